From an optimization exercise on the open Yosys and OpenROAD flow, aimed at a short achievable clock period and few clock cycles; shortcuts taken in it are not production practice. The RTL was checked by simulation tests, not by an equivalence proof against the original design. Order is by start time. A run may have started before the one above it ended, and the first run may already hold edits. The series may have gaps, and a smaller design here may also do less where the tests do not look. No activity file was given, so power comes from the tool's default toggle rates.

==> flow/design.v <==
module cla4_nov(din1, din2, carry_in, dout, carry_out);
  input	[3:0]	din1,din2;
  input		carry_in;
  output[3:0]	dout;
  output	carry_out;
  wire	[3:0]	din_and, din_or;
  wire	[4:0]	c;
  assign din_and[0] = din1[0] & din2[0];
  assign din_and[1] = din1[1] & din2[1];
  assign din_and[2] = din1[2] & din2[2];
  assign din_and[3] = din1[3] & din2[3];
  assign din_or[0] = din1[0] | din2[0];
  assign din_or[1] = din1[1] | din2[1];
  assign din_or[2] = din1[2] | din2[2];
  assign din_or[3] = din1[3] | din2[3];
  assign c[0] = carry_in;
  assign c[1] = din_and[0] | (din_or[0] & c[0]);
  assign c[2] = din_and[1] | (din_or[1] & din_and[0]) | (din_or[1] & din_or[0] & c[0]);  
  assign c[3] = din_and[2] | (din_or[2] & din_and[1]) | (din_or[2] & din_or[1] & din_and[0]) | (din_or[2] & din_or[1] & din_or[0] & c[0]);  
  assign c[4] = din_and[3] | (din_or[3] & din_and[2]) | (din_or[3] & din_or[2] & din_and[1]) | (din_or[3] & din_or[2] & din_or[1] & din_and[0]) | (din_or[3] & din_or[2] & din_or[1] & din_or[0] & c[0]); 
  assign dout[0] = din1[0] ^ din2[0] ^ c[0];
  assign dout[1] = din1[1] ^ din2[1] ^ c[1];
  assign dout[2] = din1[2] ^ din2[2] ^ c[2];
  assign dout[3] = din1[3] ^ din2[3] ^ c[3];
  assign carry_out = c[4];
endmodule
module cla4_nov_nco(din1, din2, carry_in, dout);
  input	[3:0]	din1,din2;
  input		carry_in;
  output[3:0]	dout;
  wire	[2:0]	din_and, din_or;
  wire	[3:0]	c;
  assign din_and[0] = din1[0] & din2[0];
  assign din_and[1] = din1[1] & din2[1];
  assign din_and[2] = din1[2] & din2[2];
  assign din_or[0] = din1[0] | din2[0];
  assign din_or[1] = din1[1] | din2[1];
  assign din_or[2] = din1[2] | din2[2];
  assign c[0] = carry_in;
  assign c[1] = din_and[0] | (din_or[0] & c[0]);
  assign c[2] = din_and[1] | (din_or[1] & din_and[0]) | (din_or[1] & din_or[0] & c[0]);  
  assign c[3] = din_and[2] | (din_or[2] & din_and[1]) | (din_or[2] & din_or[1] & din_and[0]) | (din_or[2] & din_or[1] & din_or[0] & c[0]);  
  assign dout[0] = din1[0] ^ din2[0] ^ c[0];
  assign dout[1] = din1[1] ^ din2[1] ^ c[1];
  assign dout[2] = din1[2] ^ din2[2] ^ c[2];
  assign dout[3] = din1[3] ^ din2[3] ^ c[3];
endmodule
module csa8_nov(din1, din2, carry_in, dout, carry_out);
  input	[7:0]	din1,din2;
  input		carry_in;
  output[7:0]	dout;
  output	carry_out;
  wire	[3:0]	sum1, sum2;
  wire		sel, cout1, cout2;
  cla4_nov a0(.din1(din1[3:0]), .din2(din2[3:0]), .carry_in(carry_in), .dout(dout[3:0]), .carry_out(sel));
  cla4_nov a1(.din1(din1[7:4]), .din2(din2[7:4]), .carry_in(1'b0), .dout(sum1), .carry_out(cout1));
  cla4_nov a2(.din1(din1[7:4]), .din2(din2[7:4]), .carry_in(1'b1), .dout(sum2), .carry_out(cout2));
  assign carry_out = (sel == 1'b1) ? cout2 : cout1;
  assign dout[7:4] = (sel == 1'b1) ? sum2 : sum1;
endmodule
module csa8_nov_nco(din1, din2, carry_in, dout);
  input	[7:0]	din1,din2;
  input		carry_in;
  output[7:0]	dout;
  wire	[3:0]	sum1, sum2;
  wire		sel;
  cla4_nov a0(.din1(din1[3:0]), .din2(din2[3:0]), .carry_in(carry_in), .dout(dout[3:0]), .carry_out(sel));
  cla4_nov_nco a1(.din1(din1[7:4]), .din2(din2[7:4]), .carry_in(1'b0), .dout(sum1));
  cla4_nov_nco a2(.din1(din1[7:4]), .din2(din2[7:4]), .carry_in(1'b1), .dout(sum2));
  assign dout[7:4] = (sel == 1'b1) ? sum2 : sum1;
endmodule
module csa16_nov(din1, din2, carry_in, dout, carry_out);
  input	[15:0]	din1,din2;
  input		carry_in;
  output[15:0]	dout;
  output	carry_out;
  wire	[7:0]	sum1, sum2;
  wire		sel, cout1, cout2;
  csa8_nov a0(.din1(din1[7:0]), .din2(din2[7:0]), .carry_in(carry_in), .dout(dout[7:0]), .carry_out(sel));
  csa8_nov a1(.din1(din1[15:8]), .din2(din2[15:8]), .carry_in(1'b0), .dout(sum1), .carry_out(cout1));
  csa8_nov a2(.din1(din1[15:8]), .din2(din2[15:8]), .carry_in(1'b1), .dout(sum2), .carry_out(cout2));
  assign carry_out = (sel == 1'b1) ? cout2 : cout1;
  assign dout[15:8] = (sel == 1'b1) ? sum2 : sum1;
endmodule
module csa16_nov_nco(din1, din2, carry_in, dout);
  input	[15:0]	din1,din2;
  input		carry_in;
  output[15:0]	dout;
  wire	[7:0]	sum1, sum2;
  wire		sel;
  csa8_nov a0(.din1(din1[7:0]), .din2(din2[7:0]), .carry_in(carry_in), .dout(dout[7:0]), .carry_out(sel));
  csa8_nov_nco a1(.din1(din1[15:8]), .din2(din2[15:8]), .carry_in(1'b0), .dout(sum1));
  csa8_nov_nco a2(.din1(din1[15:8]), .din2(din2[15:8]), .carry_in(1'b1), .dout(sum2));
  assign dout[15:8] = (sel == 1'b1) ? sum2 : sum1;
endmodule
module csa32_nov_nco(din1, din2, carry_in, dout);
  input	[31:0]	din1,din2;
  input		carry_in;
  output[31:0]	dout;
  wire	[15:0]	sum1, sum2;
  wire		sel;
  csa16_nov a0(.din1(din1[15:0]), .din2(din2[15:0]), .carry_in(carry_in), .dout(dout[15:0]), .carry_out(sel));
  csa16_nov_nco a1(.din1(din1[31:16]), .din2(din2[31:16]), .carry_in(1'b0), .dout(sum1));
  csa16_nov_nco a2(.din1(din1[31:16]), .din2(din2[31:16]), .carry_in(1'b1), .dout(sum2));
  assign dout[31:16] = (sel == 1'b1) ? sum2 : sum1;
endmodule
module ALU (Input1, Input2, EXE_CMD, aluOut);
  input [32-1:0] Input1, Input2;
  input [4-1:0] EXE_CMD;
  output reg [32-1:0] aluOut;
  wire            adder_sub;
  wire    [32-1:0]  bus_b;
  wire    [32-1:0]  bus_add;
  wire    [32-1:0]  bus_and, bus_or, bus_xor, bus_nor;
  wire    [32-1:0]  bus_logic;
  wire    [32-1:0]  bus_slt;
  always@(bus_logic or bus_add or bus_slt or
          EXE_CMD)
  begin
      case(EXE_CMD)
          4'b0000: aluOut = bus_add;       
          4'b0001: aluOut = bus_add;       
          4'b0010: aluOut = bus_add;       
          4'b0011: aluOut = bus_add;       
          4'b0100: aluOut = bus_logic;     
          4'b0101: aluOut = bus_logic;     
          4'b0110: aluOut = bus_logic;     
          4'b0111: aluOut = bus_logic;     
          4'b1000: aluOut = bus_add;       
          4'b1001: aluOut = bus_add;       
          4'b1010: aluOut = bus_slt;       
          4'b1011: aluOut = bus_slt;       
          4'b1100: aluOut = bus_logic;     
          4'b1101: aluOut = bus_logic;     
          4'b1110: aluOut = bus_logic;     
          default: aluOut = 32'hxxxx_xxxx;
      endcase
  end        
  assign  adder_sub = (EXE_CMD[2:1]==2'b01) ? 1'b1 : 1'b0 ;
  assign  bus_b=(adder_sub)?~Input2:Input2;
  csa32_nov_nco   u_adder32(
                    .din1          (Input1),
                    .din2          (bus_b),
                    .carry_in      (adder_sub),
                    .dout          (bus_add)
                  );
  assign  bus_and=Input1&Input2;
  assign  bus_or=Input1|Input2;
  assign  bus_xor=Input1^Input2;
  assign  bus_nor = ~(Input1|Input2);
  assign  bus_logic = (EXE_CMD[1:0]==2'b00)?bus_and:
                      (EXE_CMD[1:0]==2'b01)?bus_or:
                      (EXE_CMD[1:0]==2'b10)?bus_xor:
                      (EXE_CMD[1:0]==2'b11)?bus_nor:
                      32'b0;
  assign  bus_slt[32-1:1]=31'b0;
  assign  bus_slt[0] = (EXE_CMD[0]&({Input1[32-1],Input2[32-1]}==2'b01))?1'b1:
                        (EXE_CMD[0]&({Input1[32-1],Input2[32-1]}==2'b10))?1'b0:
                        (~EXE_CMD[0]&(Input1[32-1]^Input2[32-1]))?Input1[32-1]:
                        bus_add[32-1];
endmodule
module shifter(dout, din, sd,   sn);
        output  [31:0]  dout;
        input   [31:0]  din;
        input           sd;      
        input   [4:0]   sn;      
	wire	[31:0]	sl1, sl2, sl3, sl4, sl5;
	wire	[31:0]	sr1, sr2, sr3, sr4, sr5;
	wire	[31:0]	sl_result;	 
	wire	[31:0]	sr_result;	 
	wire		sr_value;
	reg	[31:0]	dout;	
	assign	sl1 = (sn[4]==1'b1) 
	               ? {din[15:0], 16'b0}
	               : din ;
	assign	sl2 = (sn[3]==1'b1) 
	               ? {sl1[23:0], 8'b0}
	               : sl1 ;
	assign	sl3 = (sn[2]==1'b1) 
	               ? {sl2[27:0], 4'b0}
	               : sl2 ;
	assign	sl4 = (sn[1]==1'b1) 
	               ? {sl3[29:0], 2'b0}
	               : sl3 ;	               
	assign	sl5 = (sn[0]==1'b1) 
	               ? {sl4[30:0], 1'b0}
	               : sl4 ;
	assign	sl_result = sl5;
	assign	sr_value = 1'b0 ;
	assign	sr1 = (sn[4]==1'b0) 
			? din
			: (sr_value) 
			? {16'b1111_1111_1111_1111, din[31:16]}
			: {16'b0000_0000_0000_0000, din[31:16]} ;
	assign	sr2 = (sn[3]==1'b0) 
			? sr1
			: (sr_value) 
			? {8'b1111_1111, sr1[31:8]}
			: {8'b0000_0000, sr1[31:8]} ;
	assign	sr3 = (sn[2]==1'b0) 
			? sr2
			: (sr_value) 
			? {4'b1111, sr2[31:4]}
			: {4'b0000, sr2[31:4]} ;
	assign	sr4 = (sn[1]==1'b0) 
			? sr3
			: (sr_value) 
			? {2'b11, sr3[31:2]}
			: {2'b00, sr3[31:2]} ;	               
	assign	sr5 = (sn[0]==1'b0) 
			? sr4
			: (sr_value) 
			? {1'b1, sr4[31:1]}
			: {1'b0, sr4[31:1]} ;	 
	assign	sr_result = sr5;
	always@(sd or sl_result or sr_result)
	begin
	    if(sd==1'b0) 		 
	    	dout = sl_result ;
	    else 			 
	    	dout = sr_result ;
	end	               
endmodule
module Mux32 (in1, in2, sel, out);
  input sel;
  input [31:0] in1, in2;
  output [31:0] out;
  assign out = (sel == 1'b0) ? in1 : in2;
endmodule  
module Mux5 (in1, in2, sel, out);
  input sel;
  input [4:0] in1, in2;
  output [4:0] out;
  assign out = (sel == 1'b0) ? in1 : in2;
endmodule  
module Mux_3input32 (in1, in2, in3, sel, out);
  input [31:0] in1, in2, in3;
  input [1:0] sel;
  output [31:0] out;
  assign out = (sel == 2'd0) ? in1 :
               (sel == 2'd1) ? in2 : in3;
endmodule  
module signExtend (in, out);
  input [15:0] in;
  output [32-1:0] out;
  assign out = (in[15] == 1'b1) ? {16'b1111111111111111, in} : {16'b0000000000000000, in};
endmodule  
module Register (clk, rst, writeEn, regIn, regOut);
  input clk, rst, writeEn;
  input [32-1:0] regIn;
  output [32-1:0] regOut;
  reg [32-1:0] regOut;
  always @ (posedge clk or posedge rst) begin
    if (rst) regOut <= 32'd0;
    else if (writeEn) regOut <= regIn;
  end
endmodule  
module controller ( hazard_detected, instruction, Branch_En, is_imm, ST_or_BNE, WB_EN, Mem_Read_EN, Mem_Write_EN, Shift_Direction, Result_sel, Branch_CMD, EXE_CMD );
  input hazard_detected;
  input [32-1:0] instruction;
  output Branch_En;
  output is_imm, WB_EN, Mem_Read_EN, Mem_Write_EN;
  output Shift_Direction, Result_sel; 
  output [1:0] Branch_CMD;
  output [4-1:0] EXE_CMD;  
  output ST_or_BNE;
    wire            nop_ins;
    wire            arith_reg_ins;
    wire            shift_ins;
    wire            SLL_ins;
    wire            SRL_ins;
    wire            arith_imm_ins;    
    wire            LW_ins;
    wire            SW_ins;
    wire            branch_ins;
    wire            BEQ_ins;
    wire            BNE_ins;
    wire            J_ins;
        assign  nop_ins = (instruction[31:0]==32'b0) ? 1'b1 : 1'b0 ;
        assign  arith_reg_ins = (instruction[31:26]==6'b0)&(instruction[10:4]==7'b0000010);
        assign  shift_ins = SLL_ins  |
                            SRL_ins  ;
        assign  SLL_ins   = (instruction[31:26]==6'b000000)&
                            (instruction[25:21]==5'b00000)&
                            (instruction[5:3]==3'b000)&
                            (instruction[2:0]==3'b000);
        assign  SRL_ins   = (instruction[31:26]==6'b000000)&
                            (instruction[25:21]==5'b00000)&
                            (instruction[5:3]==3'b000)&
                            (instruction[2:0]==3'b010);
        assign  arith_imm_ins = (instruction[31:29]==3'b001);
        assign  LW_ins  = (instruction[31:26]==6'b100011);
        assign  SW_ins    = (instruction[31:26]==6'b101011);
        assign  branch_ins = BEQ_ins |
                              BNE_ins ;
        assign  BEQ_ins    = (instruction[31:26]==6'b000100);
        assign  BNE_ins    = (instruction[31:26]==6'b000101);
        assign  J_ins      = (instruction[31:26]==6'b000010);
    assign  Branch_En = J_ins | branch_ins;
	  assign  Branch_CMD = J_ins ? 2'b10 :
                         BEQ_ins ? 2'b11 :
                         BNE_ins ? 2'b01 :
                         2'b00 ;
    assign  is_imm = arith_imm_ins|LW_ins|SW_ins|branch_ins|J_ins; 
    assign  ST_or_BNE = SW_ins|branch_ins; 
    assign  EXE_CMD[3] = (arith_reg_ins&instruction[3])|
                           (arith_imm_ins&instruction[29]);
    assign  EXE_CMD[2] = (arith_reg_ins&instruction[2])|
                           (arith_imm_ins&instruction[28]);
    assign  EXE_CMD[1] = (arith_reg_ins&instruction[1])|
                           (arith_imm_ins&instruction[27]);
    assign  EXE_CMD[0] = (arith_reg_ins&instruction[0])|
                           (arith_imm_ins&instruction[26]);
    assign  Shift_Direction = instruction[1];
    assign  Result_sel = shift_ins;
    assign  Mem_Write_EN = SW_ins & ~hazard_detected;
    assign  Mem_Read_EN = LW_ins & ~hazard_detected;
    assign      WB_EN = ((LW_ins)|
                        (shift_ins&(~nop_ins))|
                        (arith_reg_ins)|
                        (arith_imm_ins)) & ~hazard_detected;
endmodule   
module conditionChecker (Rs_Value, Rt_Value, branch_CMD, branch_Cond);
  input [32-1: 0] Rs_Value, Rt_Value;
  input [1:0] branch_CMD;
  output reg branch_Cond;
  always @ (*) begin
    case (branch_CMD)
      2'b10: branch_Cond = 1'b1;
      2'b11: branch_Cond = (Rs_Value == Rt_Value) ? 1'b1 : 1'b0;
      2'b01: branch_Cond = (Rs_Value != Rt_Value) ? 1'b1 : 1'b0;
      default: branch_Cond = 1'b0;
    endcase
  end
endmodule  
module forwarding_EXE (EXE_Rs, EXE_Rt, EXE_Store_Value, MEM_Dest, WB_Dest, MEM_WB_EN, WB_WB_EN, EXE_is_imm, ALU_src1_sel, ALU_src2_sel, Store_Value_sel);
  input [5-1:0] EXE_Rs, EXE_Rt, EXE_Store_Value, MEM_Dest, WB_Dest;
  input MEM_WB_EN, WB_WB_EN, EXE_is_imm;
  output reg [2-1:0] ALU_src1_sel, ALU_src2_sel, Store_Value_sel;
  always @ (EXE_Rs or EXE_Rt or EXE_Store_Value or MEM_Dest or WB_Dest or MEM_WB_EN or WB_WB_EN or EXE_is_imm) begin
    if (MEM_WB_EN & EXE_Store_Value == MEM_Dest & MEM_Dest != 5'b0)
      Store_Value_sel = 2'd1;
    else if (WB_WB_EN & EXE_Store_Value == WB_Dest & WB_Dest != 5'b0)
      Store_Value_sel = 2'd2;
    else
      Store_Value_sel = 2'd0;
    if (MEM_WB_EN & EXE_Rs == MEM_Dest & MEM_Dest != 5'b0) 
      ALU_src1_sel = 2'd1;
    else if (WB_WB_EN & EXE_Rs == WB_Dest & WB_Dest != 5'b0) 
      ALU_src1_sel = 2'd2;
    else
      ALU_src1_sel = 2'd0;
    if (MEM_WB_EN & EXE_Rt == MEM_Dest & MEM_Dest != 5'b0 & ~EXE_is_imm) 
      ALU_src2_sel = 2'd1;
    else if (WB_WB_EN & EXE_Rt == WB_Dest & WB_Dest != 5'b0 & ~EXE_is_imm) 
      ALU_src2_sel = 2'd2;
    else
      ALU_src2_sel = 2'd0;
  end
endmodule
module hazard_detection( ID_Rs, ID_Rt, EXE_Dest, MEM_Dest, Branch_CMD, ID_is_imm, ST_or_BNE, EXE_WB_EN, MEM_WB_EN, EXE_Mem_Read_EN, hazard_detected );
  input [5-1:0] ID_Rs, ID_Rt, EXE_Dest, MEM_Dest;
  input [1:0] Branch_CMD;
  input ID_is_imm, EXE_WB_EN, MEM_WB_EN, EXE_Mem_Read_EN;
  input ST_or_BNE;
  output hazard_detected;
  wire   instr_is_branch, load_use_hazard, branch_hazard;
  assign instr_is_branch = (Branch_CMD == 2'b11 | Branch_CMD == 2'b01);
  assign load_use_hazard = EXE_Mem_Read_EN & (ID_Rs == EXE_Dest | ( ( (~ID_is_imm) || ST_or_BNE ) & ID_Rt == EXE_Dest));
  assign branch_hazard = instr_is_branch & (EXE_WB_EN & (ID_Rs == EXE_Dest | ID_Rt == EXE_Dest) |  
                                            (MEM_WB_EN & (ID_Rs == MEM_Dest | ID_Rt == MEM_Dest) ) ); 
  assign hazard_detected = load_use_hazard | branch_hazard; 
endmodule
module regFile (clk, rst, readreg1, readreg2, writereg, writeData, writeEn, readdata1, readdata2);
  input clk, rst, writeEn;
  input [5-1:0] readreg1, readreg2, writereg;
  input [32-1:0] writeData;
  output [32-1:0] readdata1, readdata2;
  reg [32-1:0] regMem [0:32-1];  
  integer i;
  always @ (negedge clk or posedge rst) begin
    if (rst) begin
      for (i = 0; i < 32; i = i + 1)
        regMem[i] <= 0;
	    end
    else if (writeEn && writereg != 5'd0) regMem[writereg] <= writeData;
  end
  assign readdata1 = regMem[readreg1];
  assign readdata2 = regMem[readreg2];
endmodule  
module IFStage (clk, rst, branch_Taken, branch_offset, freeze, Jump_Offset, ID_op, PC   );
  input clk, rst, branch_Taken, freeze;
  input [32-1:0] branch_offset;
  input [25:0]Jump_Offset;
  input [5:0]ID_op;
  output [32-1:0] PC ; 
  wire [32-1:0] PC_succeeded, PC_offset, PC_next, branch_offset_sl2;
  wire [32-1:0] PC_wire;
  Mux32 PCoffsetInput (
    .in1(branch_offset_sl2 + PC_wire),
    .in2({PC_wire[31:28], Jump_Offset, 2'b00}),
    .sel(ID_op == 6'd2), 
    .out(PC_offset)
  );
  Mux32 PCREGInput (
    .in1(PC_succeeded),
    .in2(PC_offset),
    .sel(branch_Taken), 
    .out(PC_next)
  );
  assign PC_succeeded = PC_wire + 32'd4;
  Register PCReg (  
    .clk(clk),
    .rst(rst),
    .writeEn(~freeze),
    .regIn(PC_next),
    .regOut(PC_wire) 
  );
  assign branch_offset_sl2 = branch_offset << 2;
  assign PC = PC_wire;
endmodule  
module IDStage (clk, rst, hazard_detected_in, instruction, Rs_Value, Rt_Value, 
                is_imm_out, Rs, Rt, ALU_Input1, ALU_Input2, branch_Taken, EXE_CMD, Mem_Read_EN, Mem_Write_EN, WB_EN, branch_CMD,ST_or_BNE_out, Dest,
                Shamt, Shift_Direction, Result_sel, Jump_Offset);
  input clk, rst, hazard_detected_in;
  input [32-1:0] instruction, Rs_Value, Rt_Value;
  output branch_Taken, Mem_Read_EN, Mem_Write_EN, WB_EN, is_imm_out; 
  output ST_or_BNE_out;
  output [1:0] branch_CMD;
  output [4-1:0] EXE_CMD;
  output [5-1:0] Rs, Rt, Dest;  
  output [32-1:0] ALU_Input1, ALU_Input2;
  output Shift_Direction, Result_sel;
  output [4:0] Shamt;
  output [25:0] Jump_Offset;
  wire [5-1:0] Rd;
  wire ControlUnit2and, Condition2and;
  wire [1:0] ControlUnit2Condition;
  wire Is_Imm, ST_or_BNE;
  wire [32-1:0] imm_signExt;
  wire [5-1:0] Rt_wire;
  controller controller(  
    .instruction(instruction),
    .hazard_detected(hazard_detected_in),
    .EXE_CMD(EXE_CMD),
    .Branch_CMD(ControlUnit2Condition),
    .is_imm(Is_Imm),
    .ST_or_BNE(ST_or_BNE),
    .WB_EN(WB_EN),
    .Mem_Read_EN(Mem_Read_EN),
    .Mem_Write_EN(Mem_Write_EN),
    .Branch_En(ControlUnit2and),
    .Shift_Direction(Shift_Direction),
    .Result_sel(Result_sel)
  );
  conditionChecker conditionChecker (
    .Rs_Value(Rs_Value),
    .Rt_Value(Rt_Value),
    .branch_CMD(ControlUnit2Condition),
    .branch_Cond(Condition2and)
  );
  signExtend signExtend(  
    .in(instruction[15:0]),
    .out(imm_signExt)
  );
  Mux32 mux_val2 (  
    .in1(Rt_Value),
    .in2(imm_signExt),
    .sel(Is_Imm),
    .out(ALU_Input2)
  );
  Mux5 mux_dest (  
    .in1(Rd),
    .in2(Rt_wire),
    .sel(Is_Imm),
    .out(Dest)
  );
  assign branch_Taken = ControlUnit2and && Condition2and;
  assign ALU_Input1 = Rs_Value;
  assign Rs = instruction[25:21];
  assign Rt_wire = instruction[20:16];
  assign Rt = Rt_wire;
  assign Rd = instruction[15:11];
  assign is_imm_out = Is_Imm;
  assign ST_or_BNE_out = ST_or_BNE;
  assign branch_CMD = ControlUnit2Condition;
  assign Shamt = instruction[10:6];
  assign Jump_Offset = instruction[25:0];
endmodule  
module EXEStage(  EXE_CMD, Shift_Direction, Result_sel, Shamt, ALU_src1_sel, ALU_src2_sel, Store_Value_sel, ALU_Input1, ALU_Input2, ALU_Result_MEM, Result_WB, Store_Value_in, ALU_Result, Store_Value);
input Shift_Direction, Result_sel;
input [4:0] Shamt;
input [1:0] ALU_src1_sel, ALU_src2_sel, Store_Value_sel;
input [32-1:0] ALU_Input1, ALU_Input2, ALU_Result_MEM, Result_WB, Store_Value_in;
input [4-1:0] EXE_CMD;
output [32-1:0] ALU_Result, Store_Value;
wire [32-1:0] mux1_out, mux2_out, ALU_Result_ALU , Shift_Result;
  Mux_3input32 mux_ALU_Input1 (
    .in1(ALU_Input1),
    .in2(ALU_Result_MEM),
    .in3(Result_WB),
    .sel(ALU_src1_sel),
    .out(mux1_out)
  );
  Mux_3input32 mux_ALU_Input2 (
    .in1(ALU_Input2),
    .in2(ALU_Result_MEM),
    .in3(Result_WB),
    .sel(ALU_src2_sel),
    .out(mux2_out)
  );
  Mux_3input32 mux_Store_Valueue (
    .in1(Store_Value_in),
    .in2(ALU_Result_MEM),
    .in3(Result_WB),
    .sel(Store_Value_sel),
    .out(Store_Value)
  );
  ALU ALU(
    .Input1(mux1_out),
    .Input2(mux2_out),
    .EXE_CMD(EXE_CMD),
    .aluOut(ALU_Result_ALU)
  );
  shifter shifter(
    .din(mux2_out),
    .sn(Shamt),
    .sd(Shift_Direction),
    .dout(Shift_Result)
  );
  Mux32 mux_ALU_Result (
    .in1(ALU_Result_ALU),
    .in2(Shift_Result),
    .sel(Result_sel),
    .out(ALU_Result)
  );
endmodule
module WBStage (Mem_Read_EN, Data_memory, ALU_Result, Result_WB);
  input Mem_Read_EN;
  input [32-1:0] Data_memory, ALU_Result;
  output [32-1:0] Result_WB;
  assign Result_WB = (Mem_Read_EN) ? Data_memory : ALU_Result;
endmodule  
module IF2ID (clk, rst, Flush, freeze,   instruction_in,
										      instruction);
  input clk, rst, Flush, freeze;
  input [32-1:0]   instruction_in;
  output reg [32-1:0]   instruction;
  always@(posedge clk or posedge rst)begin
    if(rst)begin
	  instruction <= 32'b0;
	end
	else begin
	  if(~freeze)begin
	    if(Flush)begin
		  instruction <= 32'b0;
		end
		else begin
		  instruction <= instruction_in;
		end
      end
	end
  end
endmodule
module ID2EXE(clk, rst, Dest_in, Rt_Value_in, ALU_Input1_in, ALU_Input2_in,   EXE_CMD_in, Mem_Read_EN_in, Mem_Write_EN_in, WB_EN_in,   Rs_in, Rt_in, is_imm_in, Shamt_in, Shift_Direction_in, Result_sel_in,
				 Dest,    Store_Value,  ALU_Input1,    ALU_Input2,        EXE_CMD,    Mem_Read_EN,    Mem_Write_EN,    WB_EN,         Rs,    Rt,   is_imm, Shamt, Shift_Direction, Result_sel);
  input clk, rst;
  input Mem_Read_EN_in, Mem_Write_EN_in, WB_EN_in, is_imm_in;
  input [4-1:0] EXE_CMD_in;
  input [5-1:0] Dest_in, Rs_in, Rt_in;
  input [32-1:0] Rt_Value_in, ALU_Input1_in, ALU_Input2_in;
  input [4:0] Shamt_in;
  input Shift_Direction_in, Result_sel_in;
  output reg Mem_Read_EN, Mem_Write_EN, WB_EN, is_imm;
  output reg [4-1:0] EXE_CMD;
  output reg [5-1:0] Dest, Rs, Rt;
  output reg [32-1:0] Store_Value, ALU_Input1, ALU_Input2;
  output reg [4:0] Shamt;
  output reg Shift_Direction, Result_sel;
  always@(posedge clk or posedge rst)begin
    if(rst)begin
	  Mem_Read_EN <= 1'b0;
	  Mem_Write_EN <= 1'b0;
	  WB_EN <= 1'b0;
	  EXE_CMD <= 4'b0;
	  Dest <= 5'b0;
	  Rs <= 5'b0;
	  Rt <= 5'b0;
	  Store_Value <= 32'b0;
	  ALU_Input1 <= 32'b0;
	  ALU_Input2 <= 32'b0;
	  Shamt <= 5'b0;
	  Shift_Direction <= 1'b0;
	  Result_sel <= 1'b0;
          is_imm <= 1'b0;
	end
	else begin
	  Mem_Read_EN <= Mem_Read_EN_in;
	  Mem_Write_EN <= Mem_Write_EN_in;
	  WB_EN <= WB_EN_in;
	  EXE_CMD <= EXE_CMD_in;
	  Dest <= Dest_in;
	  Rs <= Rs_in;
	  Rt <= Rt_in;
	  Store_Value <= Rt_Value_in;
	  ALU_Input1 <= ALU_Input1_in;
	  ALU_Input2 <= ALU_Input2_in;
	  Shamt <= Shamt_in;
	  Shift_Direction <= Shift_Direction_in;
	  Result_sel <= Result_sel_in;
          is_imm <= is_imm_in;
	end
  end
endmodule
module EXE2MEM (clk, rst, WB_EN_in, Mem_Read_EN_in, Mem_Write_EN_in,   ALU_Result_in, Store_Value_in, Dest_in,
                          WB_EN,    Mem_Read_EN,    Mem_Write_EN,       ALU_Result,    Store_Value,    Dest);
  input clk, rst;
  input WB_EN_in, Mem_Read_EN_in, Mem_Write_EN_in;
  input [5-1:0] Dest_in;
  input [32-1:0] ALU_Result_in, Store_Value_in;
  output reg WB_EN, Mem_Read_EN, Mem_Write_EN;
  output reg [5-1:0] Dest;
  output reg [32-1:0] ALU_Result, Store_Value;
  always @ (posedge clk or posedge rst)begin
    if(rst)begin
	WB_EN <= 1'b0;
	Mem_Read_EN <= 1'b0;
	Mem_Write_EN <= 1'b0;
	ALU_Result <= 32'b0;
	Store_Value <= 32'b0;
	Dest <= 5'b0;
	end
	else begin
	  WB_EN <= WB_EN_in;
	  Mem_Read_EN <= Mem_Read_EN_in;
	  Mem_Write_EN <= Mem_Write_EN_in;
	  ALU_Result <= ALU_Result_in;
	  Store_Value <= Store_Value_in;
	  Dest <= Dest_in;
	end
  end
endmodule
module MEM2WB(clk, rst, WB_EN_in, Mem_Read_EN_in, ALU_Result_in, Data_memory_in, Dest_in,
                        WB_EN,    Mem_Read_EN,    ALU_Result,    Data_memory,    Dest);
	input clk, rst;
	input WB_EN_in, Mem_Read_EN_in;
	input [32-1:0] ALU_Result_in, Data_memory_in;
	input [5-1:0] Dest_in;
	output reg WB_EN, Mem_Read_EN;
	output reg[32-1:0] ALU_Result, Data_memory;
	output reg[5-1:0] Dest;
	always@(posedge clk or posedge rst)begin
	  if(rst)begin
		WB_EN <= 1'b0;
                Mem_Read_EN <= 1'b0;
		ALU_Result <= 32'b0;
		Data_memory <= 32'b0;
		Dest <= 5'b0;
	  end
	  else begin
		WB_EN <= WB_EN_in;
		Mem_Read_EN <= Mem_Read_EN_in;
		ALU_Result <= ALU_Result_in;
		Data_memory <= Data_memory_in;
		Dest <= Dest_in;
	  end
	end
endmodule
module MIPS_CPU (clk, rst, Mem_Read_EN, Mem_Write_EN, ALU_Result, Store_Value, Data_memory_out,  instruction, addr);
	input clk, rst;
	wire [32-1:0]   inst_ID;
	wire [32-1:0] reg1_ID, reg2_ID, ST_value_EXE, ST_value_EXE2MEM, ST_value_MEM;
	wire [32-1:0] val1_ID, val1_EXE;
	wire [32-1:0] val2_ID, val2_EXE;
	wire [32-1:0] ALURes_EXE, ALURes_MEM, ALURes_WB;
	wire [32-1:0] dataMem_out_MEM, dataMem_out_WB;
	wire [32-1:0] WB_result;
	wire [5-1:0] dest_EXE, dest_MEM, dest_WB;  
	wire [5-1:0] src1_ID, src2_regFile_ID,   src2_forw_EXE, src1_forw_EXE;
	wire [4-1:0] EXE_CMD_ID, EXE_CMD_EXE;
	wire [2-1:0] val1_sel, val2_sel, ST_val_sel;
	wire [1:0] branch_comm;
	wire Br_Taken_ID, IF_Flush ;
	wire MEM_R_EN_ID, MEM_R_EN_EXE, MEM_R_EN_MEM, MEM_R_EN_WB;
	wire MEM_W_EN_ID, MEM_W_EN_EXE, MEM_W_EN_MEM;
	wire WB_EN_ID, WB_EN_EXE, WB_EN_MEM, WB_EN_WB;
	wire hazard_detected, is_imm_ID, ST_or_BNE;
	wire Shift_Direction_ID, Result_sel_ID, is_imm_EXE, Shift_Direction_EXE, Result_sel_EXE;
	wire [4:0] Dest_ID, Shamt_ID, Shamt_EXE;		
	wire [25:0] jump_offset;
	output Mem_Read_EN, Mem_Write_EN;
	output [32-1:0] ALU_Result, Store_Value;
        input [32-1:0]Data_memory_out;
	input [32-1:0] instruction;
	output [32-1:0] addr;
	regFile regFile(
		.clk(clk),
		.rst(rst),
		.readreg1(src1_ID),
		.readreg2(src2_regFile_ID),
		.writereg(dest_WB),
		.writeData(WB_result),
		.writeEn(WB_EN_WB),
		.readdata1(reg1_ID),
		.readdata2(reg2_ID)
	);
	hazard_detection hazard (
		.ID_is_imm(is_imm_ID),
		.ST_or_BNE(ST_or_BNE),
		.ID_Rs(src1_ID),
		.ID_Rt(src2_regFile_ID),
		.EXE_Dest(dest_EXE),
		.MEM_Dest(dest_MEM),
		.EXE_WB_EN(WB_EN_EXE),
		.MEM_WB_EN(WB_EN_MEM),
		.EXE_Mem_Read_EN(MEM_R_EN_EXE),
		.Branch_CMD(branch_comm),
		.hazard_detected(hazard_detected)
	);
	forwarding_EXE forwrding_EXE (
		.EXE_Rs(src1_forw_EXE),
		.EXE_Rt(src2_forw_EXE),
		.EXE_Store_Value(dest_EXE),
		.MEM_Dest(dest_MEM),
		.WB_Dest(dest_WB),
		.MEM_WB_EN(WB_EN_MEM),
		.WB_WB_EN(WB_EN_WB),
		.EXE_is_imm(is_imm_EXE), 
		.ALU_src1_sel(val1_sel),
		.ALU_src2_sel(val2_sel),
		.Store_Value_sel(ST_val_sel)
	);
	IFStage IFStage (
		.clk(clk),
		.rst(rst),
		.freeze(hazard_detected),
		.branch_Taken(Br_Taken_ID),
		.branch_offset(val2_ID),
		.Jump_Offset(jump_offset),
		.ID_op(inst_ID[31:26]),
		.PC(addr)
	);
	IDStage IDStage (
		.clk(clk),
		.rst(rst),
		.hazard_detected_in(hazard_detected),
		.instruction(inst_ID),
		.Rs_Value(reg1_ID),
		.Rt_Value(reg2_ID),
		.Rs(src1_ID),
		.Rt(src2_regFile_ID),
		.ALU_Input1(val1_ID),
		.ALU_Input2(val2_ID),
		.branch_Taken(Br_Taken_ID),
		.EXE_CMD(EXE_CMD_ID),
		.Mem_Read_EN(MEM_R_EN_ID),
		.Mem_Write_EN(MEM_W_EN_ID),
		.WB_EN(WB_EN_ID),
		.is_imm_out(is_imm_ID),
		.ST_or_BNE_out(ST_or_BNE),
		.branch_CMD(branch_comm),
		.Dest(Dest_ID),
		.Shamt(Shamt_ID),
		.Shift_Direction(Shift_Direction_ID),
		.Result_sel(Result_sel_ID),
		.Jump_Offset(jump_offset)
	);
	EXEStage EXEStage (
		.EXE_CMD(EXE_CMD_EXE),
		.ALU_src1_sel(val1_sel),
		.ALU_src2_sel(val2_sel),
		.Store_Value_sel(ST_val_sel),
		.ALU_Input1(val1_EXE),
		.ALU_Input2(val2_EXE),
		.ALU_Result_MEM(ALURes_MEM),
		.Result_WB(WB_result),
		.Store_Value_in(ST_value_EXE),
		.Shamt(Shamt_EXE),
		.Shift_Direction(Shift_Direction_EXE),
		.Result_sel(Result_sel_EXE),
		.ALU_Result(ALURes_EXE),
		.Store_Value(ST_value_EXE2MEM)
	);
	assign Mem_Read_EN = MEM_R_EN_MEM;
	assign Mem_Write_EN = MEM_W_EN_MEM;
	assign ALU_Result = ALURes_MEM;
	assign Store_Value = ST_value_MEM;
	assign dataMem_out_MEM = Data_memory_out;
	WBStage WBStage (
		.Mem_Read_EN(MEM_R_EN_WB),
		.Data_memory(dataMem_out_WB),
		.ALU_Result(ALURes_WB),
		.Result_WB(WB_result)
	);
	IF2ID IF2IDReg (
		.clk(clk),
		.rst(rst),
		.Flush(IF_Flush),
		.freeze(hazard_detected),
		.instruction_in(instruction),
		.instruction(inst_ID)
	);
	ID2EXE ID2EXEReg (
		.clk(clk),
		.rst(rst),
		.Dest_in(Dest_ID),
		.Rs_in(src1_ID),
		.Rt_in(src2_regFile_ID),
		.Rt_Value_in(reg2_ID),
		.ALU_Input1_in(val1_ID),
		.ALU_Input2_in(val2_ID),
		.EXE_CMD_in(EXE_CMD_ID),
		.Mem_Read_EN_in(MEM_R_EN_ID),
		.Mem_Write_EN_in(MEM_W_EN_ID),
		.WB_EN_in(WB_EN_ID),
		.is_imm_in(is_imm_ID),
		.Shamt_in(Shamt_ID),
		.Shift_Direction_in(Shift_Direction_ID),
		.Result_sel_in(Result_sel_ID),
		.Rs(src1_forw_EXE),
		.Rt(src2_forw_EXE),
		.Dest(dest_EXE),
		.Store_Value(ST_value_EXE),
		.ALU_Input1(val1_EXE),
		.ALU_Input2(val2_EXE),
		.EXE_CMD(EXE_CMD_EXE),
		.Mem_Read_EN(MEM_R_EN_EXE),
		.Mem_Write_EN(MEM_W_EN_EXE),
		.WB_EN(WB_EN_EXE),
		.is_imm(is_imm_EXE),
		.Shamt(Shamt_EXE),
		.Shift_Direction(Shift_Direction_EXE),
		.Result_sel(Result_sel_EXE)
	);
	EXE2MEM EXE2MEMReg (
		.clk(clk),
		.rst(rst),
		.WB_EN_in(WB_EN_EXE),
		.Mem_Read_EN_in(MEM_R_EN_EXE),
		.Mem_Write_EN_in(MEM_W_EN_EXE),
		.ALU_Result_in(ALURes_EXE),
		.Store_Value_in(ST_value_EXE2MEM),
		.Dest_in(dest_EXE),
		.WB_EN(WB_EN_MEM),
		.Mem_Read_EN(MEM_R_EN_MEM),
		.Mem_Write_EN(MEM_W_EN_MEM),
		.ALU_Result(ALURes_MEM),
		.Store_Value(ST_value_MEM),
		.Dest(dest_MEM)
	);
	MEM2WB MEM2WB(
		.clk(clk),
		.rst(rst),
		.WB_EN_in(WB_EN_MEM),
		.Mem_Read_EN_in(MEM_R_EN_MEM),
		.ALU_Result_in(ALURes_MEM),
		.Data_memory_in(dataMem_out_MEM),
		.Dest_in(dest_MEM),
		.WB_EN(WB_EN_WB),
		.Mem_Read_EN(MEM_R_EN_WB),
		.ALU_Result(ALURes_WB),
		.Data_memory(dataMem_out_WB),
		.Dest(dest_WB)
	);
	assign IF_Flush = Br_Taken_ID;
endmodule
==> flow/run.sh <==
#!/bin/bash
# synth_recipe.tcl (not shown) runs the flow's synth.tcl, then flattens the netlist and writes it again
# the make line also repeats each setting of config.mk as NAME=value (left out here)
make -C /OpenROAD-flow-scripts/flow DESIGN_CONFIG=/design/flow/config.mk WORK_HOME=/design/flow/orfs CLKGATE_MAP_FILE= SYNTH_SCRIPT=/design/flow/synth_recipe.tcl finish
==> flow/config.mk <==
export PLATFORM = sky130hd
export DESIGN_NAME = MIPS_CPU
export DESIGN_NICKNAME = MIPS_CPU
export VERILOG_FILES = /design/flow/design.v
export SDC_FILE = /design/flow/constraint.sdc
export NUM_CORES = 4
export LEC_CHECK = 0
export CAP_MARGIN = 20
export CORE_MARGIN = 2
export CORE_UTILIZATION = 40
export SLEW_MARGIN = 20
==> flow/constraint.sdc <==
create_clock -name core_clock -period 10.0 [get_ports {clk}]
set_input_delay 2.0000 -clock core_clock [delete_from_list [all_inputs] [get_ports {clk}]]
set_output_delay 2.0000 -clock core_clock [all_outputs]
set_load 0.01 [all_outputs]
==> results of run 1 <==
==> metal layers <==
layer	vias to the layer above	routed length, um	GRT usage	part of all wire
met2	7259	163000	0.582	0.39
met5	-	561	0.00756	0.0014
met1	37600	143000	0.509	0.35
met3	2393	65500	0.193	0.16
li1	31200	-	-	-
met4	42	41700	0.323	0.10
==> cell families (layout without fill, tap and decap cells) <==
group,Yosys count,in the layout,synth area share
simple gates,3363,3363,0.214
compound gates,2430,2430,0.205
flops,1355,1355,0.454
buf+inv,1013,1104,0.0553
xor+xnor,180,180,0.0211
fa+ha+maj,163,163,0.0278
mux,147,147,0.0228
other cells,1,23,0.0000502
==> registers in the layout (all words and copies together), names as in the netlist, 30 cells and up <==
signal	cells
MEM2WB.ALU_Result	32
ID2EXEReg.ALU_Input2	32
regFile.regMem	1024
IFStage.PCReg.regOut	30
IF2IDReg.instruction	32
ID2EXEReg.Store_Value	32
EXE2MEMReg.ALU_Result	32
EXE2MEMReg.Store_Value	32
ID2EXEReg.ALU_Input1	32
MEM2WB.Data_memory	32
==> worst reg2reg max path: stages (launching register included) <==
cell and delay [ps]:
dfrtn_1 370, and3_1 150, a2111oi_0 570, nand4_1 190, o32a_1 740, xnor2_1 600
nand3_1 500, nor3_1 440, and4_1 260, or2_1 310, buf_4 230, nor3_1 70
o41ai_1 370
==> cell type report <==
type,instances,area (um2)
antenna,21,52.6
clock buffer,228,4690
clock inverter,57,682
fill,17900,98700
inverter,170,642
multi-input combinational,6285,37700
sequential,1355,33900
tap,2480,3100
timing repair buffer,649,5880
==> final timing paths <==
path | endpoint | slack (ps) | cells past startpoint
hold reg to reg | regFile.regMem[0][3] | 350 | 0
min in group asynchronous | MEM2WB.ALU_Result[19] | 2530 | 4
max in group asynchronous | regFile.regMem[27][31] | 2100 | 4
setup reg to reg | IFStage.PCReg.regOut[6] | 130 | 12
hold / removal | regFile.regMem[0][3] | 350 | 0
setup / recovery | IFStage.PCReg.regOut[6] | 130 | 12
==> placed cells by master (no fill, tap or decap), types with 30 or more instances in the layout <==
| cell type | Yosys | routed |
|---|---|---|
| a2111oi_0 | 64 | 57 |
| a211oi_1 | 33 | 30 |
| a21o_1 | 45 | 44 |
| a21oi_1 | 803 | 800 |
| a221oi_1 | 32 | 32 |
| a22o_1 | 51 | 51 |
| a22oi_1 | 378 | 378 |
| and3_1 | 265 | 263 |
| buf_12 | 0 | 44 |
| buf_4 | 21 | 440 |
| clkbuf_1 | 662 | 31 |
| clkbuf_16 | 0 | 165 |
| clkbuf_8 | 0 | 32 |
| clkdlybuf4s50_1 | 0 | 161 |
| dfrtn_1 | 1024 | 1024 |
| dfrtp_1 | 331 | 315 |
| ha_1 | 158 | 155 |
| inv_1 | 165 | 163 |
| mux2i_1 | 118 | 86 |
| mux2i_4 | 0 | 32 |
| nand2_1 | 766 | 751 |
| nand3_1 | 847 | 846 |
| nand4_1 | 280 | 280 |
| nor2_1 | 877 | 822 |
| nor2_2 | 4 | 40 |
| nor3_1 | 68 | 60 |
| o211ai_1 | 34 | 34 |
| o21ai_0 | 653 | 649 |
| o32a_1 | 58 | 52 |
| or4_1 | 44 | 43 |
| xnor2_1 | 131 | 131 |
| xor2_1 | 49 | 49 |
==> what timing repair did <==
action / 4_1_cts / 5_1_grt
hold buffers: 0 / 0
hold endpoints to repair: 0 / 0
gates resized for setup: 11 / 31
pin swaps: 1 / 16
buffers inserted: 1 / 1
setup endpoints to repair: 6 / 8
==> power by group through the flow <==
stage	combinational [mW]	sequential, mW	clock (mW)
after floorplan	3.32	7.63	0
after global placement	5.70	8.08	0
after detailed placement	5.82	8.11	0
after CTS	5.85	8.03	6.11
after global routing	6.45	8.18	6.32
final	6.13	8.12	6.12
==> cells in the mapped netlist, drive strengths merged (45+ instances only) <==
master and instances:
xor2 49, inv 168, a21o 45, dfrtn 1024
nand4 280, and3 265, a21oi 804, a22oi 378
o32a 58, a2111oi 65, mux2i 118, o21ai 661
nand3 847, nor2 881, a22o 51, xnor2 131
nand2 766, buf 181, dfrtp 331, clkbuf 662
nor3 69, ha 158
==> per-stage QoR <==
stage	hold WS [ps]	total power, mW	area, um2	util
final	348	20.4	86700	0.468
after global routing	354	21.0	86700	0.467
after CTS	346	20.0	86500	0.466
after detailed placement	346	13.9	81000	0.437
after global placement	340	13.8	80900	0.436
after floorplan	331	10.9	74700	-
==> flow_metrics.tcl, run 1 <==
set metrics [dict create \
    nets 8847 \
    combinationalPowerShare 0.301 \
    start_util 0.403 \
    drt-pass1-iter-count 15 \
    cpMostUsedCell "nor3_1" \
    path_cells "and3_1, a2111oi_0, nand4_1, o32a_1, xnor2_1, nand3_1, nor3_1, and4_1, or2_1, buf_4, nor3_1, o41ai_1" \
    cts_tree "done" \
    grtUsageTotal 0.422 \
    async_flop_share 1.00 \
    wire_per_inst_um 36.8 \
    cp.buffers_inverters 1 \
    hold_viol_final 0 \
    worstHoldStart "regFile.regMem[0][3]" \
    fin_setup_tns_ps 0 \
    worst_slew_pin_slew_ps 1320 \
    yosysWarnings 11 \
    dieArea_mm2 0.190 \
    cts.sinks 1355 \
    layout_setup_ws_ps 130 \
    vias 78600 \
    synthCells 8652 \
    p_sw_mw 7.88 \
    p_int_mw 12.5 \
    synth-seq-cells 1355 \
    gp_congestion 1.01 \
    port_buffers 161 \
    placed_cells 10900 \
    io_pins 164 \
    path_clk_slew_ps 50 \
    area_delta_synth_final_pct 16.1 \
    worstSkewPairLatency_ps 860 \
    seq_area_frac_synth 0.454 \
    critPathMaxStageDelay_ps 740 \
    cp.required_ps 10690 \
    leakagePower_nw 37.9 \
    synth.distinct_cells 96 \
    rows 158 \
    critPathCaptureType "flop" \
    drive_above_1_share 0.116 \
    viasPerCell 6.99 \
    slew_violations 0 \
    startpoint "regFile.regMem[18][27]" \
    min_path_type "reg2reg" \
    outcome "no timing/DRC/antenna violations" \
    totalWireLength_um 414000 \
    antenna_left 0 \
    critPathSlowestCell "o32a_1" \
    antenna_found_initial 45 \
    dpl.hpwl_um 265000 \
    setup_viol_count_final 0 \
    design.core.area_mm2 0.185 \
    die-width_um 436 \
    start_kind "flop" \
    grt_pass1_vias 72500 \
    cts-htree-levels 4 \
    synth_area_mm2 0.0747 \
    grt_overflow 0 \
    grt_first_pass_wirelength_um 572000 \
    critical_path_class "reg2reg" \
    drcViolationCount 0 \
    yosysTopAreaCellShare 0.343 \
    finClkSkew_ps 123 \
    p_sw_frac 0.387 \
    synthTopCellsByArea "dfrtn_1, dfrtp_1, nand3_1" \
    cp_top_family "simple AND/OR/NAND/NOR gates" \
    seq_power_share 0.399 \
    max-slew-margin-rel 0.118 \
    cts_buffer_depth 3 \
    cts_root_buf "clkbuf_16" \
    power.share.clock 0.300 \
    arrival_ps 10560 \
    cts_inserted_buffers 157 \
    cp_max_fo 8 \
    vdd_drop_max_v 0.000195 \
    synth_area_leader_cell "dfrtn_1" \
    die_h_um 436 \
    drtIter0Drc 14700 \
    final_cells 11200 \
    place_ws_ps -336 \
    grt_max_degree 95 \
    powerDensity_mw_per_mm2 235 \
    maxCapViolCount 0 \
    syn_area_per_cell_um2 8.63 \
    synth_edf_count 0 \
    synthFlopType "dfrtn_1" \
    worstReg2RegStart "regFile.regMem[18][27]" \
]
Testbench counts, summed over its fixed seeds: cycles 93,269.
==> run 2: changes to the inputs <==
==> flow/design.v (replaced) <==
module ks_add #(parameter W = 32, parameter L = 5) (x, y, ci, s, co);
  input  [W-1:0] x, y;
  input          ci;
  output [W-1:0] s;
  output         co;
  wire [W*(L+1)-1:0] g, p;
  wire [W-1:0]       hx = x ^ y;
  assign g[0] = (x[0] & y[0]) | (hx[0] & ci);
  assign p[0] = 1'b0;
  genvar i, l;
  generate
    for (i = 1; i < W; i = i + 1) begin : lv0
      assign g[i] = x[i] & y[i];
      assign p[i] = hx[i];
    end
    for (l = 1; l <= L; l = l + 1) begin : lv
      for (i = 0; i < W; i = i + 1) begin : bt
        if (i >= (1 << (l-1))) begin : op
          assign g[l*W+i] = g[(l-1)*W+i] | (p[(l-1)*W+i] & g[(l-1)*W+i-(1<<(l-1))]);
          assign p[l*W+i] = p[(l-1)*W+i] & p[(l-1)*W+i-(1<<(l-1))];
        end else begin : pass
          assign g[l*W+i] = g[(l-1)*W+i];
          assign p[l*W+i] = p[(l-1)*W+i];
        end
      end
    end
  endgenerate
  assign s  = hx ^ {g[L*W+W-2 -: W-1], ci};
  assign co = g[L*W+W-1];
endmodule
module MIPS_CPU (clk, rst, Mem_Read_EN, Mem_Write_EN, ALU_Result, Store_Value, Data_memory_out, instruction, addr);
  input         clk, rst;
  output        Mem_Read_EN, Mem_Write_EN;
  output [31:0] ALU_Result, Store_Value;
  input  [31:0] Data_memory_out;
  input  [31:0] instruction;
  output [31:0] addr;
  localparam BHB = 6;       
  integer i;
  reg [31:0] pc;
  reg [31:0] x_a;           
  reg [31:0] x_b;           
  reg [31:0] x_c;           
  reg [4:0]  x_fa, x_fb, x_fc;
  reg        x_la, x_lb, x_lc;  
  reg        x_stall;       
  reg [4:0]  x_dest;
  reg        x_wen, x_load, x_store, x_beq, x_bne, x_pred, x_st;
  reg [3:0]  x_kind;        
  reg [31:0] x_alt;         
  reg [BHB-1:0] x_bi;       
  reg [1:0]  x_ctr;         
  reg [4:0]  x_sh;
  reg        x_and, x_or, x_xor, x_nor, x_slt, x_srl, x_sft;
  reg [31:0] m_sum, m_diff, m_oth, m_sv;
  reg        m_lt;
  reg [3:0]  m_kind;
  reg [4:0]  m_dest;
  reg        m_wen, m_load, m_store;
  reg           u_en;
  reg [1:0]     u_ctr;
  reg [BHB-1:0] u_bi;
  reg [31:0] rf [1:31];
  reg [31:1] rf_v;
  reg [1:0] bht [0:(1<<BHB)-1];
  wire [31:0] m_val = ({32{m_kind[0]}} & m_sum)
                    | ({32{m_kind[1]}} & m_diff)
                    | ({32{m_kind[2]}} & m_oth)
                    | {31'b0, m_kind[3] & m_lt};
  wire [31:0] m_res = m_load ? Data_memory_out : m_val;
  assign addr         = pc;
  assign ALU_Result   = m_sum;
  assign Store_Value  = m_sv;
  assign Mem_Read_EN  = m_load;
  assign Mem_Write_EN = m_store;
  wire stall = x_stall;
  function [31:0] fwd;
    input [31:0] v;
    input [4:0]  f;
    input [31:0] s1, s2, s3;
    input        s4;
    fwd = ({32{f[0]}} & v) | ({32{f[1]}} & s1) | ({32{f[2]}} & s2) | ({32{f[3]}} & s3)
        | {31'b0, f[4] & s4};
  endfunction
  wire [31:0] a = fwd(x_a, x_fa, m_sum, m_diff, m_oth, m_lt);
  wire [31:0] b = fwd(x_b, x_fb, m_sum, m_diff, m_oth, m_lt);
  wire [31:0] c = fwd(x_c, x_fc, m_sum, m_diff, m_oth, m_lt);
  wire [31:0] sum, diff;
  wire        sum_co, diff_co;
  ks_add #(32) u_sum  (.x(a), .y(c),  .ci(1'b0), .s(sum),  .co(sum_co));
  ks_add #(32) u_diff (.x(a), .y(~c), .ci(1'b1), .s(diff), .co(diff_co));
  wire        lt_u = ~diff_co;
  wire        lt_s = (a[31] ^ c[31]) ? a[31] : lt_u;
  wire        lt   = x_slt ? lt_s : lt_u;
  wire [31:0] lg   = ({32{x_and}} & (a & c))
                   | ({32{x_or}}  & (a | c))
                   | ({32{x_xor}} & (a ^ c))
                   | ({32{x_nor}} & ~(a | c));
  wire [31:0] sft  = x_srl ? (b >> x_sh) : (b << x_sh);
  wire [31:0] oth  = x_sft ? sft : lg;
  wire eq      = (a == b);
  wire taken   = (x_beq & eq) | (x_bne & ~eq);
  wire mispred = (x_beq | x_bne) & (taken != x_pred) & ~stall;
  wire [5:0]  op    = instruction[31:26];
  wire [5:0]  fn    = instruction[5:0];
  wire [4:0]  rs    = instruction[25:21];
  wire [4:0]  rt    = instruction[20:16];
  wire [4:0]  rd    = instruction[15:11];
  wire [31:0] simm  = {{16{instruction[15]}}, instruction[15:0]};
  wire d_r     = (op == 6'b000000);
  wire d_ialu  = (op[5:3] == 3'b001);
  wire d_lw    = (op == 6'b100011);
  wire d_sw    = (op == 6'b101011);
  wire d_beq   = (op == 6'b000100);
  wire d_bne   = (op == 6'b000101);
  wire d_j     = (op == 6'b000010);
  wire d_br    = d_beq | d_bne;
  wire [4:0] d_dest = d_r ? rd : rt;
  wire       d_wen  = (d_r | d_ialu | d_lw) & (d_dest != 5'd0);
  wire       d_imm  = ~d_r;
  wire       d_ua   = ~d_j;
  wire       d_ub   = d_r | d_br | d_sw;
  wire d_add  = (d_r & (fn[5:1] == 5'b10000)) | (d_ialu & (op[2:1] == 2'b00)) | d_lw | d_sw;
  wire d_sub  = d_r & (fn[5:1] == 5'b10001);
  wire d_and  = (d_r & (fn == 6'b100100)) | (d_ialu & (op[2:0] == 3'b100));
  wire d_or   = (d_r & (fn == 6'b100101)) | (d_ialu & (op[2:0] == 3'b101));
  wire d_xor  = (d_r & (fn == 6'b100110)) | (d_ialu & (op[2:0] == 3'b110));
  wire d_nor  = (d_r & (fn == 6'b100111));
  wire d_slt  = (d_r & (fn == 6'b101010)) | (d_ialu & (op[2:0] == 3'b010));
  wire d_sltu = (d_r & (fn == 6'b101011)) | (d_ialu & (op[2:0] == 3'b011));
  wire d_sll  = d_r & (fn == 6'b000000);
  wire d_srl  = d_r & (fn == 6'b000010);
  wire [3:0] d_kind = {d_slt | d_sltu, d_sll | d_srl | d_and | d_or | d_xor | d_nor, d_sub, d_add};
  wire hit_a = x_wen && (x_dest == rs);
  wire hit_b = x_wen && (x_dest == rt);
  wire [3:0] kx = x_load ? 4'b0 : x_kind;
  wire [31:0] rf_a = (rs == 5'd0) ? 32'd0 : (rf[rs] & {32{rf_v[rs]}});
  wire [31:0] rf_b = (rt == 5'd0) ? 32'd0 : (rf[rt] & {32{rf_v[rt]}});
  wire [31:0] rv_a = (m_wen && m_dest == rs) ? m_res : rf_a;
  wire [31:0] rv_b = (m_wen && m_dest == rt) ? m_res : rf_b;
  wire [BHB-1:0] f_bi = pc[BHB+1:2];
  wire [1:0]  f_ctr   = bht[f_bi];
  wire        d_st    = instruction[15];
  wire        d_pred  = d_br & (d_st ^ f_ctr[1]);
  wire [31:0] pc4     = pc + 32'd4;
  wire [13:0] hi_inc  = pc4[31:18] + 14'd1;
  wire [13:0] hi_dec  = pc4[31:18] - 14'd1;
  wire [15:0] lo_sum;
  wire        lo_co;
  ks_add #(16, 4) u_tgt (.x(pc4[17:2]), .y(instruction[15:0]), .ci(1'b0), .s(lo_sum), .co(lo_co));
  wire [13:0] hi_t    = (d_st ^ lo_co) ? (lo_co ? hi_inc : hi_dec) : pc4[31:18];
  wire [31:0] target  = {hi_t, lo_sum, 2'b00};
  wire [31:0] jtarg   = {pc4[31:28], instruction[25:0], 2'b00};
  wire [31:0] pred_pc = d_j ? jtarg : (d_pred ? target : pc4);
  always @(posedge clk or posedge rst) begin
    if (rst) begin
      pc <= 32'd0;
    end else if (!stall) begin
      pc <= mispred ? x_alt : pred_pc;
    end
  end
  always @(posedge clk) begin
    if (stall) begin
      if (x_la) x_a <= m_res;
      if (x_lb) x_b <= m_res;
      if (x_lc) x_c <= m_res;
    end else begin
      x_a    <= rv_a;
      x_b    <= rv_b;
      x_c    <= d_imm ? simm : rv_b;
      x_dest <= d_dest;
      x_sh   <= instruction[10:6];
      x_alt  <= d_pred ? pc4 : target;
      x_bi   <= f_bi;
      x_ctr  <= f_ctr;
      x_st   <= d_st;
      x_kind <= d_kind;
      x_and <= d_and; x_or <= d_or; x_xor <= d_xor; x_nor <= d_nor;
      x_slt <= d_slt; x_srl <= d_srl; x_sft <= d_sll | d_srl;
    end
  end
  always @(posedge clk or posedge rst) begin
    if (rst) begin
      x_fa <= 5'd1; x_fb <= 5'd1; x_fc <= 5'd1;
      x_la <= 1'b0; x_lb <= 1'b0; x_lc <= 1'b0; x_stall <= 1'b0;
      x_wen <= 1'b0; x_load <= 1'b0; x_store <= 1'b0;
      x_beq <= 1'b0; x_bne <= 1'b0; x_pred <= 1'b0;
    end else if (stall) begin
      x_fa <= 5'd1; x_fb <= 5'd1; x_fc <= 5'd1;
      x_la <= 1'b0; x_lb <= 1'b0; x_lc <= 1'b0; x_stall <= 1'b0;
    end else begin
      x_fa <= (hit_a & ~x_load) ? {kx, 1'b0} : 5'd1;
      x_fb <= (hit_b & ~x_load) ? {kx, 1'b0} : 5'd1;
      x_fc <= (hit_b & ~x_load & ~d_imm) ? {kx, 1'b0} : 5'd1;
      x_la <= hit_a & x_load;
      x_lb <= hit_b & x_load;
      x_lc <= hit_b & x_load & ~d_imm;
      if (mispred) begin
        x_wen <= 1'b0; x_load <= 1'b0; x_store <= 1'b0;
        x_beq <= 1'b0; x_bne <= 1'b0; x_pred <= 1'b0;
        x_stall <= 1'b0;
      end else begin
        x_wen <= d_wen; x_load <= d_lw; x_store <= d_sw;
        x_beq <= d_beq; x_bne <= d_bne; x_pred <= d_pred;
        x_stall <= x_load & ((hit_a & d_ua) | (hit_b & d_ub));
      end
    end
  end
  always @(posedge clk) begin
    m_sum  <= sum;
    m_diff <= diff;
    m_oth  <= oth;
    m_lt   <= lt;
    m_sv   <= b;
    m_kind <= x_kind;
    m_dest <= x_dest;
  end
  always @(posedge clk or posedge rst) begin
    if (rst) begin
      m_wen <= 1'b0; m_load <= 1'b0; m_store <= 1'b0;
    end else begin
      m_wen   <= x_wen & ~stall;
      m_load  <= x_load & ~stall;
      m_store <= x_store & ~stall;
    end
  end
  always @(posedge clk or posedge rst) begin
    if (rst) begin
      u_en <= 1'b0;
    end else begin
      u_en <= (x_beq | x_bne) & ~stall;
    end
  end
  always @(posedge clk) begin
    u_bi  <= x_bi;
    if (taken ^ x_st)
      u_ctr <= (x_ctr == 2'b11) ? 2'b11 : x_ctr + 2'b01;
    else
      u_ctr <= (x_ctr == 2'b00) ? 2'b00 : x_ctr - 2'b01;
  end
  always @(posedge clk or posedge rst) begin
    if (rst) begin
      for (i = 0; i < (1<<BHB); i = i + 1) bht[i] <= 2'b01;
    end else if (u_en) begin
      bht[u_bi] <= u_ctr;
    end
  end
  always @(posedge clk or posedge rst) begin
    if (rst) begin
      rf_v <= 31'd0;
    end else if (m_wen) begin
      rf_v[m_dest] <= 1'b1;
    end
  end
  always @(posedge clk) begin
    if (m_wen) rf[m_dest] <= m_res;
  end
endmodule
==> flow/flow/run.sh (new file) <==
#!/bin/bash
set -euo pipefail
bash standard.sh SETUP_SLACK_MARGIN=6.6 finish > std_flow.log 2>&1
==> flow/standard.sh (new file) <==
#!/bin/bash
# synth_recipe.tcl (not shown) runs the flow's synth.tcl, then flattens the netlist and writes it again
# the make line also repeats each setting of config.mk as NAME=value (left out here)
make -C /OpenROAD-flow-scripts/flow DESIGN_CONFIG=/design/flow/config.mk WORK_HOME=/design/flow/orfs CLKGATE_MAP_FILE= SYNTH_SCRIPT=/design/flow/synth_recipe.tcl "${@:-finish}"
--- a/flow/config.mk
+++ b/flow/config.mk
@@ -6,6 +6,9 @@
 export NUM_CORES = 4
 export LEC_CHECK = 0
 export CAP_MARGIN = 20
+export CELL_PAD_IN_SITES_DETAIL_PLACEMENT = 1
+export CELL_PAD_IN_SITES_GLOBAL_PLACEMENT = 2
 export CORE_MARGIN = 2
-export CORE_UTILIZATION = 40
+export CORE_UTILIZATION = 25
+export PLACE_DENSITY = 0.45
 export SLEW_MARGIN = 20
removed: flow/run.sh
==> run 2 against run 1 <==
Effect of this change:
- flip-flop and latch count up 160
- area after synthesis increased by 7.3%
- largest power group unchanged
- still clean
- count of clock-buffer cells in the layout rose by 34
==> flow_metrics.tcl, run 2 <==
set metrics [dict create \
    die-width_um 570 \
    gp_congestion 0.804 \
    grt_max_degree 119 \
    dpl.hpwl_um 234000 \
    synth_common_cells "edfxtp_1, mux4_2, nand2_1" \
    path_clk_slew_ps 60 \
    syn_area_per_cell_um2 13.6 \
    worst_slew_pin_slew_ps 1160 \
    drt-pass1-iter-count 6 \
    yosysMostFrequentCell "edfxtp_1" \
    finalCritPeriodShare 0.523 \
    max-slew-margin-rel 0.227 \
    vias 57700 \
    cts_root_buf "clkbuf_16" \
    grt_overflow 0 \
    antenna_found_initial 26 \
    critPathSlowestCell "fa_2" \
    vdd_drop_max_v 0.000136 \
    dieArea_mm2 0.325 \
    viasPerCell 5.31 \
    totalWireLength_um 380000 \
    yosysTopAreaCellShare 0.431 \
    synthTopCellsByArea "edfxtp_1, mux4_2, dfrtp_1" \
    arrival_ps 5780 \
    drtIter0Drc 4622 \
    fmax_mhz 191 \
    critPathMaxStageDelay_ps 350 \
    largest-register "rf" \
    path_cells "buf_12, ha_4, fa_2, a21oi_2, nand4b_1, a21oi_2, a211o_1, and4_4, nor2_4, ha_4, a21o_1, a21oi_2, inv_2, o2111ai_4, a31oi_4, a211o_1, a21oi_2, mux2i_2, nor2_1, xnor2_1" \
    grt_pass1_vias 61000 \
    powerDensity_mw_per_mm2 203 \
    synth.distinct_cells 91 \
    grtUsageTotal 0.229 \
    synth_area_leader_cell "edfxtp_1" \
    placed_cells 9963 \
    hold_viol_final 0 \
    cts.sinks 1515 \
    design.core.area_mm2 0.319 \
    maxCapViolCount 0 \
    synth_area_mm2 0.0801 \
    async_flop_share 0.145 \
    cts_buffer_depth 4 \
    start_util 0.252 \
    setup_viol_count_final 0 \
    synth-seq-cells 1515 \
    cp_max_fo 5 \
    rows 207 \
    synthFlopType "edfxtp_1" \
    critical_path_class "in2reg" \
    reg_top3 "rf (992), bht (128)" \
    fin_setup_tns_ps 0 \
    yosysWarnings 2 \
    cts-htree-levels 4 \
    grt_first_pass_wirelength_um 523000 \
    cpMostUsedCell "a21oi_2" \
    die_h_um 570 \
    cts_hold_buf 0 \
    synthCells 5875 \
    drcViolationCount 0 \
    io_pins 164 \
    final_common_cell "edfxtp_1" \
    start_kind "input port" \
    fill_cells 33100 \
    critPathCaptureType "flop" \
    area_delta_synth_final_pct 31.4 \
    cts_inserted_buffers 195 \
    slew_violations 0 \
    cp_top_family "compound AO/OA/AOI/OAI gates" \
    drive_above_1_share 0.422 \
    seq_area_frac_synth 0.537 \
    final_cells 10900 \
    leakagePower_nw 37.7 \
    synth_edf_count 1150 \
    largest_register_ffs 992 \
    period_minus_slack_ps 5230 \
    cp.required_ps 10560 \
    multi_input_comb_area_mm2 0.0398 \
    cp.buffers_inverters 2 \
    wire_per_inst_um 35.0 \
    rsz0062_at_grt "true" \
    layout_common_cells "edfxtp_1, mux4_2, buf_4" \
    outcome "no timing/DRC/antenna violations" \
    nets 6731 \
    worstSkewPairLatency_ps 900 \
    min_path_type "reg2reg" \
    cts_tree "done" \
    seqCellArea_mm2 0.0432 \
    port_buffers 163 \
    antenna_left 0 \
    finClkSkew_ps 110 \
]
run 2: cell count changes after synthesis, sizes merged, moves of 454 or more:
cell	delta
edfxtp	+1150
dfrtn	-1024
nand3	-802
mux4	+563
nor2	-545
a21oi	-454
run 2: report_power, final:
part / leakage, nW / internal, mW / total, mW / switching (mW)
sequential: 14.9 / 7.23 / 7.66 / 0.426
combinational: 19.7 / 2.94 / 6.47 / 3.53
clock: 3.13 / 4.26 / 7.23 / 2.97
run 2: cell type report:
| type | count | share of cell area |
|---|---|---|
| flip-flops and latches | 1515 | 0.411 |
| multi-input cells | 3724 | 0.378 |
| repair buffers | 878 | 0.0925 |
| clock buffers | 262 | 0.0514 |
| well taps | 4180 | 0.0497 |
| clock inverters | 96 | 0.00981 |
| inverters | 203 | 0.00788 |
| diodes | 7 | 0.000166 |
run 2: metrics by stage:
step | setup WS [ps] | total power, mW | cell area, um2 | utilization | hold slack, ps
after floorplan | 4200 | 10.4 | 81200 | - | 323
after global placement | 2600 | 12.2 | 87800 | 0.276 | 328
after detailed placement | 2600 | 12.2 | 87900 | 0.276 | 332
after CTS | 4920 | 21.1 | 102000 | 0.321 | 343
after global routing | 4690 | 22.2 | 105000 | 0.330 | 346
final | 4770 | 21.4 | 105000 | 0.330 | 341
run 2: cells by family (layout without fill, tap and decap cells):
logic type      after synthesis  after routing  synth area share
compound gates             1286           1286             0.107
other cells                   0              7                 0
fa+ha+maj                   150            150            0.0237
flops                      1515           1515             0.537
simple gates               1103           1105            0.0620
mux                        1008           1008             0.220
xor+xnor                    175            175            0.0191
buf+inv                     638           1439            0.0311
run 2: path summary, 6_finish.rpt:
| path | startpoint | to | slack, ps | depth (start not counted) |
|---|---|---|---|---|
| worst min register to register | x_bi[5] | u_bi[5] | 340 | 0 |
| worst min-delay path | x_bi[5] | u_bi[5] | 340 | 0 |
| worst max register to register | pc[6] | x_alt[31] | 4820 | 23 |
| min in group asynchronous | rst | bht[45][1] | 1730 | 3 |
| worst max-delay path | instruction[0] | x_alt[31] | 4770 | 20 |
| max in group asynchronous | rst | pc[15] | 6930 | 4 |
run 2: metal layers:
metal	up-vias	wire length [um]	GRT usage
li1	24500	-	-
met1	31400	166000	0.304
met2	1324	190000	0.398
met3	423	13100	0.0227
met4	2	11100	0.0608
met5	-	13	0
run 2: what timing repair did:
item                                    4_1_cts  5_1_grt
endpoints found under the setup margin      520      398
pin swaps                                   163      180
buffers inserted                            360      125
gates resized for setup                    1468      315
gates cloned                                 39        4
Testbench counts for the RTL of run 2, summed over its fixed seeds: cycles 78,562.
==> run 3: changes to the inputs <==
--- a/flow/design.v
+++ b/flow/design.v
@@ -134,21 +134,27 @@
   wire hit_a = x_wen && (x_dest == rs);
   wire hit_b = x_wen && (x_dest == rt);
   wire [3:0] kx = x_load ? 4'b0 : x_kind;
-  wire [31:0] rf_a = (rs == 5'd0) ? 32'd0 : (rf[rs] & {32{rf_v[rs]}});
-  wire [31:0] rf_b = (rt == 5'd0) ? 32'd0 : (rf[rt] & {32{rf_v[rt]}});
-  wire [31:0] rv_a = (m_wen && m_dest == rs) ? m_res : rf_a;
-  wire [31:0] rv_b = (m_wen && m_dest == rt) ? m_res : rf_b;
+  reg [31:0] rf_n [0:31];
+  always @(*) begin
+    rf_n[0] = 32'd0;
+    for (i = 1; i < 32; i = i + 1)
+      rf_n[i] = (m_wen && m_dest == i) ? m_res : (rf[i] & {32{rf_v[i]}});
+  end
+  wire [31:0] rv_a = rf_n[rs];
+  wire [31:0] rv_b = rf_n[rt];
   wire [BHB-1:0] f_bi = pc[BHB+1:2];
   wire [1:0]  f_ctr   = bht[f_bi];
   wire        d_st    = instruction[15];
   wire        d_pred  = d_br & (d_st ^ f_ctr[1]);
-  wire [31:0] pc4     = pc + 32'd4;
-  wire [13:0] hi_inc  = pc4[31:18] + 14'd1;
-  wire [13:0] hi_dec  = pc4[31:18] - 14'd1;
+  wire [13:0] pc_hi   = pc[31:18];
+  wire [13:0] hi_inc  = pc_hi + 14'd1;
+  wire [13:0] hi_dec  = pc_hi - 14'd1;
+  wire [16:0] lo_inc  = {1'b0, pc[17:2]} + 17'd1;
+  wire [31:0] pc4     = {lo_inc[16] ? hi_inc : pc_hi, lo_inc[15:0], 2'b00};
   wire [15:0] lo_sum;
   wire        lo_co;
-  ks_add #(16, 4) u_tgt (.x(pc4[17:2]), .y(instruction[15:0]), .ci(1'b0), .s(lo_sum), .co(lo_co));
-  wire [13:0] hi_t    = (d_st ^ lo_co) ? (lo_co ? hi_inc : hi_dec) : pc4[31:18];
+  ks_add #(16, 4) u_tgt (.x(pc[17:2]), .y(instruction[15:0]), .ci(1'b1), .s(lo_sum), .co(lo_co));
+  wire [13:0] hi_t    = (d_st ^ lo_co) ? (lo_co ? hi_inc : hi_dec) : pc_hi;
   wire [31:0] target  = {hi_t, lo_sum, 2'b00};
   wire [31:0] jtarg   = {pc4[31:28], instruction[25:0], 2'b00};
   wire [31:0] pred_pc = d_j ? jtarg : (d_pred ? target : pc4);
==> run 3 against run 2 <==
Effect of this change:
- routed wire length up 120%
- combinational power grew 14%
- sequential power up 2%
- cell area up 27%
- utilization is 5.9 points higher
==> flow_metrics.tcl, run 3 <==
set metrics [dict create \
    outcome "no timing/DRC/antenna violations" \
    layout_common_cells "edfxtp_1, buf_4, nor2_1" \
    arrival_ps 4930 \
    design.core.area_mm2 0.342 \
    cts_buffer_depth 4 \
    worstReg2RegStart "m_kind[1]" \
    drt-pass1-iter-count 8 \
    period_minus_slack_ps 4240 \
    leakagePower_nw 45.8 \
    placed_cells 13200 \
    cp.required_ps 10690 \
    startpoint "m_kind[1]" \
    nets 10500 \
    min_path_type "reg2reg" \
    antenna_found_initial 102 \
    path_cells "buf_12, buf_12, buf_8, buf_6, buf_6, a222oi_1, a21o_4, buf_12, nor2_4, a31oi_2, o22ai_1, or4_1, nor4_2, nand4_1, buf_6, o21ai_2, o21ai_1" \
    synthTopCellsByArea "edfxtp_1, a31oi_1, nor2_1" \
    yosysWarnings 3 \
    drive_above_1_share 0.430 \
    setup_viol_count_final 0 \
    cts.sinks 1511 \
    critical_path_class "reg2reg" \
    worst_slew_pin_slew_ps 1430 \
    seqCellArea_mm2 0.0432 \
    port_buffers 161 \
    async_flop_share 0.144 \
    worstSkewPairLatency_ps 1020 \
    dpl.hpwl_um 494000 \
    synth-seq-cells 1511 \
    largest-register "rf" \
    cts-htree-levels 4 \
    area_delta_synth_final_pct 55.3 \
    finalCritPeriodShare 0.424 \
    seq_area_frac_synth 0.500 \
    critPathCaptureType "flop" \
    wire_per_inst_um 55.8 \
    rows 215 \
    grt_pass1_vias 95800 \
    start_util 0.251 \
    critPathSlowestCell "a222oi_1" \
    drcViolationCount 0 \
    slew_violations 0 \
    grt_first_pass_wirelength_um 1050000 \
    gp_congestion 1.02 \
    multi_input_comb_area_mm2 0.0530 \
    grt_overflow 0 \
    reg_top3 "rf (992), bht (128)" \
    synth_edf_count 1148 \
    cts_root_buf "clkbuf_16" \
    die_h_um 590 \
    critPathMaxStageDelay_ps 720 \
    drtIter0Drc 14900 \
    totalWireLength_um 840000 \
    worstHoldStart "x_bi[5]" \
    synthCells 8961 \
    path_clk_slew_ps 60 \
    antenna_left 0 \
    vdd_drop_max_v 0.000212 \
    vias 102000 \
    cts_inserted_buffers 203 \
    fill_cells 36400 \
    grt_max_degree 117 \
    maxCapViolCount 0 \
    cts_tree "done" \
    die-width_um 590 \
    synth.distinct_cells 94 \
    cts_hold_buf 0 \
    cp_max_fo 7 \
    grtUsageTotal 0.462 \
    final_util 0.389 \
    viasPerCell 6.79 \
    synthFlopType "edfxtp_1" \
    yosysMostFrequentCell "edfxtp_1" \
    synth_area_mm2 0.0858 \
    start_kind "flop" \
    synth_common_cells "edfxtp_1, nor2_1, clkbuf_1" \
    powerDensity_mw_per_mm2 173 \
    final_common_cell "edfxtp_1" \
    fin_setup_tns_ps 0 \
    io_pins 164 \
    hold_viol_final 0 \
    rsz0062_at_grt "true" \
    fmax_mhz 236 \
    yosysTopAreaCellShare 0.402 \
    finClkSkew_ps 84.6 \
    synth_area_leader_cell "edfxtp_1" \
    largest_register_ffs 992 \
    final_cells 15100 \
    max-slew-margin-rel 0.0437 \
    syn_area_per_cell_um2 9.58 \
    dieArea_mm2 0.348 \
]
## run 3: changes by cell type after synthesis, sizes merged, moves of 58 or more
cell	change
nand4	+58
nor2	+717
nand2	+181
o21ai	+412
a221oi	+118
a31oi	+624
nor4	+63
o22ai	+450
mux2i	-106
mux4	-574
clkbuf	+398
nand3	+422
a22oi	+82
## run 3: critical path: cells and delay by family (launching register included)
family,cells,cell delay (ps)
buffers and inverters,7,1060
AND/OR/NAND/NOR,4,900
AO/OA/AOI/OAI,6,1630
flip-flops,1,330
## run 3: logic make-up after synthesis
group                      after synthesis  synth area share
buffers and inverters                 1082            0.0492
and+or+nand+nor                       2690             0.142
xor gates and xnor gates               158            0.0161
muxes                                  308            0.0393
other                                    1         0.0000437
AOI/OAI and AO/OA                     3076             0.234
adders and majority gates              135            0.0199
DFF                                   1511             0.500
## run 3: routing by layer
layer | GRT usage | wire (um)
met1 | 0.547 | 311000
met2 | 0.661 | 341000
met3 | 0.174 | 101000
met4 | 0.381 | 86400
met5 | 0.0149 | 1280
## run 3: cell type report
type,instances,area share
Clock inverter,113,0.00898
Antenna cell,71,0.00133
Timing Repair Buffer,1924,0.176
Clock buffer,262,0.0418
Sequential cell,1511,0.324
Timing Repair inverter,2,0.000113
Inverter,219,0.00689
Multi-Input combinational cell,6395,0.398
Tap cell,4557,0.0428
## run 3: power breakdown
| part | switching, mW | leakage, nW | internal (mW) |
|---|---|---|---|
| Sequential | 0.643 | 14.8 | 7.17 |
| Clock | 3.34 | 3.30 | 4.54 |
| Combinational | 4.63 | 27.7 | 2.76 |
## run 3: final timing paths
| path | cells past startpoint | slack, ps | end |
|---|---|---|---|
| setup / recovery | 17 | 5760 | x_c[23] |
| hold / removal | 0 | 330 | u_bi[5] |
| setup reg to reg | 17 | 5760 | x_c[23] |
| hold reg to reg | 0 | 330 | u_bi[5] |
| max in group asynchronous | 4 | 7070 | rf_v[6] |
| min in group asynchronous | 3 | 1590 | bht[54][1] |
## run 3: repair_timing
action | 4_1_cts | 5_1_grt
cloned | 129 | 19
setup endpoints to repair | 1791 | 570
setup buffers | 1023 | 200
pin swaps | 570 | 436
gates resized for setup | 3319 | 999
## run 3: metrics by stage
stage          cell area, um2  total power, mW  setup slack, ps  hold slack, ps
4_1_cts                126000             22.4             5880             330
6_report               133000             23.1             5760             332
3_3_place_gp            94500             12.7             3020             328
2_1_floorplan           88600             10.1             5210             323
3_5_place_dp            94600             12.7             2990             328
5_1_grt                133000             23.4             5660             345
Testbench counts for the RTL of run 3, summed over its fixed seeds: cycles 78,562.
==> run 4: changes to the inputs <==
--- a/flow/design.v
+++ b/flow/design.v
@@ -37,11 +37,14 @@
   output [31:0] addr;
   localparam BHB = 6;       
   integer i;
-  reg [31:0] pc;
+  reg [31:0] pc;            
+  reg [31:0] pcn;           
   reg [31:0] x_a;           
   reg [31:0] x_b;           
   reg [31:0] x_c;           
   reg [4:0]  x_fa, x_fb, x_fc;
+  reg [31:0] x_asn, x_csn, x_ad, x_cd, x_ae, x_be;
+  reg [4:0]  x_fas, x_fcs, x_fad, x_fcd, x_fae, x_fbe;
   reg        x_la, x_lb, x_lc;  
   reg        x_stall;       
   reg [4:0]  x_dest;
@@ -53,8 +56,10 @@
   reg [4:0]  x_sh;
   reg        x_and, x_or, x_xor, x_nor, x_slt, x_srl, x_sft;
   reg [31:0] m_sum, m_diff, m_oth, m_sv;
+  reg [31:0] m_addrn;       
   reg        m_lt;
   reg [3:0]  m_kind;
+  reg [2:0]  m_kindn;       
   reg [4:0]  m_dest;
   reg        m_wen, m_load, m_store;
   reg           u_en;
@@ -63,13 +68,13 @@
   reg [31:0] rf [1:31];
   reg [31:1] rf_v;
   reg [1:0] bht [0:(1<<BHB)-1];
-  wire [31:0] m_val = ({32{m_kind[0]}} & m_sum)
-                    | ({32{m_kind[1]}} & m_diff)
-                    | ({32{m_kind[2]}} & m_oth)
+  wire [31:0] m_val = ({{16{~m_kindn[0]}}, {16{m_kind[0]}}} & m_sum)
+                    | ({{16{~m_kindn[1]}}, {16{m_kind[1]}}} & m_diff)
+                    | ({{16{~m_kindn[2]}}, {16{m_kind[2]}}} & m_oth)
                     | {31'b0, m_kind[3] & m_lt};
   wire [31:0] m_res = m_load ? Data_memory_out : m_val;
   assign addr         = pc;
-  assign ALU_Result   = m_sum;
+  assign ALU_Result   = ~m_addrn;
   assign Store_Value  = m_sv;
   assign Mem_Read_EN  = m_load;
   assign Mem_Write_EN = m_store;
@@ -85,12 +90,18 @@
   wire [31:0] a = fwd(x_a, x_fa, m_sum, m_diff, m_oth, m_lt);
   wire [31:0] b = fwd(x_b, x_fb, m_sum, m_diff, m_oth, m_lt);
   wire [31:0] c = fwd(x_c, x_fc, m_sum, m_diff, m_oth, m_lt);
+  wire [31:0] a_s = fwd(~x_asn, x_fas, m_sum, m_diff, m_oth, m_lt);
+  wire [31:0] c_s = fwd(~x_csn, x_fcs, m_sum, m_diff, m_oth, m_lt);
+  wire [31:0] a_d = fwd(x_ad, x_fad, m_sum, m_diff, m_oth, m_lt);
+  wire [31:0] c_d = fwd(x_cd, x_fcd, m_sum, m_diff, m_oth, m_lt);
+  wire [31:0] a_e = fwd(x_ae, x_fae, m_sum, m_diff, m_oth, m_lt);
+  wire [31:0] b_e = fwd(x_be, x_fbe, m_sum, m_diff, m_oth, m_lt);
   wire [31:0] sum, diff;
   wire        sum_co, diff_co;
-  ks_add #(32) u_sum  (.x(a), .y(c),  .ci(1'b0), .s(sum),  .co(sum_co));
-  ks_add #(32) u_diff (.x(a), .y(~c), .ci(1'b1), .s(diff), .co(diff_co));
+  ks_add #(32) u_sum  (.x(a_s), .y(c_s),  .ci(1'b0), .s(sum),  .co(sum_co));
+  ks_add #(32) u_diff (.x(a_d), .y(~c_d), .ci(1'b1), .s(diff), .co(diff_co));
   wire        lt_u = ~diff_co;
-  wire        lt_s = (a[31] ^ c[31]) ? a[31] : lt_u;
+  wire        lt_s = (a_d[31] ^ c_d[31]) ? a_d[31] : lt_u;
   wire        lt   = x_slt ? lt_s : lt_u;
   wire [31:0] lg   = ({32{x_and}} & (a & c))
                    | ({32{x_or}}  & (a | c))
@@ -98,7 +109,7 @@
                    | ({32{x_nor}} & ~(a | c));
   wire [31:0] sft  = x_srl ? (b >> x_sh) : (b << x_sh);
   wire [31:0] oth  = x_sft ? sft : lg;
-  wire eq      = (a == b);
+  wire eq      = (a_e == b_e);
   wire taken   = (x_beq & eq) | (x_bne & ~eq);
   wire mispred = (x_beq | x_bne) & (taken != x_pred) & ~stall;
   wire [5:0]  op    = instruction[31:26];
@@ -131,6 +142,8 @@
   wire d_sll  = d_r & (fn == 6'b000000);
   wire d_srl  = d_r & (fn == 6'b000010);
   wire [3:0] d_kind = {d_slt | d_sltu, d_sll | d_srl | d_and | d_or | d_xor | d_nor, d_sub, d_add};
+  wire       d_ks   = d_add;
+  wire       d_kd   = d_sub | d_slt | d_sltu;
   wire hit_a = x_wen && (x_dest == rs);
   wire hit_b = x_wen && (x_dest == rt);
   wire [3:0] kx = x_load ? 4'b0 : x_kind;
@@ -142,38 +155,58 @@
   end
   wire [31:0] rv_a = rf_n[rs];
   wire [31:0] rv_b = rf_n[rt];
-  wire [BHB-1:0] f_bi = pc[BHB+1:2];
+  wire [BHB-1:0] f_bi = pci[BHB+1:2];
   wire [1:0]  f_ctr   = bht[f_bi];
   wire        d_st    = instruction[15];
   wire        d_pred  = d_br & (d_st ^ f_ctr[1]);
-  wire [13:0] pc_hi   = pc[31:18];
+  wire [31:0] pci     = ~pcn;
+  wire [13:0] pc_hi   = pci[31:18];
   wire [13:0] hi_inc  = pc_hi + 14'd1;
   wire [13:0] hi_dec  = pc_hi - 14'd1;
-  wire [16:0] lo_inc  = {1'b0, pc[17:2]} + 17'd1;
+  wire [16:0] lo_inc  = {1'b0, pci[17:2]} + 17'd1;
   wire [31:0] pc4     = {lo_inc[16] ? hi_inc : pc_hi, lo_inc[15:0], 2'b00};
   wire [15:0] lo_sum;
   wire        lo_co;
-  ks_add #(16, 4) u_tgt (.x(pc[17:2]), .y(instruction[15:0]), .ci(1'b1), .s(lo_sum), .co(lo_co));
+  ks_add #(16, 4) u_tgt (.x(pci[17:2]), .y(instruction[15:0]), .ci(1'b1), .s(lo_sum), .co(lo_co));
   wire [13:0] hi_t    = (d_st ^ lo_co) ? (lo_co ? hi_inc : hi_dec) : pc_hi;
   wire [31:0] target  = {hi_t, lo_sum, 2'b00};
   wire [31:0] jtarg   = {pc4[31:28], instruction[25:0], 2'b00};
   wire [31:0] pred_pc = d_j ? jtarg : (d_pred ? target : pc4);
-  always @(posedge clk or posedge rst) begin
-    if (rst) begin
-      pc <= 32'd0;
-    end else if (!stall) begin
-      pc <= mispred ? x_alt : pred_pc;
+  wire        x_br   = x_beq | x_bne;
+  wire        q      = ~(x_beq ^ x_pred);
+  wire [31:0] pc_eq1 = stall ? pci : ((x_br & ~q) ? x_alt : pred_pc);
+  wire [31:0] pc_eq0 = stall ? pci : ((x_br &  q) ? x_alt : pred_pc);
+  wire [31:0] pc_nxt = eq ? pc_eq1 : pc_eq0;
+  always @(posedge clk or posedge rst) begin
+    if (rst) begin
+      pc  <= 32'd0;
+      pcn <= 32'hffffffff;
+    end else begin
+      pc  <= pc_nxt;
+      pcn <= ~pc_nxt;
     end
   end
   always @(posedge clk) begin
     if (stall) begin
-      if (x_la) x_a <= m_res;
-      if (x_lb) x_b <= m_res;
-      if (x_lc) x_c <= m_res;
+      x_a   <= x_la ? m_res : a;
+      x_b   <= x_lb ? m_res : b;
+      x_c   <= x_lc ? m_res : c;
+      x_asn <= x_la ? ~m_res : ~a_s;
+      x_csn <= x_lc ? ~m_res : ~c_s;
+      x_ad  <= x_la ? m_res : a_d;
+      x_cd  <= x_lc ? m_res : c_d;
+      x_ae  <= x_la ? m_res : a_e;
+      x_be  <= x_lb ? m_res : b_e;
     end else begin
       x_a    <= rv_a;
       x_b    <= rv_b;
       x_c    <= d_imm ? simm : rv_b;
+      x_asn  <= ~rv_a;
+      x_csn  <= ~(d_imm ? simm : rv_b);
+      x_ad   <= d_kd ? rv_a : 32'd0;
+      x_cd   <= d_kd ? (d_imm ? simm : rv_b) : 32'd0;
+      x_ae   <= d_br ? rv_a : 32'd0;
+      x_be   <= d_br ? rv_b : 32'd0;
       x_dest <= d_dest;
       x_sh   <= instruction[10:6];
       x_alt  <= d_pred ? pc4 : target;
@@ -188,16 +221,24 @@
   always @(posedge clk or posedge rst) begin
     if (rst) begin
       x_fa <= 5'd1; x_fb <= 5'd1; x_fc <= 5'd1;
+      x_fas <= 5'd1; x_fcs <= 5'd1; x_fad <= 5'd1; x_fcd <= 5'd1; x_fae <= 5'd1; x_fbe <= 5'd1;
       x_la <= 1'b0; x_lb <= 1'b0; x_lc <= 1'b0; x_stall <= 1'b0;
       x_wen <= 1'b0; x_load <= 1'b0; x_store <= 1'b0;
       x_beq <= 1'b0; x_bne <= 1'b0; x_pred <= 1'b0;
     end else if (stall) begin
       x_fa <= 5'd1; x_fb <= 5'd1; x_fc <= 5'd1;
+      x_fas <= 5'd1; x_fcs <= 5'd1; x_fad <= 5'd1; x_fcd <= 5'd1; x_fae <= 5'd1; x_fbe <= 5'd1;
       x_la <= 1'b0; x_lb <= 1'b0; x_lc <= 1'b0; x_stall <= 1'b0;
     end else begin
       x_fa <= (hit_a & ~x_load) ? {kx, 1'b0} : 5'd1;
       x_fb <= (hit_b & ~x_load) ? {kx, 1'b0} : 5'd1;
       x_fc <= (hit_b & ~x_load & ~d_imm) ? {kx, 1'b0} : 5'd1;
+      x_fas <= (d_ks & hit_a & ~x_load) ? {kx, 1'b0} : 5'd1;
+      x_fcs <= (d_ks & hit_b & ~x_load & ~d_imm) ? {kx, 1'b0} : 5'd1;
+      x_fad <= (d_kd & hit_a & ~x_load) ? {kx, 1'b0} : 5'd1;
+      x_fcd <= (d_kd & hit_b & ~x_load & ~d_imm) ? {kx, 1'b0} : 5'd1;
+      x_fae <= (d_br & hit_a & ~x_load) ? {kx, 1'b0} : 5'd1;
+      x_fbe <= (d_br & hit_b & ~x_load) ? {kx, 1'b0} : 5'd1;
       x_la <= hit_a & x_load;
       x_lb <= hit_b & x_load;
       x_lc <= hit_b & x_load & ~d_imm;
@@ -214,11 +255,13 @@
   end
   always @(posedge clk) begin
     m_sum  <= sum;
+    m_addrn <= ~sum;
     m_diff <= diff;
     m_oth  <= oth;
     m_lt   <= lt;
     m_sv   <= b;
     m_kind <= x_kind;
+    m_kindn <= ~x_kind[2:0];
     m_dest <= x_dest;
   end
   always @(posedge clk or posedge rst) begin
--- a/flow/config.mk
+++ b/flow/config.mk
@@ -12,3 +12,4 @@
 export CORE_UTILIZATION = 25
 export PLACE_DENSITY = 0.45
 export SLEW_MARGIN = 20
+export TNS_END_PERCENT = 10
==> run 4 against run 3 <==
Effect of this change:
- still clean
- via count increased by 15%
- setup slack worse by 72 ps
- fmax down 1.7%
- critical endpoint is now m_lt
- highest routed layer unchanged
==> flow_metrics.tcl, run 4 <==
set metrics [dict create \
    outcome "no timing/DRC/antenna violations" \
    cts_root_buf "clkbuf_16" \
    drcViolationCount 0 \
    rows 233 \
    critPathCaptureType "flop" \
    synth_common_cells "o21ai_0, edfxtp_1, clkbuf_1" \
    gp_congestion 0.990 \
    cp.required_ps 10890 \
    holdPathStages 0 \
    grtUsageTotal 0.448 \
    cp.buffers_inverters 3 \
    p_sw_frac 0.364 \
    reg2regPathDepth 16 \
    synth-seq-cells 1803 \
    place_ws_ps 3100 \
    grt_pass1_vias 110000 \
    cts_tree "done" \
    hold_viol_final 0 \
    place_area_mm2 0.111 \
    drive_above_1_share 0.317 \
    min_path_type "reg2reg" \
    cpMostUsedCell "a31oi_4" \
    power.share.clock 0.366 \
    cp_top_family "compound AO/OA/AOI/OAI gates" \
    cts_buffer_depth 4 \
    yosysMostFrequentCell "o21ai_0" \
    finalCritPeriodShare 0.431 \
    period_minus_slack_ps 4310 \
    grt_overflow 0 \
    p_int_mw 16.2 \
    reg_top3 "rf (992), bht (128)" \
    cp_num_cells 16 \
    viasPerCell 6.71 \
    critPathSlowestCell "dfstp_4" \
    seq_power_share 0.360 \
    synth_area_mm2 0.101 \
    antenna_found_initial 121 \
    rsz0062_at_grt "true" \
    dpl.hpwl_um 576000 \
    grt_first_pass_wirelength_um 1200000 \
    fin_setup_tns_ps 0 \
    die_h_um 640 \
    worstSkewPairLatency_ps 1040 \
    maxCapViolCount 0 \
    critPathMaxStageDelay_ps 520 \
    critical_path_class "reg2reg" \
    cts.sinks 1803 \
    worst_slew_pin_slew_ps 1370 \
    port_buffers 163 \
    path_clk_slew_ps 60 \
    vdd_drop_max_v 0.000139 \
    final_common_cell "edfxtp_1" \
    p_sw_mw 9.28 \
    synthTopCellsByArea "edfxtp_1, dfxtp_1, o21ai_0" \
    path_cells "buf_16, a22o_1, a221oi_4, ha_1, nor2b_4, o2111ai_4, nand3_2, nand4_1, buf_6, a31oi_4, buf_6, a221o_1, a211o_1, a31oi_4, nor2_4, a31oi_4" \
    leakagePower_nw 51.2 \
    synthCells 10800 \
    placed_cells 15800 \
    drtIter0Drc 18800 \
    vias 118000 \
    slew_violations 0 \
    layout_setup_ws_ps 5690 \
    finClkSkew_ps 51.3 \
    wire_per_inst_um 54.9 \
    antenna_left 0 \
    cts-htree-levels 4 \
    nets 12100 \
    setup_viol_count_final 0 \
    powerDensity_mw_per_mm2 176 \
    largest_register_ffs 992 \
    final_cells 17500 \
    totalWireLength_um 964000 \
    synth_edf_count 1052 \
    synth_area_leader_cell "edfxtp_1" \
    grt_max_degree 129 \
    final_util 0.359 \
    whs_ps 342 \
    power_mw 25.5 \
    fmax_mhz 232 \
    fill_cells 43800 \
    cts_inserted_buffers 241 \
    async_flop_share 0.156 \
    start_util 0.251 \
    dieArea_mm2 0.410 \
    yosysWarnings 3 \
    arrival_ps 5200 \
    yosysTopAreaCellShare 0.312 \
    cts_hold_buf 0 \
    start_kind "flop" \
    seq_area_frac_synth 0.476 \
    combinationalPowerShare 0.274 \
    io_pins 164 \
    synth.distinct_cells 105 \
    cp_max_fo 7 \
    design.core.area_mm2 0.403 \
    largest-register "rf" \
    die-width_um 640 \
    design_area_mm2 0.145 \
    drt-pass1-iter-count 10 \
    max-slew-margin-rel 0.0848 \
    area_delta_synth_final_pct 43.1 \
    layout_common_cells "edfxtp_1, buf_4, o21ai_0" \
    syn_area_per_cell_um2 9.35 \
    synthFlopType "edfxtp_1" \
]
-- run 4: cell count changes after synthesis, moves of 273 or more --
cell and change:
o21ai_0 +516, a22oi_1 +365, dfxtp_1 +324, a31oi_1 -297, nand2_1 +292, nand3_1 +275, nor2_1 -273
-- run 4: worst register-to-register path, stage by stage, from the launching register on --
cell and delay (ps):
dfstp_4 520, buf_16 170, a22o_1 230, a221oi_4 280
ha_1 310, nor2b_4 150, o2111ai_4 250, nand3_2 130
nand4_1 130, buf_6 140, a31oi_4 110, buf_6 170
a221o_1 380, a211o_1 380, a31oi_4 360, nor2_4 90
a31oi_4 400
-- run 4: worst paths after layout --
check,from,end,slack (ps)
setup / recovery,x_fcd[0],m_lt,5690
hold / removal,x_bi[3],u_bi[3],340
setup reg to reg,x_fcd[0],m_lt,5690
hold reg to reg,x_bi[3],u_bi[3],340
max in group asynchronous,rst,bht[17][1],6960
min in group asynchronous,rst,pc[17],1410
-- run 4: cells by family after synthesis --
kind of cell    after synthesis  share of synthesized area
compound gates             3893                      0.259
xor+xnor                    162                     0.0140
fa+ha+maj                   166                     0.0207
buf+inv                    1372                     0.0526
flops                      1803                      0.476
mux                         343                     0.0373
simple gates               3077                      0.140
-- run 4: power by group through the flow --
stage | sequential, mW | combinational, mW | clock, mW
floorplan | 8.76 | 2.70 | 0
global placement | 9.26 | 5.11 | 0
global route | 9.19 | 7.13 | 9.64
CTS | 9.13 | 6.44 | 9.40
detailed placement | 9.27 | 5.12 | 0
finish | 9.17 | 6.98 | 9.34
-- run 4: cell type report --
cell class / count / area, um2 / area share
repair buffers: 1858 / 22300 / 0.154
multi-input cells: 7663 / 57900 / 0.400
diodes: 82 / 205 / 0.00142
clock inverters: 117 / 1340 / 0.00926
clock buffers: 330 / 6670 / 0.0461
well taps: 5405 / 6760 / 0.0467
inverters: 289 / 1150 / 0.00795
flip-flops and latches: 1803 / 48300 / 0.334
-- run 4: per-layer routing --
metal  track usage  wire length [um]  up-vias
met5       0.00461               612        -
met4         0.288             80700       54
met3         0.176            122000     2587
met2         0.610            375000     9509
met1         0.583            385000    61900
li1              -                 -    43700
-- run 4: repair_timing --
| action | in CTS | in global routing |
|---|---|---|
| resized for setup | 2538 | 631 |
| pin swaps | 478 | 183 |
| cloned | 100 | 20 |
| buffers inserted | 865 | 202 |
| setup endpoints to repair | 1894 | 920 |
Testbench counts for the RTL of run 4, summed over its fixed seeds: cycles 78,562.
==> run 5: changes to the inputs <==
--- a/flow/design.v
+++ b/flow/design.v
@@ -45,12 +45,12 @@
   reg [4:0]  x_fa, x_fb, x_fc;
   reg [31:0] x_asn, x_csn, x_ad, x_cd, x_ae, x_be;
   reg [4:0]  x_fas, x_fcs, x_fad, x_fcd, x_fae, x_fbe;
-  reg        x_la, x_lb, x_lc;  
-  reg        x_stall;       
   reg [4:0]  x_dest;
   reg        x_wen, x_load, x_store, x_beq, x_bne, x_pred, x_st;
   reg [3:0]  x_kind;        
-  reg [31:0] x_alt;         
+  reg [31:0] x_tgt;         
+  reg [31:0] x_pc4;         
+  reg        x_bad;         
   reg [BHB-1:0] x_bi;       
   reg [1:0]  x_ctr;         
   reg [4:0]  x_sh;
@@ -62,6 +62,7 @@
   reg [2:0]  m_kindn;       
   reg [4:0]  m_dest;
   reg        m_wen, m_load, m_store;
+  reg        m_loadn;       
   reg           u_en;
   reg [1:0]     u_ctr;
   reg [BHB-1:0] u_bi;
@@ -72,13 +73,12 @@
                     | ({{16{~m_kindn[1]}}, {16{m_kind[1]}}} & m_diff)
                     | ({{16{~m_kindn[2]}}, {16{m_kind[2]}}} & m_oth)
                     | {31'b0, m_kind[3] & m_lt};
-  wire [31:0] m_res = m_load ? Data_memory_out : m_val;
+  wire [31:0] m_res = m_loadn ? m_val : Data_memory_out;
   assign addr         = pc;
   assign ALU_Result   = ~m_addrn;
   assign Store_Value  = m_sv;
   assign Mem_Read_EN  = m_load;
   assign Mem_Write_EN = m_store;
-  wire stall = x_stall;
   function [31:0] fwd;
     input [31:0] v;
     input [4:0]  f;
@@ -111,7 +111,7 @@
   wire [31:0] oth  = x_sft ? sft : lg;
   wire eq      = (a_e == b_e);
   wire taken   = (x_beq & eq) | (x_bne & ~eq);
-  wire mispred = (x_beq | x_bne) & (taken != x_pred) & ~stall;
+  wire mispred = (x_beq | x_bne) & ((taken != x_pred) | (taken & x_pred & x_bad));
   wire [5:0]  op    = instruction[31:26];
   wire [5:0]  fn    = instruction[5:0];
   wire [4:0]  rs    = instruction[25:21];
@@ -147,6 +147,7 @@
   wire hit_a = x_wen && (x_dest == rs);
   wire hit_b = x_wen && (x_dest == rt);
   wire [3:0] kx = x_load ? 4'b0 : x_kind;
+  wire stall = x_load & ((hit_a & d_ua) | (hit_b & d_ub));
   reg [31:0] rf_n [0:31];
   always @(*) begin
     rf_n[0] = 32'd0;
@@ -171,11 +172,21 @@
   wire [13:0] hi_t    = (d_st ^ lo_co) ? (lo_co ? hi_inc : hi_dec) : pc_hi;
   wire [31:0] target  = {hi_t, lo_sum, 2'b00};
   wire [31:0] jtarg   = {pc4[31:28], instruction[25:0], 2'b00};
-  wire [31:0] pred_pc = d_j ? jtarg : (d_pred ? target : pc4);
+  wire [9:0]  l10_sum;
+  wire        l10_co;
+  ks_add #(10, 4) u_t10 (.x(pci[11:2]), .y(instruction[9:0]), .ci(1'b1), .s(l10_sum), .co(l10_co));
+  wire [31:0] ptarget = {pci[31:12], l10_sum, 2'b00};
+  wire        d_bad   = ~(((instruction[15:10] == 6'b000000) & ~l10_co) |
+                          ((instruction[15:10] == 6'b111111) &  l10_co));
+  wire [31:0] pred_pc = d_j ? jtarg : (d_pred ? ptarget : pc4);
   wire        x_br   = x_beq | x_bne;
   wire        q      = ~(x_beq ^ x_pred);
-  wire [31:0] pc_eq1 = stall ? pci : ((x_br & ~q) ? x_alt : pred_pc);
-  wire [31:0] pc_eq0 = stall ? pci : ((x_br &  q) ? x_alt : pred_pc);
+  wire        red1   = x_br & ((x_beq != x_pred) | (x_beq & x_pred & x_bad));
+  wire        red0   = x_br & ((x_bne != x_pred) | (x_bne & x_pred & x_bad));
+  wire [31:0] alt1   = x_beq ? x_tgt : x_pc4;
+  wire [31:0] alt0   = x_bne ? x_tgt : x_pc4;
+  wire [31:0] pc_eq1 = red1 ? alt1 : (stall ? pci : pred_pc);
+  wire [31:0] pc_eq0 = red0 ? alt0 : (stall ? pci : pred_pc);
   wire [31:0] pc_nxt = eq ? pc_eq1 : pc_eq0;
   always @(posedge clk or posedge rst) begin
     if (rst) begin
@@ -187,17 +198,7 @@
     end
   end
   always @(posedge clk) begin
-    if (stall) begin
-      x_a   <= x_la ? m_res : a;
-      x_b   <= x_lb ? m_res : b;
-      x_c   <= x_lc ? m_res : c;
-      x_asn <= x_la ? ~m_res : ~a_s;
-      x_csn <= x_lc ? ~m_res : ~c_s;
-      x_ad  <= x_la ? m_res : a_d;
-      x_cd  <= x_lc ? m_res : c_d;
-      x_ae  <= x_la ? m_res : a_e;
-      x_be  <= x_lb ? m_res : b_e;
-    end else begin
+    begin
       x_a    <= rv_a;
       x_b    <= rv_b;
       x_c    <= d_imm ? simm : rv_b;
@@ -209,7 +210,9 @@
       x_be   <= d_br ? rv_b : 32'd0;
       x_dest <= d_dest;
       x_sh   <= instruction[10:6];
-      x_alt  <= d_pred ? pc4 : target;
+      x_tgt  <= target;
+      x_pc4  <= pc4;
+      x_bad  <= d_bad;
       x_bi   <= f_bi;
       x_ctr  <= f_ctr;
       x_st   <= d_st;
@@ -222,13 +225,8 @@
     if (rst) begin
       x_fa <= 5'd1; x_fb <= 5'd1; x_fc <= 5'd1;
       x_fas <= 5'd1; x_fcs <= 5'd1; x_fad <= 5'd1; x_fcd <= 5'd1; x_fae <= 5'd1; x_fbe <= 5'd1;
-      x_la <= 1'b0; x_lb <= 1'b0; x_lc <= 1'b0; x_stall <= 1'b0;
       x_wen <= 1'b0; x_load <= 1'b0; x_store <= 1'b0;
       x_beq <= 1'b0; x_bne <= 1'b0; x_pred <= 1'b0;
-    end else if (stall) begin
-      x_fa <= 5'd1; x_fb <= 5'd1; x_fc <= 5'd1;
-      x_fas <= 5'd1; x_fcs <= 5'd1; x_fad <= 5'd1; x_fcd <= 5'd1; x_fae <= 5'd1; x_fbe <= 5'd1;
-      x_la <= 1'b0; x_lb <= 1'b0; x_lc <= 1'b0; x_stall <= 1'b0;
     end else begin
       x_fa <= (hit_a & ~x_load) ? {kx, 1'b0} : 5'd1;
       x_fb <= (hit_b & ~x_load) ? {kx, 1'b0} : 5'd1;
@@ -239,17 +237,12 @@
       x_fcd <= (d_kd & hit_b & ~x_load & ~d_imm) ? {kx, 1'b0} : 5'd1;
       x_fae <= (d_br & hit_a & ~x_load) ? {kx, 1'b0} : 5'd1;
       x_fbe <= (d_br & hit_b & ~x_load) ? {kx, 1'b0} : 5'd1;
-      x_la <= hit_a & x_load;
-      x_lb <= hit_b & x_load;
-      x_lc <= hit_b & x_load & ~d_imm;
-      if (mispred) begin
+      if (mispred | stall) begin
         x_wen <= 1'b0; x_load <= 1'b0; x_store <= 1'b0;
         x_beq <= 1'b0; x_bne <= 1'b0; x_pred <= 1'b0;
-        x_stall <= 1'b0;
       end else begin
         x_wen <= d_wen; x_load <= d_lw; x_store <= d_sw;
         x_beq <= d_beq; x_bne <= d_bne; x_pred <= d_pred;
-        x_stall <= x_load & ((hit_a & d_ua) | (hit_b & d_ub));
       end
     end
   end
@@ -266,18 +259,19 @@
   end
   always @(posedge clk or posedge rst) begin
     if (rst) begin
-      m_wen <= 1'b0; m_load <= 1'b0; m_store <= 1'b0;
+      m_wen <= 1'b0; m_load <= 1'b0; m_store <= 1'b0; m_loadn <= 1'b1;
     end else begin
-      m_wen   <= x_wen & ~stall;
-      m_load  <= x_load & ~stall;
-      m_store <= x_store & ~stall;
+      m_wen   <= x_wen;
+      m_load  <= x_load;
+      m_loadn <= ~x_load;
+      m_store <= x_store;
     end
   end
   always @(posedge clk or posedge rst) begin
     if (rst) begin
       u_en <= 1'b0;
     end else begin
-      u_en <= (x_beq | x_bne) & ~stall;
+      u_en <= x_beq | x_bne;
     end
   end
   always @(posedge clk) begin
--- a/flow/config.mk
+++ b/flow/config.mk
@@ -12,4 +12,3 @@
 export CORE_UTILIZATION = 25
 export PLACE_DENSITY = 0.45
 export SLEW_MARGIN = 20
-export TNS_END_PERCENT = 10
==> run 5 against run 4 <==
Effect of this change:
- still clean on timing, DRC and antenna
- total power about the same
- utilization increased by 3.8 points
- first-iteration DRC count decreased by 14%
- sequential share of layout area decreased by 1.6 points
- largest power group unchanged
==> flow_metrics.tcl, run 5 <==
set metrics [dict create \
    outcome "no timing/DRC/antenna violations" \
    cts_inserted_buffers 239 \
    path_clk_slew_ps 60 \
    critPathCaptureType "flop" \
    gp_congestion 0.972 \
    port_buffers 163 \
    finClkSkew_ps 95.6 \
    drcViolationCount 0 \
    die-width_um 625 \
    cts-htree-levels 4 \
    synth_area_mm2 0.0963 \
    antenna_left 0 \
    synth_edf_count 992 \
    grt_overflow 0 \
    cp_max_fo 2 \
    syn_area_per_cell_um2 9.52 \
    cts_buffer_depth 4 \
    drive_above_1_share 0.432 \
    leakagePower_nw 54.6 \
    r2r_slack_ps 5990 \
    synth_common_cells "nor2_1, edfxtp_1, clkbuf_1" \
    rows 227 \
    grtUsageTotal 0.443 \
    synthTopCellsByArea "edfxtp_1, dfxtp_1, dfrtp_1" \
    cts_root_buf "clkbuf_16" \
    hold_viol_final 0 \
    fmax_mhz 249 \
    design_area_mm2 0.152 \
    critical_path_class "reg2reg" \
    grt_pass1_vias 105000 \
    cts.sinks 1831 \
    max-slew-margin-rel 0.0979 \
    maxCapViolCount 0 \
    io_pins 164 \
    grt_first_pass_wirelength_um 1130000 \
    worstSkewPairLatency_ps 1040 \
    min_path_type "reg2reg" \
    cp.required_ps 10900 \
    power_mw 25.5 \
    yosysMostFrequentCell "nor2_1" \
    final_common_cell "buf_4" \
    largest-register "rf" \
    die_h_um 625 \
    powerDensity_mw_per_mm2 167 \
    place_area_mm2 0.106 \
    fill_cells 40400 \
    synth.distinct_cells 99 \
    seq_area_frac_synth 0.500 \
    viasPerCell 6.66 \
    arrival_ps 4910 \
    start_kind "flop" \
    drt-pass1-iter-count 8 \
    dpl.hpwl_um 501000 \
    vias 114000 \
    slew_violations 0 \
    synth-seq-cells 1831 \
    holdPathStages 0 \
    reg_top3 "rf (992), bht (128)" \
    async_flop_share 0.152 \
    fin_setup_tns_ps 0 \
    totalWireLength_um 904000 \
    period_minus_slack_ps 4010 \
    multi_input_comb_area_mm2 0.0585 \
    r2r_end "m_lt" \
    rsz0062_at_grt "true" \
    design.core.area_mm2 0.383 \
    reg2regPathDepth 17 \
    yosysWarnings 3 \
    finalCritPeriodShare 0.401 \
    start_util 0.251 \
    vdd_drop_max_v 0.000163 \
    antenna_found_initial 99 \
    area_delta_synth_final_pct 58.0 \
    cts_tree "done" \
    startpoint "x_fad[0]" \
    synth_area_leader_cell "edfxtp_1" \
    largest_register_ffs 992 \
    wire_per_inst_um 52.8 \
    synthCells 10100 \
    endpoint "m_lt" \
    worstHoldStart "x_bi[2]" \
    drtIter0Drc 16200 \
    worst_slew_pin_slew_ps 1350 \
    yosysTopAreaCellShare 0.309 \
    nets 12000 \
    worstReg2RegStart "x_fad[0]" \
    setup_viol_count_final 0 \
    dieArea_mm2 0.390 \
    seqCellArea_mm2 0.0483 \
    layout_common_cells "buf_4, edfxtp_1, nor2_1" \
    grt_max_degree 117 \
    synthFlopType "edfxtp_1" \
]
==> run 5: cell types whose count changed in the layout (fill, tap and decap cells not counted), moves of 105 or more <==
cell	previous run	this run
a22oi_1	616	354
o21ai_0	833	367
clkdlybuf4s50_1	108	3
buf_4	924	1115
a21oi_1	308	192
buf_12	278	470
o22ai_1	206	314
nand3_1	723	491
a31oi_2	107	257
buf_6	301	457
nor2_1	633	787
nand2_1	772	543
==> run 5: how the worst min path moves through the flow <==
stage / to / slack [ps]
after CTS: u_bi[2] / 330
after global placement: u_bi[2] / 310
final: u_bi[2] / 330
after detailed placement: u_bi[2] / 310
after floorplan: u_bi[0] / 310
after global routing: u_bi[2] / 340
==> run 5: timing repair <==
item                                    4_1_cts  5_1_grt
endpoints found under the setup margin     1966      730
buffers inserted                           1185      459
endpoints found under the hold margin         0        0
gates resized for setup                    3360     1226
gates cloned                                145       19
pin swaps                                   612      575
hold buffers                                  0        0
==> run 5: through the flow <==
stage | hold slack, ps | util | std cells | worst slack [ps]
after floorplan | 310 | - | 10100 | 4390
after global placement | 312 | 0.278 | 14800 | 3420
after detailed placement | 313 | 0.278 | 14800 | 3500
after CTS | 327 | 0.370 | 16500 | 5920
after global routing | 336 | 0.397 | 17000 | 5920
final | 326 | 0.397 | 17100 | 5990
==> run 5: critical path: stages (launching register included) <==
cell and delay [ps]:
dfstp_4 480, a222oi_1 320, inv_1 120, a221oi_2 220, ha_2 250, fa_2 210, nor2b_2 50, o31a_1 290
o2111a_1 290, a311oi_4 270, o21ai_1 100, buf_4 170, a41oi_4 310, a21oi_4 130, a21oi_2 190, nand2b_1 130
a31oi_1 170, buf_4 210
==> run 5: layout make-up <==
| cell class | count | area share |
|---|---|---|
| Clock buffer | 314 | 0.0433 |
| Timing Repair Buffer | 2371 | 0.192 |
| Inverter | 373 | 0.00976 |
| Clock inverter | 131 | 0.00986 |
| Multi-Input combinational cell | 6964 | 0.384 |
| Antenna cell | 89 | 0.00146 |
| Sequential cell | 1831 | 0.317 |
| Tap cell | 5038 | 0.0414 |
==> run 5: power breakdown <==
part / switching (mW) / total (mW) / internal (mW) / leakage (nW)
clock network: 3.95 / 9.34 / 5.39 / 3.95
logic: 4.42 / 6.93 / 2.51 / 33.4
registers: 0.759 / 9.20 / 8.44 / 17.2
==> run 5: kinds of logic (layout without fill, tap and decap cells) <==
group / after synthesis / in the layout / synth area share
other: 0 / 89 / 0
multiplexers: 303 / 303 / 0.0343
AND/OR/NAND/NOR: 2876 / 2915 / 0.136
AO/OA/AOI/OAI: 3394 / 3404 / 0.238
flip-flops: 1831 / 1831 / 0.500
XOR/XNOR: 172 / 172 / 0.0156
buffers and inverters: 1365 / 3189 / 0.0544
adder cells (fa/ha/maj): 170 / 170 / 0.0222
==> run 5: routing by layer <==
| layer | global-route usage | routed length (um) |
|---|---|---|
| met1 | 0.511 | 328000 |
| met3 | 0.169 | 104000 |
| met5 | 0.00173 | 541 |
| met4 | 0.372 | 95900 |
| met2 | 0.645 | 375000 |
Testbench counts for the RTL of run 5, summed over its fixed seeds: cycles 78,562.
==> run 6: changes to the inputs <==
--- a/flow/config.mk
+++ b/flow/config.mk
@@ -5,10 +5,10 @@
 export SDC_FILE = /design/flow/constraint.sdc
 export NUM_CORES = 4
 export LEC_CHECK = 0
-export CAP_MARGIN = 20
+export CAP_MARGIN = 40
 export CELL_PAD_IN_SITES_DETAIL_PLACEMENT = 1
 export CELL_PAD_IN_SITES_GLOBAL_PLACEMENT = 2
 export CORE_MARGIN = 2
 export CORE_UTILIZATION = 25
 export PLACE_DENSITY = 0.45
-export SLEW_MARGIN = 20
+export SLEW_MARGIN = 40
==> run 6 against run 5 <==
Effect of this change:
- still clean on timing, DRC and antenna
- synthesized cell count unchanged
- register-to-register slack worse by 90 ps
- area after synthesis unchanged
- setup slack worse by 91 ps
- flip-flop and latch count unchanged
- critical endpoint is now x_bi[1]
- largest cell class unchanged
==> flow_metrics.tcl, run 6 <==
set metrics [dict create \
    outcome "no timing/DRC/antenna violations" \
    grt_max_degree 117 \
    cts_root_buf "clkbuf_16" \
    finalCritPeriodShare 0.410 \
    drcViolationCount 0 \
    synth_common_cells "nor2_1, edfxtp_1, clkbuf_1" \
    drt-pass1-iter-count 9 \
    synth-xor-area-share 0.0156 \
    cts_buffer_depth 4 \
    slew_violations 0 \
    io_pins 164 \
    cts_tree "done" \
    power.share.clock 0.357 \
    p_sw_frac 0.362 \
    gp_congestion 0.972 \
    synthCells 10100 \
    dpl.hpwl_um 502000 \
    critPathMaxStageDelay_ps 570 \
    seq_power_share 0.359 \
    synth_area_leader_cell "edfxtp_1" \
    cts.sinks 1831 \
    critical_path_class "reg2reg" \
    whs_ps 320 \
    p_int_mw 16.3 \
    drive_above_1_share 0.431 \
    totalWireLength_um 927000 \
    final_common_cell "buf_4" \
    die-width_um 625 \
    grtUsageTotal 0.453 \
    synthTopCellsByArea "edfxtp_1, dfxtp_1, dfrtp_1" \
    die_h_um 625 \
    fin_setup_tns_ps 0 \
    synth.distinct_cells 99 \
    fill_cells 40600 \
    yosysWarnings 3 \
    reg_top3 "rf (992), bht (128)" \
    rows 227 \
    largest-register "rf" \
    antenna_found_initial 108 \
    start_util 0.251 \
    cp_max_fo 3 \
    hold_viol_final 0 \
    async_flop_share 0.152 \
    p_sw_mw 9.26 \
    arrival_ps 5000 \
    worstSkewPairLatency_ps 1070 \
    largest_register_ffs 992 \
    muxShareOfSynthArea 0.0343 \
    vias 116000 \
    cp.buffers_inverters 28 \
    wire_per_inst_um 53.8 \
    synth_edf_count 992 \
    port_buffers 163 \
    viasPerCell 6.71 \
    fmax_mhz 244 \
    dieArea_mm2 0.390 \
    antenna_left 0 \
    seq_area_frac_synth 0.500 \
    max-slew-margin-rel 0.263 \
    start_kind "flop" \
    synth_area_mm2 0.0963 \
    critPathSlowestCell "dfstp_2" \
    combinationalPowerShare 0.284 \
    synth-seq-cells 1831 \
    layout_common_cells "buf_4, edfxtp_1, nor2_1" \
    cts_inserted_buffers 239 \
    synth_compound_area_frac 0.238 \
    area_delta_synth_final_pct 58.7 \
    setup_viol_count_final 0 \
    worst_slew_pin_slew_ps 1110 \
    finClkSkew_ps 100 \
    path_clk_slew_ps 60 \
    drtIter0Drc 17100 \
    yosysMostFrequentCell "nor2_1" \
    cp.required_ps 10900 \
    cts-htree-levels 4 \
    grt_first_pass_wirelength_um 1150000 \
    final_cells 17200 \
    min_path_type "reg2reg" \
    syn_area_per_cell_um2 9.52 \
    placed_cells 14800 \
    vdd_drop_max_v 0.000170 \
    period_minus_slack_ps 4100 \
    powerDensity_mw_per_mm2 167 \
    synthAdderAreaFrac 0.0222 \
    leakagePower_nw 55.2 \
    power_mw 25.6 \
    critPathCaptureType "flop" \
    synthFlopType "edfxtp_1" \
    grt_pass1_vias 106000 \
    yosysTopAreaCellShare 0.309 \
    grt_overflow 0 \
    rsz0062_at_grt "true" \
    nets 12100 \
    cpMostUsedCell "buf_4" \
    synth_top_family_by_area "compound AO/OA/AOI/OAI gates" \
    cts_hold_buf 0 \
    cp_top_family "buffers and inverters" \
    maxCapViolCount 0 \
    design.core.area_mm2 0.383 \
    yosys.area_share.simple 0.136 \
]
## run 6: changes by cell type in the layout (fill, tap and decap cells not counted), moves of 28 or more
| cell | change |
|---|---|
| nor2_1 | +38 |
| a31oi_1 | +31 |
| a31oi_4 | -28 |
| nor2_4 | -34 |
| buf_16 | +37 |
| o22ai_1 | +32 |
| buf_4 | +43 |
## run 6: cells by family after synthesis
| kind of cell | Yosys count |
|---|---|
| adder cells (fa/ha/maj) | 170 |
| flip-flops | 1831 |
| multiplexers | 303 |
| buffers and inverters | 1365 |
| XOR/XNOR | 172 |
| AND/OR/NAND/NOR | 2876 |
| AO/OA/AOI/OAI | 3394 |
## run 6: repair_timing
| item | in CTS | in global routing |
|---|---|---|
| gates resized for setup | 3226 | 1221 |
| pin swaps | 612 | 615 |
| buffers inserted | 1158 | 552 |
| cloned | 169 | 21 |
| setup endpoints to repair | 1523 | 635 |
## run 6: power by group through the flow
stage | Clock, mW | Combinational, mW | Sequential, mW
floorplan | 0 | 2.51 | 8.75
global route | 9.44 | 7.31 | 9.20
finish | 9.13 | 7.26 | 9.19
detailed placement | 0 | 4.67 | 9.28
CTS | 9.19 | 6.27 | 9.12
global placement | 0 | 4.65 | 9.26
## run 6: area by class of cell
| type | instances | area [um2] | area share |
|---|---|---|---|
| clock inverter | 113 | 1180 | 0.00775 |
| multi-input combinational | 6971 | 57700 | 0.377 |
| timing repair buffer | 2470 | 30900 | 0.202 |
| inverter | 373 | 1500 | 0.00981 |
| tap | 5038 | 6300 | 0.0412 |
| antenna | 100 | 250 | 0.00164 |
| sequential | 1831 | 48300 | 0.316 |
| clock buffer | 332 | 6680 | 0.0437 |
## run 6: worst paths after layout
kind                       startpoint    endpoint  slack [ps]  cells past startpoint
min reg2reg                   x_bi[2]     u_bi[2]         320                      0
min                           x_bi[2]     u_bi[2]         320                      0
max                            pcn[3]     x_bi[1]        5900                     28
max in group asynchronous         rst    rf_v[23]        7060                      5
max reg2reg                    pcn[3]     x_bi[1]        5900                     28
min in group asynchronous         rst  bht[40][1]        1400                      3
## run 6: routing by layer
layer | part of all wire | track usage
met5 | 0.0012 | 0.0130
met4 | 0.11 | 0.378
met3 | 0.12 | 0.186
met2 | 0.41 | 0.656
met1 | 0.36 | 0.518
## run 6: stage by stage
| stage | setup slack, ps | area, um2 | util |
|---|---|---|---|
| after floorplan | 4390 | 100000 | - |
| after global placement | 3420 | 106000 | 0.278 |
| after CTS | 5940 | 141000 | 0.369 |
| after detailed placement | 3420 | 107000 | 0.279 |
| final | 5900 | 153000 | 0.399 |
| after global routing | 5840 | 153000 | 0.399 |
==> run 7: changes to the inputs <==
--- a/flow/design.v
+++ b/flow/design.v
@@ -45,6 +45,8 @@
   reg [4:0]  x_fa, x_fb, x_fc;
   reg [31:0] x_asn, x_csn, x_ad, x_cd, x_ae, x_be;
   reg [4:0]  x_fas, x_fcs, x_fad, x_fcd, x_fae, x_fbe;
+  reg [31:0] x_ae2n, x_be2n;
+  reg [4:0]  x_fae2n, x_fbe2n;
   reg [4:0]  x_dest;
   reg        x_wen, x_load, x_store, x_beq, x_bne, x_pred, x_st;
   reg [3:0]  x_kind;        
@@ -110,6 +112,9 @@
   wire [31:0] sft  = x_srl ? (b >> x_sh) : (b << x_sh);
   wire [31:0] oth  = x_sft ? sft : lg;
   wire eq      = (a_e == b_e);
+  wire [31:0] a_e2 = fwd(~x_ae2n, ~x_fae2n, m_sum, m_diff, m_oth, m_lt);
+  wire [31:0] b_e2 = fwd(~x_be2n, ~x_fbe2n, m_sum, m_diff, m_oth, m_lt);
+  wire eq2     = (a_e2 == b_e2);
   wire taken   = (x_beq & eq) | (x_bne & ~eq);
   wire mispred = (x_beq | x_bne) & ((taken != x_pred) | (taken & x_pred & x_bad));
   wire [5:0]  op    = instruction[31:26];
@@ -188,13 +193,14 @@
   wire [31:0] pc_eq1 = red1 ? alt1 : (stall ? pci : pred_pc);
   wire [31:0] pc_eq0 = red0 ? alt0 : (stall ? pci : pred_pc);
   wire [31:0] pc_nxt = eq ? pc_eq1 : pc_eq0;
+  wire [31:0] pc_nx2 = eq2 ? pc_eq1 : pc_eq0;
   always @(posedge clk or posedge rst) begin
     if (rst) begin
       pc  <= 32'd0;
       pcn <= 32'hffffffff;
     end else begin
       pc  <= pc_nxt;
-      pcn <= ~pc_nxt;
+      pcn <= ~pc_nx2;
     end
   end
   always @(posedge clk) begin
@@ -208,6 +214,8 @@
       x_cd   <= d_kd ? (d_imm ? simm : rv_b) : 32'd0;
       x_ae   <= d_br ? rv_a : 32'd0;
       x_be   <= d_br ? rv_b : 32'd0;
+      x_ae2n <= ~(d_br ? rv_a : 32'd0);
+      x_be2n <= ~(d_br ? rv_b : 32'd0);
       x_dest <= d_dest;
       x_sh   <= instruction[10:6];
       x_tgt  <= target;
@@ -225,6 +233,7 @@
     if (rst) begin
       x_fa <= 5'd1; x_fb <= 5'd1; x_fc <= 5'd1;
       x_fas <= 5'd1; x_fcs <= 5'd1; x_fad <= 5'd1; x_fcd <= 5'd1; x_fae <= 5'd1; x_fbe <= 5'd1;
+      x_fae2n <= 5'b11110; x_fbe2n <= 5'b11110;
       x_wen <= 1'b0; x_load <= 1'b0; x_store <= 1'b0;
       x_beq <= 1'b0; x_bne <= 1'b0; x_pred <= 1'b0;
     end else begin
@@ -237,6 +246,8 @@
       x_fcd <= (d_kd & hit_b & ~x_load & ~d_imm) ? {kx, 1'b0} : 5'd1;
       x_fae <= (d_br & hit_a & ~x_load) ? {kx, 1'b0} : 5'd1;
       x_fbe <= (d_br & hit_b & ~x_load) ? {kx, 1'b0} : 5'd1;
+      x_fae2n <= ~((d_br & hit_a & ~x_load) ? {kx, 1'b0} : 5'd1);
+      x_fbe2n <= ~((d_br & hit_b & ~x_load) ? {kx, 1'b0} : 5'd1);
       if (mispred | stall) begin
         x_wen <= 1'b0; x_load <= 1'b0; x_store <= 1'b0;
         x_beq <= 1'b0; x_bne <= 1'b0; x_pred <= 1'b0;
--- a/flow/config.mk
+++ b/flow/config.mk
@@ -5,10 +5,10 @@
 export SDC_FILE = /design/flow/constraint.sdc
 export NUM_CORES = 4
 export LEC_CHECK = 0
-export CAP_MARGIN = 40
+export CAP_MARGIN = 20
 export CELL_PAD_IN_SITES_DETAIL_PLACEMENT = 1
 export CELL_PAD_IN_SITES_GLOBAL_PLACEMENT = 2
 export CORE_MARGIN = 2
 export CORE_UTILIZATION = 25
 export PLACE_DENSITY = 0.45
-export SLEW_MARGIN = 40
+export SLEW_MARGIN = 30
==> run 7 against run 6 <==
Effect of this change:
- routed wire length is 2.3% higher
- via count is 3.1% higher
- fmax is 3.6% lower
- combinational power is 0.7% higher
- clock skew is 18 ps lower
- largest power group is now clock
==> flow_metrics.tcl, run 7 <==
set metrics [dict create \
    outcome "no timing/DRC/antenna violations" \
    finClkSkew_ps 82.3 \
    drtIter0Drc 16900 \
    grt_overflow 0 \
    busiest_layer "met2" \
    largest_register_ffs 992 \
    synth_edf_count 992 \
    cts_root_buf "clkbuf_16" \
    synth_area_mm2 0.101 \
    p_int_mw 17.0 \
    drt-pass1-iter-count 9 \
    path_cells "clkinvlp_4, ha_4, buf_12, a22o_1, a221o_1, a211oi_4, o32ai_2, nor4_4, buf_6, a2111o_1, buf_6, buf_12, nand3_4, buf_6, nor2_4, buf_12, a211oi_4, o32a_1" \
    worst_slew_pin_slew_ps 1300 \
    grtUsageTotal 0.445 \
    maxCapViolCount 0 \
    startpoint "pcn[3]" \
    rows 233 \
    yosysTopAreaCellShare 0.295 \
    die_h_um 640 \
    critPathCaptureType "flop" \
    reg_top3 "rf (992), bht (128)" \
    gr-usage-met3 0.166 \
    worstReg2RegStart "pcn[3]" \
    place_area_mm2 0.112 \
    drive_above_1_share 0.409 \
    cts_tree "done" \
    vias 119000 \
    nets 12500 \
    layout_common_cells "buf_4, edfxtp_1, nor2_1" \
    critPathSlowestCell "dfstp_2" \
    port_buffers 163 \
    placed_cells 15600 \
    arrival_ps 5110 \
    gr-usage-met2 0.645 \
    async_flop_share 0.152 \
    syn_area_per_cell_um2 9.44 \
    viasPerCell 6.65 \
    synth_area_leader_cell "edfxtp_1" \
    setup_viol_count_final 0 \
    synth_common_cells "nor2_1, edfxtp_1, clkbuf_1" \
    slew_violations 0 \
    rsz0062_at_grt "true" \
    cts_inserted_buffers 266 \
    r2r_slack_ps 5740 \
    worstHoldStart "x_bi[3]" \
    design.core.area_mm2 0.402 \
    critical_path_class "reg2reg" \
    design_area_mm2 0.156 \
    seqCellArea_mm2 0.0498 \
    period_minus_slack_ps 4260 \
    final_cells 17900 \
    synth-seq-cells 1905 \
    p_sw_mw 9.58 \
    min_path_type "reg2reg" \
    grt_first_pass_wirelength_um 1200000 \
    cp_max_fo 8 \
    hold_viol_final 0 \
    grt_max_degree 126 \
    gp_congestion 0.974 \
    final_common_cell "buf_4" \
    path_clk_slew_ps 60 \
    critPathMaxStageDelay_ps 580 \
    cp.required_ps 10850 \
    antenna_found_initial 92 \
    seq_power_share 0.358 \
    wire_per_inst_um 53.0 \
    cts_buffer_depth 4 \
    fin_setup_tns_ps 0 \
    finalCritPeriodShare 0.426 \
    drcViolationCount 0 \
    reg2regPathDepth 18 \
    largest-register "rf" \
    start_util 0.251 \
    synthTopCellsByArea "edfxtp_1, dfxtp_1, dfrtp_1" \
    max-slew-margin-rel 0.133 \
    dieArea_mm2 0.409 \
    totalWireLength_um 948000 \
    start_kind "flop" \
    worstSkewPairLatency_ps 1010 \
    leakagePower_nw 56.7 \
    grt_pass1_vias 112000 \
    io_pins 164 \
    power_mw 26.6 \
    yosysMostFrequentCell "nor2_1" \
    multi_input_comb_area_mm2 0.0600 \
    fill_cells 42800 \
    cts.sinks 1905 \
    area_delta_synth_final_pct 54.4 \
    die-width_um 640 \
    hold_end "u_bi[3]" \
    yosysWarnings 3 \
    holdPathStages 0 \
    power.share.clock 0.368 \
    synthCells 10700 \
    r2r_end "pcn[23]" \
    dpl.hpwl_um 522000 \
    grtUsageMet1 0.518 \
    cts_hold_buf 0 \
    powerDensity_mw_per_mm2 171 \
    seq_area_frac_synth 0.492 \
    antenna_left 0 \
    p_sw_frac 0.360 \
    synth.distinct_cells 93 \
    cts-htree-levels 5 \
    vdd_drop_max_v 0.000125 \
    combinationalPowerShare 0.275 \
    fmax_mhz 235 \
    synthFlopType "edfxtp_1" \
]
[run 7: layout make-up]
cell class | instances | share of cell area
multi-input cells | 7320 | 0.385
flip-flops and latches | 1905 | 0.320
repair buffers | 2327 | 0.185
clock buffers | 375 | 0.0484
well taps | 5287 | 0.0424
inverters | 482 | 0.0121
clock inverters | 97 | 0.00613
diodes | 107 | 0.00172
[run 7: power by group through the flow]
stage	Combinational [mW]	Sequential (mW)	Clock (mW)
2_1_floorplan	2.95	9.17	0
3_3_place_gp	5.31	9.62	0
3_5_place_dp	5.34	9.63	0
4_1_cts	6.63	9.48	9.85
5_1_grt	7.46	9.55	10.1
6_report	7.31	9.52	9.79
[run 7: per-layer routing]
layer	routed length, um	share of wire	vias to the layer above
met5	1220	0.0013	-
met2	390000	0.41	9757
met4	99400	0.10	36
met3	109000	0.11	3690
li1	-	-	44100
met1	349000	0.37	61500
[run 7: per-stage QoR]
| step | hold WS (ps) | setup slack, ps | utilization |
|---|---|---|---|
| 2_1_floorplan | 310 | 4260 | - |
| 3_3_place_gp | 311 | 3090 | 0.278 |
| 3_5_place_dp | 316 | 3350 | 0.279 |
| 4_1_cts | 329 | 5880 | 0.368 |
| 5_1_grt | 334 | 5670 | 0.387 |
| 6_report | 328 | 5740 | 0.388 |
[run 7: how the worst max path moves through the flow]
| stage | end | slack, ps | depth (start not counted) |
|---|---|---|---|
| 6_report | pcn[23] | 5740 | 18 |
| 5_1_grt | pcn[23] | 5670 | 18 |
| 4_1_cts | pc[27] | 5880 | 19 |
| 3_5_place_dp | x_ad[9] | 3350 | 10 |
| 3_3_place_gp | x_ad[9] | 3090 | 10 |
| 2_1_floorplan | bht[0][1] | 4260 | 1 |
[run 7: logic make-up (layout without fill, tap and decap cells)]
family,count (synthesis),in the layout,synth area share
AOI/OAI and AO/OA,3553,3557,0.239
and+or+nand+nor,3022,3057,0.137
DFF,1905,1905,0.492
buffers and inverters,1516,3281,0.0580
muxes,347,347,0.0367
xor gates and xnor gates,190,190,0.0165
adders and majority gates,169,169,0.0211
other,0,107,0
[run 7: what timing repair did]
action | 4_1_cts | 5_1_grt
pin swaps | 620 | 434
resized for setup | 3347 | 954
buffers inserted | 1196 | 368
endpoints found under the setup margin | 2045 | 749
cloned | 143 | 10
[run 7: worst max-delay path: cells and delay by family (launching register included)]
family | cells | cell delay (ps)
AO/OA/AOI/OAI | 7 | 1770
buffers and inverters | 7 | 1040
flip-flops | 1 | 580
AND/OR/NAND/NOR | 3 | 550
adder cells (fa/ha/maj) | 1 | 210
Testbench counts for the RTL of run 7, summed over its fixed seeds: cycles 78,562.

re-timing with driven ports:
The flow's constraints put no driver on any port. The routed layouts listed below were extracted and timed again, unchanged, in two steps.
Step 1, drivers: a clkbuf_16 drives clk and a buf_2 each remaining input, both assumed.
Step 2 also shifts input and output timing later by t, the mid clock arrival at the registers, as if the neighbouring blocks saw the same clock.
Three values: ideal ports, drivers, drivers and shift; two values: the first two.
run | shift t [ns] | setup slack, ns | slew at the worst register clock pin (ns)
run 2 | 0.941 | 4.774 / 4.818 / 3.879 | 0.06 / 0.06
run 3 | 1.073 | 5.762 / 5.762 / 4.854 | 0.07 / 0.07
run 4 | 1.133 | 5.690 / 5.656 / 4.523 | 0.07 / 0.07
run 5 | 1.119 | 5.989 / 5.989 / 4.968 | 0.07 / 0.07
run 6 | 1.144 | 5.898 / 5.898 / 4.925 | 0.07 / 0.07
run 7 | 1.097 | 5.744 / 5.744 / 4.824 | 0.07 / 0.07
After both steps setup and hold are still met in every run listed. The setup slack of run 4, which loses most, moves by -0.034 ns with the drivers and by -1.167 ns with both steps.
